This design comes from an exercise in tuning for small area on the open sky130 flow, not from production work.
RTL that was checked went through simulation tests only; none was proved equivalent to the original.
Order is by start time. A run may have started before the one above it ended, and the first run may already hold edits.
The series may have gaps, and a smaller design here may also do less where the tests do not look.
No functional check of the RTL was part of run 3.
Power and IR drop assume default switching activity.

--- flow/run.sh ---
#!/bin/bash
# synth_recipe.tcl (not shown) runs the flow's synth.tcl, then flattens the netlist and writes it again
# the make line also repeats each setting of config.mk as NAME=value (left out here)
make -C /OpenROAD-flow-scripts/flow DESIGN_CONFIG=/design/flow/config.mk WORK_HOME=/design/flow/orfs CLKGATE_MAP_FILE= SYNTH_SCRIPT=/design/flow/synth_recipe.tcl finish
--- flow/design.v ---
/*verilator lint_off WIDTH*/
/*verilator lint_off CASEX*/
/*verilator lint_off CASEINCOMPLETE*/
module KR580VM80ALite
(
    input               clock,
    input               reset_n,
    input               ce,
    output              m0,
    output      [15:0]  address,
    output reg  [ 7:0]  port,
    input       [ 7:0]  in,
    input       [ 7:0]  port_in,
    output reg  [ 7:0]  out,
    output reg          rd,
    output reg          we,
    output reg          port_we,
    output reg          iff1
);
assign address = sw ? cp : pc;
assign m0 = (t == 0);
localparam
    CF = 0, PF = 2, HF = 4, ZF = 6, SF = 7;
localparam
    ADD = 0, ADC = 1, SUB = 2, SBB = 3,
    AND = 4, XOR = 5, OR  = 6, CMP = 7;
reg [15:0]  pc;
reg [15:0]  bc, de, hl, sp;   
reg [ 7:0]  a, psw;           
reg         sw;      
reg [15:0]  cp;      
reg [ 7:0]  opcode;  
reg [ 4:0]  t;       
reg         b;       
reg         w;       
reg [16:0]  d;       
reg [ 2:0]  n;       
wire [ 7:0] opc = t ? opcode : in;
wire [15:0] r16 =
    opc[5:4] == 2'b00 ? bc :
    opc[5:4] == 2'b01 ? de :
    opc[5:4] == 2'b10 ? hl : sp;
wire [ 7:0] op53 =
    opc[5:3] == 3'b000 ? bc[15:8] : opc[5:3] == 3'b001 ? bc[ 7:0] :
    opc[5:3] == 3'b010 ? de[15:8] : opc[5:3] == 3'b011 ? de[ 7:0] :
    opc[5:3] == 3'b100 ? hl[15:8] : opc[5:3] == 3'b101 ? hl[ 7:0] :
    opc[5:3] == 3'b110 ? in       : a;
wire [ 7:0] op20 =
    opc[2:0] == 3'b000 ? bc[15:8] : opc[2:0] == 3'b001 ? bc[ 7:0] :
    opc[2:0] == 3'b010 ? de[15:8] : opc[2:0] == 3'b011 ? de[ 7:0] :
    opc[2:0] == 3'b100 ? hl[15:8] : opc[2:0] == 3'b101 ? hl[ 7:0] :
    opc[2:0] == 3'b110 ? in       : a;
wire [15:0] pcn = pc + 1;
wire [15:0] cpn = cp + 1;
wire        m53 = opc[5:3] == 3'b110;
wire        m20 = opc[2:0] == 3'b110;
wire        daa1 = psw[HF] || a[3:0] > 9;
wire        daa2 = psw[CF] || a[7:4] > 9 || (a[7:4] >= 9 && a[3:0] > 9);
wire [3:0]  cond = {psw[SF], psw[PF], psw[CF], psw[ZF]};
wire        ccc  = (cond[ opc[5:4] ] == opc[3]) || (opc == 8'hC9) || (opc == 8'hCD);
wire [8:0]  alur =
    opc[5:3] == ADD ? a + op20 :              
    opc[5:3] == ADC ? a + op20 + psw[CF] :    
    opc[5:3] == SBB ? a - op20 - psw[CF] :    
    opc[5:3] == AND ? a & op20 :              
    opc[5:3] == XOR ? a ^ op20 :              
    opc[5:3] == OR  ? a | op20 :              
                      a - op20;               
wire sf =   alur[7];
wire zf =   alur[7:0] == 0;
wire hf =   a[4] ^ op20[4] ^ alur[4];
wire af =  (a[4] | op20[4]) & (opc[5:3] == AND);
wire pf = ~^alur[7:0];
wire cf =   alur[8];
wire [7:0] aluf =
    opc[5:3] == AND || opc[5:3] == XOR || opc[5:3] == OR ?
        {sf, zf, 1'b0, af, 1'b0, pf, 1'b1, 1'b0} :  
        {sf, zf, 1'b0, hf, 1'b0, pf, 1'b1,   cf};   
always @(posedge clock)
if (reset_n == 0) begin
    t    <= 0;         
    sw   <= 0;         
    pc   <= 16'hF800;  
    iff1 <= 0;         
    rd   <= 1;
    psw  <= 8'b00000011;
    b    <= 0;
    w    <= 0;
    we   <= 0;
    port_we <= 0;
    port <= 0;
end
else if (ce) begin
    t  <= t + 1;     
    b  <= 0;         
    w  <= 0;         
    we <= 0;         
    rd <= 0;         
    port_we <= 0;    
    if (m0) begin opcode <= in; pc <= pcn; end
    casex (opc)
    8'b0000_0000: case (t)
        3: begin t <= 0; rd <= 1; end
    endcase
    8'b00xx_0001: case (t)
        0: begin rd <= 1; end
        1: begin pc <= pcn; d[ 7:0] <= in; n <= opcode[5:4]; rd <= 1; end
        2: begin pc <= pcn; d[15:8] <= in; w <= 1; end
        9: begin t <= 0; rd <= 1; end
    endcase
    8'b00xx_1001: case (t)
        0: begin d <= hl + r16; w <= 1; n <= 2; end
        1: begin psw[CF] <= d[16]; end
        9: begin t <= 0; rd <= 1; end
    endcase
    8'b000x_0010: case (t)
        0: begin we <= 1; out <= a; cp <= r16; sw <= 1; end
        6: begin sw <= 0; t <= 0; rd <= 1; end
    endcase
    8'b000x_1010: case (t)
        0: begin cp <= r16; sw <= 1; rd <= 1; end
        1: begin b  <= 1; n <= 7; d <= in; end
        6: begin sw <= 0; t <= 0; rd <= 1; end
    endcase
    8'b0010_0010: case (t)
        0: begin rd <= 1; end
        1: begin cp[ 7:0] <= in; pc <= pcn; rd <= 1; end
        2: begin cp[15:8] <= in; pc <= pcn; sw <= 1; end
        3: begin we <= 1; out <= hl[ 7:0]; end
        4: begin we <= 1; out <= hl[15:8]; cp <= cpn; end
        15: begin sw <= 0; t <= 0; rd <= 1; end
    endcase
    8'b0010_1010: case (t)
        0: begin rd <= 1; end
        1: begin cp[ 7:0] <= in; pc <= pcn; rd <= 1; end
        2: begin cp[15:8] <= in; pc <= pcn; rd <= 1; sw <= 1; end
        3: begin d [ 7:0] <= in; rd <= 1; cp <= cpn; end
        4: begin d [15:8] <= in; w <= 1; n <= 2; sw <= 0; end
        15: begin t <= 0; rd <= 1; end
    endcase
    8'b0011_x010: case (t)
        0: begin rd <= 1; end
        1: begin cp[ 7:0] <= in; pc <= pcn; rd <= 1; end
        2: begin cp[15:8] <= in; pc <= pcn; sw <= 1; we <= ~opc[3]; rd <= opc[3]; out <= a; end
        3: begin d <= in; b <= opc[3]; n <= 7; sw <= 0; end
        12: begin t <= 0; rd <= 1; end
    endcase
    8'b00xx_x011: case (t)
        0: begin w <= 1; n <= in[5:4]; d <= in[3] ? r16 - 1 : r16 + 1; end
        4: begin t <= 0; rd <= 1; end
    endcase
    8'b00xx_x10x: case (t)
        0: begin cp <= hl; sw <= 1; rd <= 1; end
        1: begin d <= opc[0] ? op53 - 1 : op53 + 1; end
        2: begin
            psw[SF] <= d[7];
            psw[ZF] <= d[7:0] == 0;
            psw[HF] <= d[3:0] == (opc[0] ? 4'hF : 4'h0);
            psw[PF] <= ~^d[7:0];
            n   <= opc[5:3];
            b   <= ~m53;         
            we  <= m53;          
            out <= d;
        end
        4: begin sw <= 0; t <= m53 ? 5 : 0; rd <= m53 ? 0 : 1; end
        9: begin t <= 0; rd <= 1; end
    endcase
    8'b00xx_x110: case (t)
        0: begin rd <= 1; end
        1: begin
            pc  <= pcn;       
            cp  <= hl;        
            n   <= opc[5:3];  
            b   <= !m53;      
            we  <= m53;       
            sw  <= m53;       
            d   <= in;        
            out <= in;        
        end
        6: begin t <= sw ? 7 : 0; sw <= 0; rd <= sw ? 0 : 1; end
        9: begin t <= 0; rd <= 1; end
    endcase
    8'b000x_x111: case (t)
        0: begin
            b <= 1;
            n <= 7;
            case (opc[4:3])
            2'b00: d <= {a[6:0],  a[7]};     
            2'b01: d <= {a[0],    a[7:1]};   
            2'b10: d <= {a[6:0],  psw[CF]};  
            2'b11: d <= {psw[CF], a[7:1]};   
            endcase
            psw[CF] <= a[opc[3] ? 0 : 7];
        end
        3: begin t <= 0; rd <= 1; end
    endcase
    8'b0010_0111: case (t)
        0: begin d[15:8] <= (daa1 ? 6 : 0) + (daa2 ? 8'h60 : 0); end
        1: begin d[ 7:0] <= a + d[15:8]; end
        2: begin
            psw[SF] <= d[7];
            psw[ZF] <= d[7:0] == 0;
            psw[HF] <= a[4] ^ d[4] ^ d[12];
            psw[PF] <= ~^d[7:0];
            psw[CF] <= daa2 | psw[0];
            b <= 1;
            n <= 7;
        end
        3: begin t <= 0; rd <= 1; end
    endcase
    8'b0010_1111: case (t)
        0: begin d <= ~a; b <= 1; n <= 7; end
        3: begin t <= 0; rd <= 1; end
    endcase
    8'b0011_x111: case (t)
        0: begin psw[CF] <= opc[3] ? ~psw[CF] : 1'b1; end
        3: begin t <= 0; rd <= 1; end
    endcase
    8'b01xx_xxxx: case (t)
        0: begin cp <= hl; sw <= 1; rd <= m20; if (m53 && m20) pc <= pc; end
        1: begin
            n   <= opc[5:3];
            b   <= !m53;
            we  <=  m53;
            d   <= op20;
            out <= op20;
        end
        4: begin sw <= 0; t <= (m53 || m20) ? 5 : 0; rd <= (m53 || m20) ? 0 : 1; end
        6: begin t <= 0; rd <= 1; end
    endcase
    8'b10xx_xxxx: case (t)
        0: begin cp <= hl; sw <= 1; rd <= m20; end
        1: begin d  <= alur; b <= (opc[5:3] != CMP); n <= 7; psw <= aluf; end
        4: begin sw <= 0; t <= m20 ? 5 : 0; rd <= m20 ? 0 : 1; end
        6: begin t  <= 0; rd <= 1; end
    endcase
    8'b11xx_x000,
    8'b1100_1001: case (t)
        0:  begin d <= sp + 2; w <= ccc; n <= 3; sw <= 1; cp <= sp; rd <= 1; end
        1:  begin d[ 7:0] <= in; cp <= cpn; rd <= 1; end
        2:  begin d[15:8] <= in; sw <= 0; end
        4:  begin t <= ccc ? 5 : 0; rd <= ccc ? 0 : 1; end
        10: begin t <= 0; pc <= d; rd <= 1; end
    endcase
    8'b11xx_0001: case (t)
        0:  begin d <= sp + 2; w <= 1; n <= 3; sw <= 1; cp <= sp; rd <= 1; end
        1:  begin d[ 7:0] <= in; cp <= cpn; rd <= 1;end
        2:  begin d[15:8] <= in; sw <= 0; n <= opc[5:4]; w <= opc[5:4] != 3; end
        3:  begin if (opc[5:4] == 3) begin d[7:0] <= d[15:8]; psw <= d[7:0]; b <= 1; n <= 7; end end
        10: begin t <= 0; rd <= 1; end
    endcase
    8'b1110_1001: case (t)
        4: begin pc <= hl; t <= 0; rd <= 1; end
    endcase
    8'b1111_1001: case (t)
        0: begin d <= hl; w <= 1; n <= 3; end
        4: begin t <= 0; end
    endcase
    8'b11xx_x010,
    8'b1100_0011: case (t)
        0: begin rd <= 1; end
        1: begin cp[ 7:0] <= in; pc <= pcn; rd <= 1;end
        2: begin cp[15:8] <= in; pc <= pcn; end
        9: begin t <= 0; rd <= 1; if (ccc || opc[0]) pc <= cp; end
    endcase
    8'b1111_x011: case (t)
        0: begin iff1 <= opc[3]; end
        3: begin t <= 0; rd <= 1; end
    endcase
    8'b1101_0011: case (t)
        0: begin rd <= 1; end
        1: begin port <= in; port_we <= 1; out <= a; pc <= pcn; end
        9: begin t <= 0; rd <= 1; end
    endcase
    8'b1101_1011: case (t)
        0: begin rd <= 1; end
        1: begin port <= in; pc <= pcn; end
        2: begin b <= 1; n <= 7; d <= port_in; end
        9: begin t <= 0; rd <= 1; end
    endcase
    8'b1110_0011: case (t)
        0: begin sw <= 1; cp <= sp; rd <= 1; end
        1: begin d[ 7:0] <= in; cp <= cpn; rd <= 1; end
        2: begin d[15:8] <= in; w <= 1; n <= 2; cp <= hl; end
        3: begin we <= 1; out <= cp[7:0]; d[7:0] <= cp[15:8]; cp <= sp; end
        4: begin we <= 1; out <= d[7:0]; cp <= cpn; end
        17: begin sw <= 0; t <= 0; rd <= 1; end
    endcase
    8'b1110_1011: case (t)
        0: begin d <= de; n <= 2; w <= 1; cp <= hl; end
        1: begin d <= cp; n <= 1; w <= 1; end
        3: begin t <= 0; rd <= 1; end
    endcase
    8'b11xx_x100,
    8'b1100_1101: case (t)
        0: begin rd <= 1; end
        1: begin d[ 7:0] <= in; pc <= pcn; rd <= 1; end
        2: begin d[15:8] <= in; pc <= pcn; end
        3: begin we <= ccc; out <= pc[ 7:0]; sw <= 1; cp <= sp - 2; end
        4: begin we <= ccc; out <= pc[15:8]; cp <= cpn; end
        5: begin if (ccc) pc <= d[15:0]; end
        6: begin w <= ccc; d <= sp - 2; n <= 3; end
        10: begin t <= ccc ? 11 : 0; rd <= ccc ? 0 : 1;end
        16: begin t <= 0; rd <= 1; end
    endcase
    8'b11xx_0101: case (t)
        0: begin d <= sp - 2; w <= 1; n <= 3; sw <= 1; cp <= sp - 2; end
        1: begin d <= opc[5:4] == 2'b11 ? {a, (psw & 8'b11010101) | 2'b10} : r16; end
        2: begin we <= 1; out <= d[ 7:0]; end
        3: begin we <= 1; out <= d[15:8]; cp <= cpn; end
        10: begin sw <= 0; t <= 0; rd <= 1; end
    endcase
    8'b11xx_x110: case (t)
        0: begin rd <= 1; end
        1: begin d <= alur; pc <= pcn; b <= (opc[5:3] != CMP); n <= 7; psw <= aluf; end
        6: begin t <= 0; end
    endcase
    8'b11xx_x111: case (t)
        1: begin we <= 1; d <= sp - 2; n <= 3; w <= 1; cp <= sp - 2; sw <= 1; out <= pc[7:0]; end
        2: begin we <= 1; out <= pc[15:8]; cp <= cpn; pc <= {opc[5:3], 3'b000}; end
        10: begin sw <= 0; t <= 0; rd <= 1; end
    endcase
    endcase
end
always @(posedge clock)
if (reset_n == 0) begin
    bc <= 16'h10FF;
    de <= 16'hBEEF;
    hl <= 16'hFF13;
    sp <= 16'h00FF;
    a  <= 8'h9A;
end
else if (ce) begin
    if (b)
    case (n)
    0: bc[15:8] <= d[7:0]; 1: bc[ 7:0] <= d[7:0];  
    2: de[15:8] <= d[7:0]; 3: de[ 7:0] <= d[7:0];  
    4: hl[15:8] <= d[7:0]; 5: hl[ 7:0] <= d[7:0];  
    7:  a       <= d[7:0];
    endcase
    if (w)
    case (n)
    2'b00: bc <= d[15:0];
    2'b01: de <= d[15:0];
    2'b10: hl <= d[15:0];
    2'b11: sp <= d[15:0];
    endcase
end
endmodule
--- flow/constraint.sdc ---
create_clock -name core_clock -period 10.0 [get_ports {clock}]
set_input_delay 2.0000 -clock core_clock [delete_from_list [all_inputs] [get_ports {clock}]]
set_output_delay 2.0000 -clock core_clock [all_outputs]
set_load 0.01 [all_outputs]
--- flow/config.mk ---
export PLATFORM = sky130hd
export DESIGN_NAME = KR580VM80ALite
export DESIGN_NICKNAME = KR580VM80ALite
export VERILOG_FILES = /design/flow/design.v
export SDC_FILE = /design/flow/constraint.sdc
export NUM_CORES = 4
export LEC_CHECK = 0
export CAP_MARGIN = 20
export CORE_MARGIN = 2
export CORE_UTILIZATION = 40
export SLEW_MARGIN = 20
==> metrics.cfg, run 1 <==
[status]
outcome = complete, no violations

[sta]
finalSetupViolCount = 0
worstMarginPinSlew_ps = 1346
post-route-min-period_ps = 8062
setup_ws_ps = 1938
period_share = 0.8062
slew_viol_final = 0
clock_skew_ps = 20.28
finalSetupTns_ps = 0
grt_setup_unrepaired = false
slew_headroom = 0.09463
finalHoldViolCount = 0
max_freq_ghz = 0.1240

[synthesis]
synth_area_um2 = 22000
yosysWarnings = 1
async_reset_ff_frac = 0
synth_cell_types = 98
ys_ff_latch = 165
synth.avg_cell_area_um2 = 6.856
synth_top_area_cell = dfxtp_1
synth_most_common_cell = nand2_1
ys_seq_area_frac = 0.1738
synth_top_area_frac = 0.1028
synthTopCellsByCount = nand2_1 (459), nor2_1 (312), a21oi_1 (261), clkbuf_1 (239), o21ai_0 (220)
synthTopCellsByArea = dfxtp_1 (10%), nand2_1 (7.8%), edfxtp_1 (7.1%)
ys.flop_type = dfxtp_1
synth_nets = 3323
synth_edf_count = 52
syn_inst = 3209

[global_routing]
grt_pass1_wl_um = 209300
grt-ovfl-total = 0
grt_usage = 0.5232
grt_max_degree = 66
grt_pass1_vias = 26720
antenna_found_initial = 18

[floorplan]
start_util = 0.4064
coreArea_um2 = 54130
die_y_um = 238.5
io-pin-count = 56
die_width_um = 238.5
die_area_um2 = 56900
row_count = 85

[pwr]
power.density_nw_per_um2 = 241.4
ir_worst_vdd_mv = 0.1608
p_leak_uw = 0.008925
sw_frac_of_total = 0.5732
pwr-share-comb = 0.691
p_switching_uw = 3326
pwr-share-seq = 0.177
clkPwrFrac = 0.132
cellInternalPower_uw = 2476

[routing]
wl_met1_um = 55550
wl_per_cell_um = 39.68
drc = 0
wl_met2_um = 56510
num_vias = 29770
top_layer = met5
ant_nets = 0
drt_pass1_iterations = 10
wirelength_um = 152800
wl_met3_um = 24850
drtIter0Drc = 5762
routed_via_density = 7.730

[clock_tree]
clkTransAtPathRegs_ps = 90
ctsHtreeMaxLevel = 4
ctsResizeCount = 0
cts_tree = done
post_cts_buffers = 0
clock_sinks = 165
hold_buffers = 0
cts_buffer_depth = 2
clock_latency_ps = 520
root_buffer = clkbuf_16
cts_buffers = 17

[placed_design]
port_buffers = 55
dp.cells = 3802
dp_hpwl_um = 109400
pre_cts_ws_ps = 1840
gp_congestion = 1.095

[hold_path]
hp-class = flip-flop to flip-flop

[setup_path]
r2r_slack_ps = 2360
cp.arrival_ps = 8310
crit_fanout = 30
cp-end-kind = flip-flop
critPathLaunchType = input port
critPathRequiredTime_ps = 10240
crit_type = input port to flip-flop

[run]
maxCapViolations = 0

[cells_and_area]
nNetsFinal = 3243
layout-drive-gt1-share = 0.08402
final_util = 0.4441
syn_to_final_growth_pct = 9.264
stdcell_count = 3851

-- worst max-delay path: stages --
cell and delay, ps:
clkdlybuf4s50_1 460, buf_4 480, nand2_1 80, and2_1 190, inv_1 80, ha_1 420
nor4bb_1 590, nand2_1 440, o22ai_1 750, and2_1 880, or3_1 230, or2_1 160
or4_4 430, o21ai_0 330, a2111oi_0 600, a31oi_1 170
-- stage by stage --
stage / total power [uW] / hold WS [ps] / area (um2)
floorplan: 3389 / 478.4 / 22000
global placement: 4753 / 476.6 / 23300
detailed placement: 4765 / 487.2 / 23310
CTS: 5531 / 507.5 / 23950
global route: 5948 / 536.7 / 24010
finish: 5802 / 507.1 / 24040
-- cells by family (layout without fill, tap and decap cells) --
family                     after synthesis  after routing  share of synthesized area
AOI/OAI and AO/OA                     1113           1113                     0.3364
adders and majority gates               95             95                    0.05573
buffers and inverters                  376            309                    0.06864
and+or+nand+nor                       1190           1190                     0.2474
muxes                                  128            128                    0.06159
DFF                                    165            165                     0.1738
xor gates and xnor gates               142            142                    0.05653
other                                    0             13                          0
-- cell type report --
class,count,area (um2)
timing repair buffer,194,1583
tap,696,870.8
fill,5667,30090
clock inverter,15,216.5
antenna,13,32.53
multi-input combinational,2668,16780
inverter,83,311.5
sequential,165,3824
clock buffer,17,425.4
-- routing by layer --
layer,track usage,up-vias
met2,0.6922,2963
met5,0.01385,-
met1,0.6536,14000
met4,0.4059,18
met3,0.2307,970
li1,-,11810
-- cells in the final DEF (no fill, tap or decap), drive strengths merged, types with 21 or more instances in the layout --
| cell | instances |
|---|---|
| nor4 | 22 |
| a211oi | 55 |
| o221ai | 25 |
| inv | 89 |
| clkdlybuf4s50 | 51 |
| nand4 | 26 |
| a2111oi | 31 |
| dfxtp | 113 |
| a21oi | 261 |
| nor2b | 21 |
| mux2 | 27 |
| a221oi | 57 |
| nor3 | 73 |
| a31oi | 82 |
| nand3 | 92 |
| nand2 | 459 |
| edfxtp | 52 |
| o22ai | 53 |
| a221o | 30 |
| ha | 90 |
| a22oi | 39 |
| o211ai | 57 |
| nand2b | 23 |
| xor2 | 50 |
| nor2 | 313 |
| buf | 143 |
| o21ai | 235 |
| xnor2 | 92 |
| and3 | 39 |
| mux2i | 101 |
-- path summary, 6_finish.rpt --
path | cells after the start | start | to
worst min register to register | 2 | port[2] | port[2]
worst max-delay path | 16 | in[6] | d[3]
worst min-delay path | 2 | port[2] | port[2]
worst max register to register | 19 | t[0] | d[3]
-- power groups by stage --
stage | sequential [uW] | clock (uW) | combinational [uW]
after global placement | 1020 | 0 | 3730
after global routing | 1020 | 789 | 4140
after detailed placement | 1020 | 0 | 3740
final | 1030 | 764 | 4010
after floorplan | 877 | 0 | 2510
after CTS | 1010 | 760 | 3760
-- flip-flops by register name, summed over array words and instances (netlist names) --
signal	cells
sp	16
bc	16
n	3
cp	16
a	8
psw	5
sw	1
rd	1
w	1
de	16
we	1
iff1	1
pc	16
port	8
port_we	1
hl	16
d	17
b	1
opcode	8
t	5
out	8
==> inputs of run 2 (changes only) <==
==> flow/design.v (replaced) <==
/*verilator lint_off WIDTH*/
/*verilator lint_off CASEX*/
/*verilator lint_off CASEINCOMPLETE*/
module KR580VM80ALite
(
    input               clock,
    input               reset_n,
    input               ce,
    output              m0,
    output      [15:0]  address,
    output      [ 7:0]  port,
    input       [ 7:0]  in,
    input       [ 7:0]  port_in,
    output reg  [ 7:0]  out,
    output reg          rd,
    output reg          we,
    output reg          port_we,
    output reg          iff1
);
reg [15:0]  pc, cp;
reg [15:0]  bc, de, hl, sp;
reg [ 7:0]  a;
reg         fs, fz, fh, fp, fc;
reg         sw;
reg [ 7:0]  opcode;
reg [ 4:0]  t;
reg [ 7:0]  tmp;
assign address = sw ? cp : pc;
assign m0      = (t == 0);
assign port    = tmp;
wire [7:0] opc = m0 ? in : opcode;
reg [4:0] t_nx;
reg       rd_n, we_n, pwe_n;
reg       sw_set, sw_clr;
reg       pc_inc, pc_u2, pc_lo_out, pc_hi_tmp, pc_rst;
reg       cp_u2, cp_lo_in, cp_hi_in, cp_lo_tmp;
reg       x_cp;              
reg [1:0] ridx;              
reg [2:0] dsel;              
reg       rpm;               
reg [2:0] rsel;
reg       wr8, wpm;
reg [2:0] widx;
reg [1:0] w8src;             
reg       wr16;
reg [1:0] wpair;
reg [1:0] asel;              
reg [1:0] bsel;              
reg [2:0] aop;               
reg       asub, acin_c, acin_1;
reg       fl_all, fl_szhp, fl_c_alu, fl_c_daa, fl_c_rot, fl_c_stc, fl_psw;
reg       h_inv;
reg       out_ld;
reg [2:0] out_src;           
reg       tmp_ld, tmp_cph;
reg       iff_ld;
wire [3:0] cond = {fs, fp, fc, fz};
wire       ccc  = (cond[opc[5:4]] == opc[3]) || (opc == 8'hC9) || (opc == 8'hCD);
wire       m53  = opc[5:3] == 3'b110;
wire       m20  = opc[2:0] == 3'b110;
always @* begin
    t_nx = t + 1;
    rd_n = 0; we_n = 0; pwe_n = 0;
    sw_set = 0; sw_clr = 0;
    pc_inc = 0; pc_u2 = 0; pc_lo_out = 0; pc_hi_tmp = 0; pc_rst = 0;
    cp_u2 = 0; cp_lo_in = 0; cp_hi_in = 0; cp_lo_tmp = 0;
    x_cp = 0; ridx = 2'b10; dsel = 0;
    rpm = 0; rsel = opc[2:0];
    wr8 = 0; wpm = 0; widx = opc[5:3]; w8src = 0;
    wr16 = 0; wpair = opc[5:4];
    asel = 0; bsel = 0; aop = 0; asub = 0; acin_c = 0; acin_1 = 0;
    fl_all = 0; fl_szhp = 0; fl_c_alu = 0; fl_c_daa = 0; fl_c_rot = 0; fl_c_stc = 0; fl_psw = 0;
    h_inv = 0;
    out_ld = 0; out_src = 0;
    tmp_ld = 0; tmp_cph = 0;
    iff_ld = 0;
    if (m0) pc_inc = 1;
    casez (opc)
    8'b0000_0000: case (t)
        3: begin t_nx = 0; rd_n = 1; end
    endcase
    8'b00??_0001: case (t)
        0: rd_n = 1;
        1: begin pc_inc = 1; rd_n = 1; wr8 = 1; wpm = 1; widx = {opc[5:4], 1'b1}; rsel = 3'b110; end
        2: begin pc_inc = 1;           wr8 = 1; wpm = 1; widx = {opc[5:4], 1'b0}; rsel = 3'b110; end
        9: begin t_nx = 0; rd_n = 1; end
    endcase
    8'b00??_1001: case (t)
        1: begin rpm = 1; rsel = {opc[5:4], 1'b1}; ridx = opc[5:4]; asel = 3;
                 wr8 = 1; wpm = 1; widx = 3'b101; w8src = 1; fl_c_alu = 1; end
        2: begin rpm = 1; rsel = {opc[5:4], 1'b0}; ridx = opc[5:4]; asel = 3; acin_c = 1;
                 wr8 = 1; wpm = 1; widx = 3'b100; w8src = 1; fl_c_alu = 1; end
        9: begin t_nx = 0; rd_n = 1; end
    endcase
    8'b000?_0010: case (t)
        0: begin we_n = 1; out_ld = 1; rsel = 3'b111; ridx = opc[5:4]; cp_u2 = 1; sw_set = 1; end
        6: begin sw_clr = 1; t_nx = 0; rd_n = 1; end
    endcase
    8'b000?_1010: case (t)
        0: begin ridx = opc[5:4]; cp_u2 = 1; sw_set = 1; rd_n = 1; end
        1: begin wr8 = 1; widx = 3'b111; rsel = 3'b110; end
        6: begin sw_clr = 1; t_nx = 0; rd_n = 1; end
    endcase
    8'b0010_0010: case (t)
        0: rd_n = 1;
        1: begin cp_lo_in = 1; pc_inc = 1; rd_n = 1; end
        2: begin cp_hi_in = 1; pc_inc = 1; sw_set = 1; end
        3: begin we_n = 1; out_ld = 1; rsel = 3'b101; end
        4: begin we_n = 1; out_ld = 1; rsel = 3'b100; x_cp = 1; dsel = 1; cp_u2 = 1; end
        15: begin sw_clr = 1; t_nx = 0; rd_n = 1; end
    endcase
    8'b0010_1010: case (t)
        0: rd_n = 1;
        1: begin cp_lo_in = 1; pc_inc = 1; rd_n = 1; end
        2: begin cp_hi_in = 1; pc_inc = 1; rd_n = 1; sw_set = 1; end
        3: begin wr8 = 1; widx = 3'b101; rsel = 3'b110; rd_n = 1; x_cp = 1; dsel = 1; cp_u2 = 1; end
        4: begin wr8 = 1; widx = 3'b100; rsel = 3'b110; sw_clr = 1; end
        15: begin t_nx = 0; rd_n = 1; end
    endcase
    8'b0011_?010: case (t)
        0: rd_n = 1;
        1: begin cp_lo_in = 1; pc_inc = 1; rd_n = 1; end
        2: begin cp_hi_in = 1; pc_inc = 1; sw_set = 1; we_n = ~opc[3]; rd_n = opc[3];
                 out_ld = 1; rsel = 3'b111; end
        3: begin wr8 = opc[3]; widx = 3'b111; rsel = 3'b110; sw_clr = 1; end
        12: begin t_nx = 0; rd_n = 1; end
    endcase
    8'b00??_?011: case (t)
        0: begin ridx = opc[5:4]; dsel = opc[3] ? 2 : 1; wr16 = 1; end
        4: begin t_nx = 0; rd_n = 1; end
    endcase
    8'b00??_?10?: case (t)
        0: begin cp_u2 = 1; sw_set = 1; rd_n = 1; end
        1: begin rsel = opc[5:3]; ridx = opc[5:4]; asel = opc[0] ? 2 : 1; acin_1 = ~opc[0]; h_inv = opc[0];
                 fl_szhp = 1; wr8 = ~m53; w8src = 1; out_ld = 1; out_src = 1; end
        2: begin we_n = m53; end
        4: begin sw_clr = 1; t_nx = m53 ? 5 : 0; rd_n = ~m53; end
        9: begin t_nx = 0; rd_n = 1; end
    endcase
    8'b00??_?110: case (t)
        0: rd_n = 1;
        1: begin pc_inc = 1; cp_u2 = 1; rsel = 3'b110; wr8 = ~m53; we_n = m53; sw_set = m53; sw_clr = ~m53;
                 out_ld = 1; end
        6: begin t_nx = m53 ? 7 : 0; sw_clr = 1; rd_n = ~m53; end
        9: begin t_nx = 0; rd_n = 1; end
    endcase
    8'b000?_?111: case (t)
        0: begin aop = 4; wr8 = 1; widx = 3'b111; w8src = 1; fl_c_rot = 1; end
        3: begin t_nx = 0; rd_n = 1; end
    endcase
    8'b0010_0111: case (t)
        0: begin bsel = 1; wr8 = 1; widx = 3'b111; w8src = 1; fl_szhp = 1; fl_c_daa = 1; end
        3: begin t_nx = 0; rd_n = 1; end
    endcase
    8'b0010_1111: case (t)
        0: begin bsel = 2; aop = 2; wr8 = 1; widx = 3'b111; w8src = 1; end
        3: begin t_nx = 0; rd_n = 1; end
    endcase
    8'b0011_?111: case (t)
        0: fl_c_stc = 1;
        3: begin t_nx = 0; rd_n = 1; end
    endcase
    8'b01??_????: case (t)
        0: begin cp_u2 = 1; sw_set = 1; rd_n = m20; if (m53 && m20) pc_inc = 0; end
        1: begin ridx = opc[2:1]; wr8 = ~m53; we_n = m53; out_ld = 1; end
        4: begin sw_clr = 1; t_nx = (m53 || m20) ? 5 : 0; rd_n = ~(m53 || m20); end
        6: begin t_nx = 0; rd_n = 1; end
    endcase
    8'b10??_????: case (t)
        0: begin cp_u2 = 1; sw_set = 1; rd_n = m20; end
        1: begin ridx = opc[2:1]; aop = (opc[5:3] == 4) ? 1 : (opc[5:3] == 5) ? 2 : (opc[5:3] == 6) ? 3 : 0;
                 asub = opc[4] & ~opc[5] | (opc[5:3] == 7); acin_c = opc[3] & ~opc[5];
                 wr8 = opc[5:3] != 7; widx = 3'b111; w8src = 1; fl_all = 1; end
        4: begin sw_clr = 1; t_nx = m20 ? 5 : 0; rd_n = ~m20; end
        6: begin t_nx = 0; rd_n = 1; end
    endcase
    8'b11??_?000,
    8'b1100_1001: case (t)
        0: begin ridx = 3; cp_u2 = 1; sw_set = 1; rd_n = 1; end
        1: begin tmp_ld = 1; x_cp = 1; dsel = 1; cp_u2 = 1; rd_n = 1; end
        2: begin cp_lo_tmp = 1; cp_hi_in = 1; sw_clr = 1; ridx = 3; dsel = 3; wr16 = ccc; wpair = 3; end
        4: begin t_nx = ccc ? 5 : 0; rd_n = ~ccc; end
        10: begin t_nx = 0; x_cp = 1; pc_u2 = 1; rd_n = 1; end
    endcase
    8'b11??_0001: case (t)
        0: begin ridx = 3; cp_u2 = 1; sw_set = 1; rd_n = 1; end
        1: begin x_cp = 1; dsel = 1; cp_u2 = 1; rd_n = 1; rsel = 3'b110;
                 wr8 = (opc[5:4] != 3); wpm = 1; widx = {opc[5:4], 1'b1}; fl_psw = (opc[5:4] == 3); end
        2: begin sw_clr = 1; rsel = 3'b110; wr8 = 1; wpm = (opc[5:4] != 3); widx = (opc[5:4] == 3) ? 3'b111 : {opc[5:4], 1'b0};
                 ridx = 3; dsel = 3; wr16 = 1; wpair = 3; end
        10: begin t_nx = 0; rd_n = 1; end
    endcase
    8'b1110_1001: case (t)
        4: begin pc_u2 = 1; t_nx = 0; rd_n = 1; end
    endcase
    8'b1111_1001: case (t)
        0: begin wr16 = 1; wpair = 3; end
        4: t_nx = 0;
    endcase
    8'b11??_?010,
    8'b1100_0011: case (t)
        0: rd_n = 1;
        1: begin cp_lo_in = 1; pc_inc = 1; rd_n = 1; end
        2: begin cp_hi_in = 1; pc_inc = 1; end
        9: begin t_nx = 0; rd_n = 1; x_cp = 1; pc_u2 = ccc | opc[0]; end
    endcase
    8'b1111_?011: case (t)
        0: iff_ld = 1;
        3: begin t_nx = 0; rd_n = 1; end
    endcase
    8'b1101_0011: case (t)
        0: rd_n = 1;
        1: begin tmp_ld = 1; pwe_n = 1; out_ld = 1; rsel = 3'b111; pc_inc = 1; end
        9: begin t_nx = 0; rd_n = 1; end
    endcase
    8'b1101_1011: case (t)
        0: rd_n = 1;
        1: begin tmp_ld = 1; pc_inc = 1; end
        2: begin wr8 = 1; widx = 3'b111; w8src = 3; end
        9: begin t_nx = 0; rd_n = 1; end
    endcase
    8'b1110_0011: case (t)
        0: begin ridx = 3; cp_u2 = 1; sw_set = 1; rd_n = 1; end
        1: begin tmp_ld = 1; x_cp = 1; dsel = 1; cp_u2 = 1; rd_n = 1; end
        2: begin cp_u2 = 1; out_ld = 1; rsel = 3'b101; wr8 = 1; widx = 3'b101; w8src = 2; tmp_ld = 1; end
        3: begin ridx = 3; cp_u2 = 1; wr8 = 1; widx = 3'b100; w8src = 2; tmp_ld = 1; tmp_cph = 1; we_n = 1; end
        4: begin we_n = 1; out_ld = 1; out_src = 4; x_cp = 1; dsel = 1; cp_u2 = 1; end
        17: begin sw_clr = 1; t_nx = 0; rd_n = 1; end
    endcase
    8'b1110_1011: case (t)
        0: begin cp_u2 = 1; end
        1: begin ridx = 1; wr16 = 1; wpair = 2; end
        2: begin x_cp = 1; wr16 = 1; wpair = 1; end
        3: begin t_nx = 0; rd_n = 1; end
    endcase
    8'b11??_?100,
    8'b1100_1101: case (t)
        0: rd_n = 1;
        1: begin out_ld = 1; rsel = 3'b110; pc_inc = 1; rd_n = 1; end
        2: begin tmp_ld = 1; pc_inc = 1; end
        3: begin we_n = ccc; out_ld = 1; out_src = 2; sw_set = 1; ridx = 3; dsel = 4; cp_u2 = 1; pc_lo_out = ccc; end
        4: begin we_n = ccc; out_ld = 1; out_src = 3; x_cp = 1; dsel = 1; cp_u2 = 1; pc_hi_tmp = ccc; end
        6: begin ridx = 3; dsel = 4; wr16 = ccc; wpair = 3; end
        10: begin t_nx = ccc ? 11 : 0; rd_n = ~ccc; end
        16: begin t_nx = 0; rd_n = 1; end
    endcase
    8'b11??_0101: case (t)
        0: begin ridx = 3; dsel = 4; wr16 = 1; wpair = 3; cp_u2 = 1; sw_set = 1; end
        2: begin we_n = 1; out_ld = 1; out_src = (opc[5:4] == 3) ? 5 : 0; rpm = 1; rsel = {opc[5:4], 1'b1}; ridx = opc[5:4]; end
        3: begin we_n = 1; out_ld = 1; rpm = (opc[5:4] != 3); rsel = (opc[5:4] == 3) ? 3'b111 : {opc[5:4], 1'b0}; ridx = opc[5:4];
                 x_cp = 1; dsel = 1; cp_u2 = 1; end
        10: begin sw_clr = 1; t_nx = 0; rd_n = 1; end
    endcase
    8'b11??_?110: case (t)
        0: rd_n = 1;
        1: begin aop = (opc[5:3] == 4) ? 1 : (opc[5:3] == 5) ? 2 : (opc[5:3] == 6) ? 3 : 0;
                 asub = opc[4] & ~opc[5] | (opc[5:3] == 7); acin_c = opc[3] & ~opc[5];
                 wr8 = opc[5:3] != 7; widx = 3'b111; w8src = 1; fl_all = 1; pc_inc = 1; end
        6: t_nx = 0;
    endcase
    8'b11??_?111: case (t)
        1: begin we_n = 1; ridx = 3; dsel = 4; wr16 = 1; wpair = 3; cp_u2 = 1; sw_set = 1; out_ld = 1; out_src = 2; end
        2: begin we_n = 1; out_ld = 1; out_src = 3; x_cp = 1; dsel = 1; cp_u2 = 1; pc_rst = 1; end
        10: begin sw_clr = 1; t_nx = 0; rd_n = 1; end
    endcase
    endcase
end
wire [15:0] r16 = ridx == 0 ? bc : ridx == 1 ? de : ridx == 2 ? hl : sp;
wire [7:0]  R8 = (!rpm && rsel == 3'b110) ? in :
                 (!rpm && rsel == 3'b111) ? a  :
                 rsel[0] ? r16[7:0] : r16[15:8];
wire [15:0] u2x = x_cp ? cp : r16;
wire [15:0] u2d = dsel == 1 ? 16'h0001 : dsel == 2 ? 16'hFFFF : dsel == 3 ? 16'h0002 : dsel == 4 ? 16'hFFFE : 16'h0000;
wire [15:0] u2  = u2x + u2d;
wire        daa1 = fh || a[3:0] > 9;
wire        daa2 = fc || a[7:4] > 9 || (a[7:4] >= 9 && a[3:0] > 9);
wire [7:0]  corr = {1'b0, daa2, daa2, 1'b0, 1'b0, daa1, daa1, 1'b0};
wire [7:0]  A = asel == 0 ? a : asel == 1 ? 8'h00 : asel == 2 ? 8'hFF : (rsel[0] ? hl[7:0] : hl[15:8]);
wire [7:0]  B = bsel == 0 ? R8 : bsel == 1 ? corr : 8'hFF;
wire        cin = acin_1 | (acin_c ? (fc ^ asub) : asub);
wire [8:0]  sum = A + (B ^ {8{asub}}) + cin;
reg  [7:0]  rot;
always @*
    case (opc[4:3])
    2'b00: rot = {a[6:0], a[7]};
    2'b01: rot = {a[0], a[7:1]};
    2'b10: rot = {a[6:0], fc};
    2'b11: rot = {fc, a[7:1]};
    endcase
wire [7:0]  alu = aop == 0 ? sum[7:0] : aop == 1 ? (A & B) : aop == 2 ? (A ^ B) : aop == 3 ? (A | B) : rot;
wire        c_alu = (aop == 0) & (sum[8] ^ asub);
wire        h_alu = (aop == 0) ? (A[4] ^ B[4] ^ sum[4] ^ h_inv) : (aop == 1) & (A[4] | B[4]);
wire [7:0]  W8 = w8src == 0 ? R8 : w8src == 1 ? alu : w8src == 2 ? tmp : port_in;
wire [7:0]  flagsbyte = {fs, fz, 1'b0, fh, 1'b0, fp, 1'b1, fc};
wire w8a   = wr8 & ~wpm & (widx == 3'b111);
wire w8r   = wr8 & (wpm | ~widx[2] | ~widx[1]);
wire [1:0] w8pair = widx[2:1];
always @(posedge clock)
if (reset_n == 0) begin
    bc <= 16'h10FF;
    de <= 16'hBEEF;
    hl <= 16'hFF13;
    sp <= 16'h00FF;
    a  <= 8'h9A;
    {fs, fz, fh, fp, fc} <= 5'b00001;
end
else if (ce) begin
    if (w8a) a <= W8;
    if (w8r) case (w8pair)
        0: if (widx[0]) bc[7:0] <= W8; else bc[15:8] <= W8;
        1: if (widx[0]) de[7:0] <= W8; else de[15:8] <= W8;
        2: if (widx[0]) hl[7:0] <= W8; else hl[15:8] <= W8;
        3: if (widx[0]) sp[7:0] <= W8; else sp[15:8] <= W8;
    endcase
    if (wr16) case (wpair)
        0: bc <= u2;
        1: de <= u2;
        2: hl <= u2;
        3: sp <= u2;
    endcase
    if (fl_all | fl_szhp) begin
        fs <= alu[7];
        fz <= alu == 0;
        fp <= ~^alu;
        fh <= h_alu;
    end
    if (fl_all | fl_c_alu) fc <= c_alu;
    if (fl_c_daa) fc <= daa2 | fc;
    if (fl_c_rot) fc <= opc[3] ? a[0] : a[7];
    if (fl_c_stc) fc <= opc[3] ? ~fc : 1'b1;
    if (fl_psw) {fs, fz, fh, fp, fc} <= {in[7], in[6], in[4], in[2], in[0]};
end
always @(posedge clock)
if (reset_n == 0) begin
    t       <= 0;
    sw      <= 0;
    pc      <= 16'hF800;
    iff1    <= 0;
    rd      <= 1;
    we      <= 0;
    port_we <= 0;
end
else if (ce) begin
    t       <= t_nx;
    rd      <= rd_n;
    we      <= we_n;
    port_we <= pwe_n;
    if (m0) opcode <= in;
    if (sw_set) sw <= 1; else if (sw_clr) sw <= 0;
    if (iff_ld) iff1 <= opc[3];
    if (pc_inc) pc <= pc + 1;
    if (pc_u2) pc <= u2;
    if (pc_lo_out) pc[7:0] <= out;
    if (pc_hi_tmp) pc[15:8] <= tmp;
    if (pc_rst) pc <= {10'b0, opc[5:3], 3'b000};
    if (cp_u2) cp <= u2;
    if (cp_lo_in) cp[7:0] <= in;
    if (cp_hi_in) cp[15:8] <= in;
    if (cp_lo_tmp) cp[7:0] <= tmp;
    if (out_ld) case (out_src)
        0: out <= R8;
        1: out <= alu;
        2: out <= pc[7:0];
        3: out <= pc[15:8];
        4: out <= tmp;
        default: out <= flagsbyte;
    endcase
    if (tmp_ld) tmp <= tmp_cph ? cp[15:8] : in;
end
endmodule
==> run 2 against run 1 <==
  * Worst setup slack worse by 1200 ps
  * Maximum frequency shrank 13%
  * Cell count fell by 37%
  * Final area decreased by 32%
  * Via count shrank 42%
  * Critical path type unchanged
  * Largest power group unchanged
==> metrics.cfg, run 2 <==
[status]
outcome = complete, no violations

[sta]
period_share = 0.9227  ; +0.1165
slew_headroom = 0.1581  ; +0.06351
worstMarginPinSlew_ps = 1259  ; -87.13 ps
finalSetupTns_ps = 0  ; unchanged
whs_ps = 449.3  ; -57.84 ps
slew_viol_final = 0  ; unchanged
finalSetupViolCount = 0  ; unchanged
finalHoldViolCount = 0  ; unchanged
clock_skew_ps = 19.35  ; -0.9307 ps
max_freq_ghz = 0.1084  ; -13%
grt_setup_unrepaired = false
post-route-min-period_ps = 9227  ; +1165 ps

[pwr]
p_switching_uw = 2280  ; -31%
clkPwrFrac = 0.158  ; +0.026
cellInternalPower_uw = 2046  ; -17%
pwr-share-seq = 0.170  ; -0.007
power.density_nw_per_um2 = 264.3  ; +9.5%
pwr-share-comb = 0.672  ; -0.019
sw_frac_of_total = 0.5270  ; -0.04621
p_leak_uw = 0.006210  ; -30%
ir_worst_vdd_mv = 0.2193  ; +36%

[synthesis]
ys_seq_area_frac = 0.2248  ; +0.05102
ys.flop_type = dfxtp_1
syn_inst = 1938  ; -40%
synth_edf_count = 40  ; -23%
synthTopCellsByArea = dfxtp_1 (14%), edfxtp_1 (8.3%), o21ai_0 (6.9%)
ys_ff_latch = 143  ; -13%
synth.avg_cell_area_um2 = 7.490  ; +9.2%
synth_cell_types = 103  ; +5.1%
synth_top_area_frac = 0.1421  ; +0.03924
synth_area_um2 = 14520  ; -34%
synth_top_area_cell = dfxtp_1
yosysWarnings = 1  ; unchanged
synthTopCellsByCount = o21ai_0 (201), nand2_1 (192), nor2_1 (164), a21oi_1 (127), dfxtp_1 (103)
async_reset_ff_frac = 0  ; unchanged
synth_nets = 2013  ; -39%
synth_most_common_cell = o21ai_0

[clock_tree]
cts_tree = done
hold_buffers = 0  ; unchanged
root_buffer = clkbuf_16
post_cts_buffers = 0  ; unchanged
clock_sinks = 143  ; -13%
ctsHtreeMaxLevel = 4  ; unchanged
ctsResizeCount = 0  ; unchanged
cts_buffer_depth = 2  ; unchanged
clkTransAtPathRegs_ps = 70  ; -20 ps
cts_buffers = 17  ; unchanged
clock_latency_ps = 460  ; -60 ps

[routing]
drc = 0  ; unchanged
wirelength_um = 76780  ; -50%
num_vias = 17280  ; -42%
wl_per_cell_um = 31.47  ; -21%
drt_pass1_iterations = 7  ; -3
top_layer = met4
wl_met2_um = 31800  ; -44%
ant_nets = 0  ; unchanged
drtIter0Drc = 2613  ; -55%
wl_met3_um = 9724  ; -61%
wl_met1_um = 31780  ; -43%
routed_via_density = 7.081  ; -8.4%

[floorplan]
start_util = 0.4071  ; +0.0006469
row_count = 69  ; -19%
die_area_um2 = 37830  ; -34%
die_y_um = 194.5  ; -18%
coreArea_um2 = 35660  ; -34%
die_width_um = 194.5  ; -18%
io-pin-count = 56  ; unchanged

[hold_path]
min_from = bc[13]
whs_endpoint = bc[13]
hold_depth = 2  ; unchanged
hp-class = flip-flop to flip-flop

[cells_and_area]
nNetsFinal = 2041  ; -37%
ff_latch_area_um2 = 3263  ; -15%
final_area_um2 = 16370  ; -32%
fillCellCount = 3688  ; -35%
final_util = 0.4590  ; +0.01493
syn_to_final_growth_pct = 12.76
final_cell_mix = o21ai_0 (201), nand2_1 (192), nor2_1 (161)
multi_input_area_um2 = 10420  ; -38%
layout-drive-gt1-share = 0.1223  ; +0.03826
layout_commonest_cell = o21ai_0
diodes = 0  ; -13

[run]
maxCapViolations = 0  ; unchanged

[setup_path]
path_depth = 29  ; +13
crit_fanout = 16  ; -47%
rr_endpoint = sp[7]
r2r_slack_ps = 900  ; -1460 ps
slowest_stage = a21oi_1
r2r.worst_path.cells = 31  ; +12
cp.arrival_ps = 9520  ; +1210 ps
reg2reg_from = t[0]
path_buf_inv = 3  ; unchanged
critPathLaunchType = input port
critPathTopFamily = compound AO/OA/AOI/OAI gates
cp-end-kind = flip-flop
crit_type = input port to flip-flop
cpPeakStageDelay_ps = 900  ; +20 ps
critPathRequiredTime_ps = 10300  ; +60 ps

[global_routing]
grt_pass1_vias = 15770  ; -41%
grt-ovfl-total = 0  ; unchanged
grt_max_degree = 56  ; -15%
grt_pass1_wl_um = 111800  ; -47%
antenna_found_initial = 2  ; -16
grt_usage = 0.3997  ; -0.1235

[placed_design]
dp_hpwl_um = 57900  ; -47%
gp_congestion = 1.040  ; -5.0%
placed_area_um2 = 15730  ; -33%
port_buffers = 55  ; unchanged

run 2: changes by cell type after synthesis, moves of 56 or more:
| cell | previous run | this run |
|---|---|---|
| nor2_1 | 312 | 164 |
| xnor2_1 | 92 | 30 |
| a31oi_1 | 82 | 26 |
| clkbuf_1 | 239 | 100 |
| nand2_1 | 459 | 192 |
| a21oi_1 | 261 | 127 |
run 2: worst register-to-register path: cells and delay by family, from the launching register on:
| kind | cells | cell delay, ps |
|---|---|---|
| adders and majority gates | 3 | 1120 |
| AOI/OAI and AO/OA | 12 | 3120 |
| xor gates and xnor gates | 2 | 370 |
| and+or+nand+nor | 10 | 3120 |
| muxes | 1 | 370 |
| DFF | 1 | 390 |
| buffers and inverters | 3 | 440 |
run 2: worst max path at each step:
stage,endpoint,from,slack [ps]
floorplan,fp,t[0],1130
global placement,pc[15],in[6],660
detailed placement,fp,in[6],540
CTS,fp,in[6],980
global route,fp,in[6],280
finish,sp[7],in[6],770
run 2: cells by family (layout without fill, tap and decap cells):
family	Yosys count	after routing	share of synthesized area
buffers and inverters	216	257	0.06241
DFF	143	143	0.2248
adders and majority gates	56	56	0.04982
AOI/OAI and AO/OA	649	649	0.2919
xor gates and xnor gates	50	50	0.03112
and+or+nand+nor	713	713	0.2515
muxes	111	111	0.08844
run 2: cell type report:
cell class,instances,share of cell area
Clock buffer,18,0.02622
Sequential cell,143,0.1994
Timing Repair Buffer,145,0.07476
Multi-Input combinational cell,1579,0.6367
Clock inverter,14,0.009403
Tap cell,461,0.03524
Inverter,80,0.01835
run 2: per-stage QoR:
stage	instances	setup WS, ps	power (uW)
2_1_floorplan	1938	1131	2512
3_3_place_gp	2405	657.9	3509
3_5_place_dp	2405	539.4	3518
4_1_cts	2437	983.0	4198
5_1_grt	2440	283.3	4507
6_report	2440	772.7	4326
run 2: metal layers:
layer,GRT usage,vias to the layer above
li1,-,7358
met4,0.1692,0
met5,0,-
met3,0.09092,239
met2,0.5812,1301
met1,0.5647,8380
run 2: power by group through the flow:
stage	clock network [uW]	registers (uW)	logic (uW)
final	684	736	2910
after global placement	0	743	2770
after global routing	697	738	3070
after CTS	678	731	2790
after floorplan	0	699	1810
after detailed placement	0	744	2770
==> inputs of run 3 (changes only) <==
==> flow/design.v (replaced) <==
/*verilator lint_off WIDTH*/
/*verilator lint_off CASEX*/
/*verilator lint_off CASEINCOMPLETE*/
module KR580VM80ALite
(
    input               clock,
    input               reset_n,
    input               ce,
    output              m0,
    output      [15:0]  address,
    output      [ 7:0]  port,
    input       [ 7:0]  in,
    input       [ 7:0]  port_in,
    output reg  [ 7:0]  out,
    output reg          rd,
    output reg          we,
    output reg          port_we,
    output reg          iff1
);
reg [15:0]  pc, cp;
reg [15:0]  bc, de, hl, sp;
reg [ 7:0]  a;
reg         fs, fz, fh, fp, fc;
reg         sw;
reg [ 7:0]  opcode;
reg [ 4:0]  t;
reg [ 7:0]  tmp;
assign address = sw ? cp : pc;
assign m0      = (t == 0);
assign port    = tmp;
wire [7:0] opc = m0 ? in : opcode;
reg       fin, nord;
reg       rd_n, we_n, pwe_n;
reg       sw_set, sw_clr;
reg       pc_inc, pc_u2, pc_lo_w8, pc_hi_w8, pc_rst;
reg       cp_u2, cp_lo_w8, cp_hi_w8;
reg       x_cp;              
reg [1:0] ridx;              
reg [2:0] dsel;              
reg       rpm;               
reg [2:0] rsel;
reg       wr8, wpm;
reg [2:0] widx;
reg [1:0] w8src;             
reg       wr16;
reg [1:0] wpair;
reg [1:0] asel;              
reg [1:0] bsel;              
reg [2:0] aop;               
reg       asub, acin_c, acin_1;
reg       fl_all, fl_szhp, fl_c_alu, fl_c_daa, fl_c_rot, fl_c_stc, fl_psw;
reg       h_inv;
reg       out_ld;
reg [2:0] out_src;           
reg       tmp_ld, tmp_out;
reg       iff_ld;
wire [3:0] cond = {fs, fp, fc, fz};
wire       ccc  = (cond[opc[5:4]] == opc[3]) || (opc == 8'hC9) || (opc == 8'hCD);
wire       m53  = opc[5:3] == 3'b110;
wire       m20  = opc[2:0] == 3'b110;
always @* begin
    fin = 0; nord = 0;
    rd_n = 0; we_n = 0; pwe_n = 0;
    sw_set = 0; sw_clr = 0;
    pc_inc = 0; pc_u2 = 0; pc_lo_w8 = 0; pc_hi_w8 = 0; pc_rst = 0;
    cp_u2 = 0; cp_lo_w8 = 0; cp_hi_w8 = 0;
    x_cp = 0; ridx = 2'b10; dsel = 0;
    rpm = 0; rsel = opc[2:0];
    wr8 = 0; wpm = 0; widx = opc[5:3]; w8src = 0;
    wr16 = 0; wpair = opc[5:4];
    asel = 0; bsel = 0; aop = 0; asub = 0; acin_c = 0; acin_1 = 0;
    fl_all = 0; fl_szhp = 0; fl_c_alu = 0; fl_c_daa = 0; fl_c_rot = 0; fl_c_stc = 0; fl_psw = 0;
    h_inv = 0;
    out_ld = 0; out_src = 0;
    tmp_ld = 0; tmp_out = 0;
    iff_ld = 0;
    if (m0) pc_inc = 1;
    casez (opc)
    8'b0000_0000: case (t)
        3: begin fin = 1; end
    endcase
    8'b00??_0001: case (t)
        0: rd_n = 1;
        1: begin pc_inc = 1; rd_n = 1; wr8 = 1; wpm = 1; widx = {opc[5:4], 1'b1}; rsel = 3'b110; end
        2: begin pc_inc = 1;           wr8 = 1; wpm = 1; widx = {opc[5:4], 1'b0}; rsel = 3'b110; end
        9: begin fin = 1; end
    endcase
    8'b00??_1001: case (t)
        1: begin rpm = 1; rsel = {opc[5:4], 1'b1}; ridx = opc[5:4]; asel = 3;
                 wr8 = 1; wpm = 1; widx = 3'b101; w8src = 1; fl_c_alu = 1; end
        2: begin rpm = 1; rsel = {opc[5:4], 1'b0}; ridx = opc[5:4]; asel = 3; acin_c = 1;
                 wr8 = 1; wpm = 1; widx = 3'b100; w8src = 1; fl_c_alu = 1; end
        9: begin fin = 1; end
    endcase
    8'b000?_0010: case (t)
        0: begin we_n = 1; out_ld = 1; rsel = 3'b111; ridx = opc[5:4]; cp_u2 = 1; sw_set = 1; end
        6: begin sw_clr = 1; fin = 1; end
    endcase
    8'b000?_1010: case (t)
        0: begin ridx = opc[5:4]; cp_u2 = 1; sw_set = 1; rd_n = 1; end
        1: begin wr8 = 1; widx = 3'b111; rsel = 3'b110; end
        6: begin sw_clr = 1; fin = 1; end
    endcase
    8'b0010_0010: case (t)
        0: rd_n = 1;
        1: begin cp_lo_w8 = 1; rsel = 3'b110; pc_inc = 1; rd_n = 1; end
        2: begin cp_hi_w8 = 1; rsel = 3'b110; pc_inc = 1; sw_set = 1; end
        3: begin we_n = 1; out_ld = 1; rsel = 3'b101; end
        4: begin we_n = 1; out_ld = 1; rsel = 3'b100; x_cp = 1; dsel = 1; cp_u2 = 1; end
        15: begin sw_clr = 1; fin = 1; end
    endcase
    8'b0010_1010: case (t)
        0: rd_n = 1;
        1: begin cp_lo_w8 = 1; rsel = 3'b110; pc_inc = 1; rd_n = 1; end
        2: begin cp_hi_w8 = 1; rsel = 3'b110; pc_inc = 1; rd_n = 1; sw_set = 1; end
        3: begin wr8 = 1; widx = 3'b101; rsel = 3'b110; rd_n = 1; x_cp = 1; dsel = 1; cp_u2 = 1; end
        4: begin wr8 = 1; widx = 3'b100; rsel = 3'b110; sw_clr = 1; end
        15: begin fin = 1; end
    endcase
    8'b0011_?010: case (t)
        0: begin rd_n = 1; out_ld = 1; rsel = 3'b111; end
        1: begin cp_lo_w8 = 1; rsel = 3'b110; pc_inc = 1; rd_n = 1; end
        2: begin cp_hi_w8 = 1; rsel = 3'b110; pc_inc = 1; sw_set = 1; we_n = ~opc[3]; rd_n = opc[3]; end
        3: begin wr8 = opc[3]; widx = 3'b111; rsel = 3'b110; sw_clr = 1; end
        12: begin fin = 1; end
    endcase
    8'b00??_?011: case (t)
        0: begin ridx = opc[5:4]; dsel = opc[3] ? 2 : 1; wr16 = 1; end
        4: begin fin = 1; end
    endcase
    8'b00??_?10?: case (t)
        0: begin cp_u2 = 1; sw_set = 1; rd_n = 1; end
        1: begin rsel = opc[5:3]; ridx = opc[5:4]; asel = opc[0] ? 2 : 1; acin_1 = ~opc[0]; h_inv = opc[0];
                 fl_szhp = 1; wr8 = ~m53; w8src = 1; out_ld = 1; out_src = 1; end
        2: begin we_n = m53; end
        4: begin sw_clr = 1; fin = ~m53; end
        9: begin fin = 1; end
    endcase
    8'b00??_?110: case (t)
        0: rd_n = 1;
        1: begin pc_inc = 1; cp_u2 = 1; rsel = 3'b110; wr8 = ~m53; we_n = m53; sw_set = m53; sw_clr = ~m53;
                 out_ld = 1; end
        6: begin fin = ~m53; sw_clr = 1; end
        9: begin fin = 1; end
    endcase
    8'b000?_?111: case (t)
        0: begin aop = 4; wr8 = 1; widx = 3'b111; w8src = 1; fl_c_rot = 1; end
        3: begin fin = 1; end
    endcase
    8'b0010_0111: case (t)
        0: begin bsel = 1; wr8 = 1; widx = 3'b111; w8src = 1; fl_szhp = 1; fl_c_daa = 1; end
        3: begin fin = 1; end
    endcase
    8'b0010_1111: case (t)
        0: begin bsel = 2; aop = 2; wr8 = 1; widx = 3'b111; w8src = 1; end
        3: begin fin = 1; end
    endcase
    8'b0011_?111: case (t)
        0: fl_c_stc = 1;
        3: begin fin = 1; end
    endcase
    8'b01??_????: case (t)
        0: begin cp_u2 = 1; sw_set = 1; rd_n = m20; if (m53 && m20) pc_inc = 0; end
        1: begin ridx = opc[2:1]; wr8 = ~m53; we_n = m53; out_ld = 1; end
        4: begin sw_clr = 1; fin = ~(m53 || m20); end
        6: begin fin = 1; end
    endcase
    8'b10??_????: case (t)
        0: begin cp_u2 = 1; sw_set = 1; rd_n = m20; end
        1: begin ridx = opc[2:1]; aop = (opc[5:3] == 4) ? 1 : (opc[5:3] == 5) ? 2 : (opc[5:3] == 6) ? 3 : 0;
                 asub = opc[4] & ~opc[5] | (opc[5:3] == 7); acin_c = opc[3] & ~opc[5];
                 wr8 = opc[5:3] != 7; widx = 3'b111; w8src = 1; fl_all = 1; end
        4: begin sw_clr = 1; fin = ~m20; end
        6: begin fin = 1; end
    endcase
    8'b11??_?000,
    8'b1100_1001: case (t)
        0: begin ridx = 3; cp_u2 = 1; sw_set = 1; rd_n = 1; end
        1: begin tmp_ld = 1; x_cp = 1; dsel = 1; cp_u2 = 1; rd_n = 1; end
        2: begin cp_hi_w8 = 1; rsel = 3'b110; sw_clr = 1; ridx = 3; dsel = 3; wr16 = ccc; wpair = 3; end
        3: begin cp_lo_w8 = 1; w8src = 2; end
        4: begin fin = ~ccc; end
        10: begin fin = 1; x_cp = 1; pc_u2 = 1; end
    endcase
    8'b11??_0001: case (t)
        0: begin ridx = 3; cp_u2 = 1; sw_set = 1; rd_n = 1; end
        1: begin x_cp = 1; dsel = 1; cp_u2 = 1; rd_n = 1; rsel = 3'b110;
                 wr8 = (opc[5:4] != 3); wpm = 1; widx = {opc[5:4], 1'b1}; fl_psw = (opc[5:4] == 3); end
        2: begin sw_clr = 1; rsel = 3'b110; wr8 = 1; wpm = (opc[5:4] != 3); widx = (opc[5:4] == 3) ? 3'b111 : {opc[5:4], 1'b0}; end
        3: begin ridx = 3; dsel = 3; wr16 = 1; wpair = 3; end
        10: begin fin = 1; end
    endcase
    8'b1110_1001: case (t)
        4: begin pc_u2 = 1; fin = 1; end
    endcase
    8'b1111_1001: case (t)
        0: begin wr16 = 1; wpair = 3; end
        4: begin fin = 1; nord = 1; end
    endcase
    8'b11??_?010,
    8'b1100_0011: case (t)
        0: rd_n = 1;
        1: begin cp_lo_w8 = 1; rsel = 3'b110; pc_inc = 1; rd_n = 1; end
        2: begin cp_hi_w8 = 1; rsel = 3'b110; pc_inc = 1; end
        9: begin fin = 1; x_cp = 1; pc_u2 = ccc | opc[0]; end
    endcase
    8'b1111_?011: case (t)
        0: iff_ld = 1;
        3: begin fin = 1; end
    endcase
    8'b1101_0011: case (t)
        0: rd_n = 1;
        1: begin tmp_ld = 1; pwe_n = 1; out_ld = 1; rsel = 3'b111; pc_inc = 1; end
        9: begin fin = 1; end
    endcase
    8'b1101_1011: case (t)
        0: rd_n = 1;
        1: begin tmp_ld = 1; pc_inc = 1; end
        2: begin wr8 = 1; widx = 3'b111; w8src = 3; end
        9: begin fin = 1; end
    endcase
    8'b1110_0011: case (t)
        0: begin ridx = 3; cp_u2 = 1; sw_set = 1; rd_n = 1; end
        1: begin tmp_ld = 1; x_cp = 1; dsel = 1; cp_u2 = 1; rd_n = 1; end
        2: begin cp_u2 = 1; out_ld = 1; rsel = 3'b101; wr8 = 1; widx = 3'b101; w8src = 2; tmp_ld = 1; end
        3: begin ridx = 3; cp_u2 = 1; we_n = 1; end
        4: begin we_n = 1; out_ld = 1; rsel = 3'b100; wr8 = 1; widx = 3'b100; w8src = 2; x_cp = 1; dsel = 1; cp_u2 = 1; end
        17: begin sw_clr = 1; fin = 1; end
    endcase
    8'b1110_1011: case (t)
        0: begin cp_u2 = 1; end
        1: begin ridx = 1; wr16 = 1; wpair = 2; end
        2: begin x_cp = 1; wr16 = 1; wpair = 1; end
        3: begin fin = 1; end
    endcase
    8'b11??_?100,
    8'b1100_1101: case (t)
        0: rd_n = 1;
        1: begin tmp_ld = 1; pc_inc = 1; rd_n = 1; end
        2: begin out_ld = 1; rsel = 3'b110; pc_inc = 1; end
        3: begin we_n = ccc; out_ld = 1; out_src = 2; sw_set = 1; ridx = 3; dsel = 4; cp_u2 = 1;
                 pc_lo_w8 = ccc; w8src = 2; tmp_ld = 1; tmp_out = 1; end
        4: begin we_n = ccc; out_ld = 1; out_src = 3; x_cp = 1; dsel = 1; cp_u2 = 1; pc_hi_w8 = ccc; w8src = 2; end
        6: begin ridx = 3; dsel = 4; wr16 = ccc; wpair = 3; end
        10: begin fin = ~ccc; end
        16: begin fin = 1; end
    endcase
    8'b11??_0101: case (t)
        0: begin ridx = 3; dsel = 4; wr16 = 1; wpair = 3; cp_u2 = 1; sw_set = 1; end
        2: begin we_n = 1; out_ld = 1; out_src = (opc[5:4] == 3) ? 5 : 0; rpm = 1; rsel = {opc[5:4], 1'b1}; ridx = opc[5:4]; end
        3: begin we_n = 1; out_ld = 1; rpm = (opc[5:4] != 3); rsel = (opc[5:4] == 3) ? 3'b111 : {opc[5:4], 1'b0}; ridx = opc[5:4];
                 x_cp = 1; dsel = 1; cp_u2 = 1; end
        10: begin sw_clr = 1; fin = 1; end
    endcase
    8'b11??_?110: case (t)
        0: rd_n = 1;
        1: begin aop = (opc[5:3] == 4) ? 1 : (opc[5:3] == 5) ? 2 : (opc[5:3] == 6) ? 3 : 0;
                 asub = opc[4] & ~opc[5] | (opc[5:3] == 7); acin_c = opc[3] & ~opc[5];
                 wr8 = opc[5:3] != 7; widx = 3'b111; w8src = 1; fl_all = 1; pc_inc = 1; end
        6: begin fin = 1; nord = 1; end
    endcase
    8'b11??_?111: case (t)
        1: begin we_n = 1; ridx = 3; dsel = 4; wr16 = 1; wpair = 3; cp_u2 = 1; sw_set = 1; out_ld = 1; out_src = 2; end
        2: begin we_n = 1; out_ld = 1; out_src = 3; x_cp = 1; dsel = 1; cp_u2 = 1; pc_rst = 1; end
        10: begin sw_clr = 1; fin = 1; end
    endcase
    endcase
end
function [16:0] radd16(input [15:0] x, input [15:0] y, input c0);
    integer i;
    reg c;
    begin
        c = c0;
        for (i = 0; i < 16; i = i + 1) begin
            radd16[i] = x[i] ^ y[i] ^ c;
            c = (x[i] & y[i]) | (c & (x[i] ^ y[i]));
        end
        radd16[16] = c;
    end
endfunction
function [8:0] radd8(input [7:0] x, input [7:0] y, input c0);
    integer i;
    reg c;
    begin
        c = c0;
        for (i = 0; i < 8; i = i + 1) begin
            radd8[i] = x[i] ^ y[i] ^ c;
            c = (x[i] & y[i]) | (c & (x[i] ^ y[i]));
        end
        radd8[8] = c;
    end
endfunction
function [15:0] rinc16(input [15:0] x);
    integer i;
    reg c;
    begin
        c = 1'b1;
        for (i = 0; i < 16; i = i + 1) begin
            rinc16[i] = x[i] ^ c;
            c = c & x[i];
        end
    end
endfunction
function [4:0] rinc5(input [4:0] x);
    integer i;
    reg c;
    begin
        c = 1'b1;
        for (i = 0; i < 5; i = i + 1) begin
            rinc5[i] = x[i] ^ c;
            c = c & x[i];
        end
    end
endfunction
wire [15:0] r16 = ridx == 0 ? bc : ridx == 1 ? de : ridx == 2 ? hl : sp;
wire [7:0]  R8 = (!rpm && rsel == 3'b110) ? in :
                 (!rpm && rsel == 3'b111) ? a  :
                 rsel[0] ? r16[7:0] : r16[15:8];
wire [15:0] u2x = x_cp ? cp : r16;
wire        u2dec = (dsel == 2) | (dsel == 4);
wire [15:0] u2d = {{14{u2dec}}, (dsel == 2) | (dsel == 3) | (dsel == 4), (dsel == 1) | (dsel == 2)};
wire [16:0] u2s = radd16(u2x, u2d, 1'b0);
wire [15:0] u2  = u2s[15:0];
wire        lo9  = a[3] & (a[2] | a[1]);
wire        daa1 = fh | lo9;
wire        daa2 = fc | (a[7] & (a[6] | a[5])) | (a[7] & (a[6] | a[5] | a[4]) & lo9);
wire [7:0]  corr = {1'b0, daa2, daa2, 1'b0, 1'b0, daa1, daa1, 1'b0};
wire [7:0]  A = asel == 0 ? a : asel == 1 ? 8'h00 : asel == 2 ? 8'hFF : (rsel[0] ? hl[7:0] : hl[15:8]);
wire [7:0]  B = bsel == 0 ? R8 : bsel == 1 ? corr : 8'hFF;
wire        cin = acin_1 | (acin_c ? (fc ^ asub) : asub);
wire [8:0]  sum = radd8(A, B ^ {8{asub}}, cin);
reg  [7:0]  rot;
always @*
    case (opc[4:3])
    2'b00: rot = {a[6:0], a[7]};
    2'b01: rot = {a[0], a[7:1]};
    2'b10: rot = {a[6:0], fc};
    2'b11: rot = {fc, a[7:1]};
    endcase
wire [7:0]  alu = aop == 0 ? sum[7:0] : aop == 1 ? (A & B) : aop == 2 ? (A ^ B) : aop == 3 ? (A | B) : rot;
wire        c_alu = (aop == 0) & (sum[8] ^ asub);
wire        h_alu = (aop == 0) ? (A[4] ^ B[4] ^ sum[4] ^ h_inv) : (aop == 1) & (A[4] | B[4]);
wire [7:0]  W8 = w8src == 0 ? R8 : w8src == 1 ? alu : w8src == 2 ? tmp : port_in;
wire [7:0]  flagsbyte = {fs, fz, 1'b0, fh, 1'b0, fp, 1'b1, fc};
wire w8a   = wr8 & ~wpm & (widx == 3'b111);
wire w8r   = wr8 & (wpm | ~widx[2] | ~widx[1]);
wire [1:0] w8pair = widx[2:1];
wire        wb_u2 = wr16 | pc_u2;
wire [15:0] WB = wb_u2 ? u2 : {W8, W8};
wire [3:0] en_hi, en_lo;
genvar gi;
generate for (gi = 0; gi < 4; gi = gi + 1) begin : g_en
    assign en_hi[gi] = (wr16 & (wpair == gi)) | (w8r & (w8pair == gi) & ~widx[0]);
    assign en_lo[gi] = (wr16 & (wpair == gi)) | (w8r & (w8pair == gi) &  widx[0]);
end endgenerate
always @(posedge clock)
if (reset_n == 0) begin
    bc <= 16'h10FF;
    de <= 16'hBEEF;
    hl <= 16'hFF13;
    sp <= 16'h00FF;
    a  <= 8'h9A;
    {fs, fz, fh, fp, fc} <= 5'b00001;
end
else if (ce) begin
    if (w8a) a <= W8;
    if (en_hi[0]) bc[15:8] <= WB[15:8];
    if (en_lo[0]) bc[ 7:0] <= WB[ 7:0];
    if (en_hi[1]) de[15:8] <= WB[15:8];
    if (en_lo[1]) de[ 7:0] <= WB[ 7:0];
    if (en_hi[2]) hl[15:8] <= WB[15:8];
    if (en_lo[2]) hl[ 7:0] <= WB[ 7:0];
    if (en_hi[3]) sp[15:8] <= WB[15:8];
    if (en_lo[3]) sp[ 7:0] <= WB[ 7:0];
    if (fl_all | fl_szhp) begin
        fs <= alu[7];
        fz <= alu == 0;
        fp <= ~^alu;
        fh <= h_alu;
    end
    if (fl_all | fl_c_alu) fc <= c_alu;
    if (fl_c_daa) fc <= daa2 | fc;
    if (fl_c_rot) fc <= opc[3] ? a[0] : a[7];
    if (fl_c_stc) fc <= opc[3] ? ~fc : 1'b1;
    if (fl_psw) {fs, fz, fh, fp, fc} <= {in[7], in[6], in[4], in[2], in[0]};
end
always @(posedge clock)
if (reset_n == 0) begin
    t       <= 0;
    sw      <= 0;
    pc      <= 16'hF800;
    iff1    <= 0;
    rd      <= 1;
    we      <= 0;
    port_we <= 0;
end
else if (ce) begin
    t       <= fin ? 5'd0 : rinc5(t);
    rd      <= rd_n | (fin & ~nord);
    we      <= we_n;
    port_we <= pwe_n;
    if (m0) opcode <= in;
    if (sw_set) sw <= 1; else if (sw_clr) sw <= 0;
    if (iff_ld) iff1 <= opc[3];
    if (pc_inc) pc <= rinc16(pc);
    if (pc_u2 | pc_lo_w8) pc[ 7:0] <= WB[ 7:0];
    if (pc_u2 | pc_hi_w8) pc[15:8] <= WB[15:8];
    if (pc_rst) pc <= {10'b0, opc[5:3], 3'b000};
    if (cp_u2) cp <= u2;
    if (cp_lo_w8) cp[ 7:0] <= W8;
    if (cp_hi_w8) cp[15:8] <= W8;
    if (out_ld) case (out_src)
        0: out <= R8;
        1: out <= alu;
        2: out <= pc[7:0];
        3: out <= pc[15:8];
        default: out <= flagsbyte;
    endcase
    if (tmp_ld) tmp <= tmp_out ? out : in;
end
endmodule
--- a/flow/config.mk
+++ b/flow/config.mk
@@ -6,4 +6,5 @@
 export NUM_CORES = 4
 export LEC_CHECK = 0
+export ABC_AREA = 1
 export CAP_MARGIN = 20
 export CORE_MARGIN = 2
==> run 3 against run 2 <==
  * Worst hold slack improved by 4.4 ps
  * Via count fell by 12%
  * Clock skew fell by 5.5 ps
  * Critical path depth rose by 11
  * Non-clock buffer count rose by 66
  * Global-route usage fell by 1.1 points
  * Synthesized area fell by 9.4%
  * Die area fell by 9.3%
  * Critical endpoint is now cp[15]
  * Largest cell class unchanged
==> metrics.cfg, run 3 <==
[status]
outcome = complete, no violations

[clock_tree]
cts_tree = done
clkTransAtPathRegs_ps = 70  ; about the same
ctsHtreeMaxLevel = 4  ; unchanged
clock_sinks = 143  ; unchanged
cts_buffers = 17  ; unchanged
clock_latency_ps = 450  ; about the same
hold_buffers = 0  ; unchanged
root_buffer = clkbuf_16
cts_buffer_depth = 2  ; unchanged

[synthesis]
ys.flop_type = dfxtp_1
async_reset_ff_frac = 0  ; unchanged
synth_cell_types = 65  ; -37%
synth_most_common_cell = nand2_1
synthTopCellsByCount = nand2_1 (458), inv_1 (216), nor2_1 (177), nand3_1 (170), o21ai_0 (162)
synthTopCellsByArea = dfxtp_1 (16%), nand2_1 (13%), edfxtp_1 (9.1%)
synth_area_um2 = 13140  ; -9.4%
syn_inst = 1983  ; +2.3%
ys_ff_latch = 143  ; unchanged
ys_seq_area_frac = 0.2483  ; +0.02345
yosysWarnings = 1  ; unchanged
synth.avg_cell_area_um2 = 6.628  ; -12%
synth_top_area_frac = 0.1569  ; +0.01482
synth_edf_count = 40  ; unchanged
synth_nets = 2069  ; +2.8%
synth_top_area_cell = dfxtp_1

[setup_path]
cpPeakStageDelay_ps = 510  ; -390 ps
path_buf_inv = 9  ; +6
cp.arrival_ps = 9760  ; +240 ps
cp-end-kind = flip-flop
critPathLaunchType = input port
critPathTopFamily = adder cells
cpMostUsedCell = fa_1
crit_type = input port to flip-flop
crit_fanout = 14  ; -2
critPathRequiredTime_ps = 10180  ; -120 ps
slowest_stage = clkdlybuf4s50_1

[floorplan]
die_width_um = 185.3  ; -4.7%
io-pin-count = 56  ; unchanged
row_count = 66  ; -4.3%
die_area_um2 = 34330  ; -9.3%
die_y_um = 185.3  ; -4.7%
coreArea_um2 = 32450  ; -9.0%
start_util = 0.4050  ; -0.002091

[cells_and_area]
layout_commonest_cell = nand2_1
fillCellCount = 3449  ; -6.5%
layout-drive-gt1-share = 0.1784  ; +0.05609
nNetsFinal = 2237  ; +9.6%
diodes = 0  ; unchanged
final_util = 0.4837  ; +0.02470
final_cell_mix = nand2_1 (458), inv_1 (216), nor2_1 (175)
syn_to_final_growth_pct = 19.44

[routing]
num_vias = 15150  ; -12%
wl_per_cell_um = 25.28  ; -20%
routed_via_density = 5.814  ; -18%
drtIter0Drc = 1952  ; -25%
wirelength_um = 65890  ; -14%
drc = 0  ; unchanged
drt_pass1_iterations = 9  ; +2
ant_nets = 0  ; unchanged

[pwr]
total_power_uw = 3209  ; -26%
ir_worst_vdd_mv = 0.1229  ; -44%
p_leak_uw = 0.007427  ; +20%
power.density_nw_per_um2 = 204.4  ; -23%

[hold_path]
hp-class = flip-flop to flip-flop

[global_routing]
grt_usage = 0.3890  ; -0.01072
grt-ovfl-total = 0  ; unchanged
grt_pass1_wl_um = 95100  ; -15%
grt_max_degree = 72  ; +29%
antenna_found_initial = 3  ; +1
grt_pass1_vias = 14330  ; -9.2%

[sta]
finalSetupViolCount = 0  ; unchanged
grt_setup_unrepaired = false
post-route-min-period_ps = 9581  ; +353.7 ps
period_share = 0.9581  ; +0.03537
max_freq_ghz = 0.1044  ; -3.7%
finalHoldViolCount = 0  ; unchanged
slew_viol_final = 0  ; unchanged
clock_skew_ps = 13.89  ; -5.458 ps
slew_headroom = 0.1900  ; +0.03190
finalSetupTns_ps = 0  ; unchanged
worstMarginPinSlew_ps = 1204  ; -54.69 ps

[run]
maxCapViolations = 0  ; unchanged

[placed_design]
dp_hpwl_um = 53590  ; -7.5%
port_buffers = 55  ; unchanged
gp_congestion = 1.114  ; +7.1%

## run 3: cell types whose count changed after synthesis, sizes merged, moves of 22 or more
cell    delta
a221oi    -27
and2      -25
clkbuf    -69
inv      +169
mux2      -45
mux2i     -55
nand2    +330
nand2b    -22
nand3    +117
nor2      +52
nor3      -24
xnor2     -25
## run 3: per-stage QoR
stage                     cells  area (um2)  hold slack, ps  setup slack [ps]
after floorplan            1983       13140           429.2             775.5
after global placement     2570       15080           437.6             78.70
after detailed placement   2570       15080           439.7             46.28
after CTS                  2602       15630           457.1             511.8
after global routing       2606       15700           483.6             18.85
final                      2606       15700           453.6             419.0
## run 3: repair_timing
action / 4_1_cts / 5_1_grt
resized for setup: 0 / 10
setup endpoints to repair: 0 / 11
setup buffers: 0 / 4
## run 3: layer usage
| layer | share of wire | vias up | track usage |
|---|---|---|---|
| met2 | 0.41 | 883 | 0.5604 |
| met3 | 0.12 | 151 | 0.1431 |
| met4 | 0.039 | 2 | 0.1479 |
| li1 | - | 6977 | - |
| met1 | 0.43 | 7137 | 0.5254 |
| met5 | 0.00020 | - | 0 |
## run 3: layout make-up
type                    count  area, um2  share of cell area
multi-input cells        1529       8642              0.5505
clock buffers              20      457.9             0.02917
flip-flops and latches    143       3263              0.2079
well taps                 442      553.0             0.03523
inverters                 249      944.7             0.06017
clock inverters            12      96.34            0.006137
repair buffers            211       1742              0.1109
## run 3: report_power, final
group / internal, uW / switching, uW
Clock: 338 / 289
Sequential: 652 / 29.6
Combinational: 644 / 1260
Total: 1630 / 1570
## run 3: worst paths after layout
path / to / depth (start not counted) / startpoint / slack [ps]
worst min register to register: iff1 / 2 / iff1 / 450
worst max-delay path: cp[15] / 40 / in[3] / 420
worst max register to register: cp[15] / 42 / t[0] / 1130
worst min-delay path: iff1 / 2 / iff1 / 450
## run 3: worst min-delay path: cells and delay by family (launching register included)
kind	cells	cell delay (ps)
AO/OA/AOI/OAI	1	50
buffers and inverters	1	50
flip-flops	1	310
## run 3: cells by family after synthesis
family | after synthesis | share of synthesized area
xor+xnor | 16 | 0.01066
flops | 143 | 0.2483
buf+inv | 311 | 0.09776
fa+ha+maj | 67 | 0.07634
compound gates | 429 | 0.1909
simple gates | 1013 | 0.3727
mux | 4 | 0.003427

==> static timing again, ports no longer ideal <==
How much do the figures lean on ideal ports? The routed layouts below were timed once more, with nothing changed but the port constraints.
Step 1: set_driving_cell puts a clkbuf_16 on clock and a buf_2 on each other input, an assumption about the parent block.
Step 2, shift: input delay + t, output delay - t, t = (earliest + latest rising clock arrival at the registers) / 2. This alone moves slack from input paths to output paths.
Three values: ideal, step 1, step 2; two values: the first two.
run | shift t [ns] | setup WS [ns] | pins driven straight from the clock port
run 1 | 0.579 | 1.938 / 1.980 / 1.402 | 1
run 2 | 0.512 | 0.773 / 0.806 / 0.295 | 1
run 3 | 0.502 | 0.419 / 0.452 / -0.050 | 1
With both steps, setup timing fails in run 3, where it was met with ideal ports. For run 1, which loses most, drivers alone change the setup slack by +0.042 ns; drivers and shift together by -0.536 ns.
